What follows belongs to an exercise in optimizing a design on an open flow for small area, a short achievable clock period and few clock cycles per item; a production flow would make more cautious choices.
At most, simulation tests tie the RTL to the original design; equivalence was not proved.
Runs are listed by start time; runs that overlapped did not see each other's results, and the first one shown may already differ from the original design.
Not every run is shown, and edits may drop behaviour that the tests do not exercise.
Function not checked in run 2: the RTL went through the layout flow alone.

File: flow/run.sh
#!/bin/bash
# synth_recipe.tcl (not shown) runs the flow's synth.tcl, then flattens the netlist and writes it again
# the make line also repeats each setting of config.mk as NAME=value (left out here)
make -C /OpenROAD-flow-scripts/flow DESIGN_CONFIG=/design/flow/config.mk WORK_HOME=/design/flow/orfs CLKGATE_MAP_FILE= SYNTH_SCRIPT=/design/flow/synth_recipe.tcl finish
File: flow/config.mk
export PLATFORM = sky130hd
export DESIGN_NAME = sha256_chunk
export DESIGN_NICKNAME = sha256_chunk
export VERILOG_FILES = /design/flow/design.v
export SDC_FILE = /design/flow/constraint.sdc
export NUM_CORES = 4
export LEC_CHECK = 0
export CAP_MARGIN = 20
export CORE_MARGIN = 2
export CORE_UTILIZATION = 40
export SLEW_MARGIN = 20
File: flow/constraint.sdc
create_clock -name core_clock -period 12.5 [get_ports {clk}]
set_input_delay 2.5000 -clock core_clock [delete_from_list [all_inputs] [get_ports {clk}]]
set_output_delay 2.5000 -clock core_clock [all_outputs]
set_load 0.01 [all_outputs]
File: flow/design.v
`timescale 1ns / 1ps
module sha256_chunk(
		input wire clk, input wire rst,
		input wire in_valid, output wire in_ready,
		input wire [511:0] data, input wire [255:0] V_in,
		output wire out_valid, output wire [255:0] hash
	);
	function [31:0] kconst (input [5:0] idx);
		case (idx)
			6'd0: kconst = 32'h428a2f98;
			6'd1: kconst = 32'h71374491;
			6'd2: kconst = 32'hb5c0fbcf;
			6'd3: kconst = 32'he9b5dba5;
			6'd4: kconst = 32'h3956c25b;
			6'd5: kconst = 32'h59f111f1;
			6'd6: kconst = 32'h923f82a4;
			6'd7: kconst = 32'hab1c5ed5;
			6'd8: kconst = 32'hd807aa98;
			6'd9: kconst = 32'h12835b01;
			6'd10: kconst = 32'h243185be;
			6'd11: kconst = 32'h550c7dc3;
			6'd12: kconst = 32'h72be5d74;
			6'd13: kconst = 32'h80deb1fe;
			6'd14: kconst = 32'h9bdc06a7;
			6'd15: kconst = 32'hc19bf174;
			6'd16: kconst = 32'he49b69c1;
			6'd17: kconst = 32'hefbe4786;
			6'd18: kconst = 32'h0fc19dc6;
			6'd19: kconst = 32'h240ca1cc;
			6'd20: kconst = 32'h2de92c6f;
			6'd21: kconst = 32'h4a7484aa;
			6'd22: kconst = 32'h5cb0a9dc;
			6'd23: kconst = 32'h76f988da;
			6'd24: kconst = 32'h983e5152;
			6'd25: kconst = 32'ha831c66d;
			6'd26: kconst = 32'hb00327c8;
			6'd27: kconst = 32'hbf597fc7;
			6'd28: kconst = 32'hc6e00bf3;
			6'd29: kconst = 32'hd5a79147;
			6'd30: kconst = 32'h06ca6351;
			6'd31: kconst = 32'h14292967;
			6'd32: kconst = 32'h27b70a85;
			6'd33: kconst = 32'h2e1b2138;
			6'd34: kconst = 32'h4d2c6dfc;
			6'd35: kconst = 32'h53380d13;
			6'd36: kconst = 32'h650a7354;
			6'd37: kconst = 32'h766a0abb;
			6'd38: kconst = 32'h81c2c92e;
			6'd39: kconst = 32'h92722c85;
			6'd40: kconst = 32'ha2bfe8a1;
			6'd41: kconst = 32'ha81a664b;
			6'd42: kconst = 32'hc24b8b70;
			6'd43: kconst = 32'hc76c51a3;
			6'd44: kconst = 32'hd192e819;
			6'd45: kconst = 32'hd6990624;
			6'd46: kconst = 32'hf40e3585;
			6'd47: kconst = 32'h106aa070;
			6'd48: kconst = 32'h19a4c116;
			6'd49: kconst = 32'h1e376c08;
			6'd50: kconst = 32'h2748774c;
			6'd51: kconst = 32'h34b0bcb5;
			6'd52: kconst = 32'h391c0cb3;
			6'd53: kconst = 32'h4ed8aa4a;
			6'd54: kconst = 32'h5b9cca4f;
			6'd55: kconst = 32'h682e6ff3;
			6'd56: kconst = 32'h748f82ee;
			6'd57: kconst = 32'h78a5636f;
			6'd58: kconst = 32'h84c87814;
			6'd59: kconst = 32'h8cc70208;
			6'd60: kconst = 32'h90befffa;
			6'd61: kconst = 32'ha4506ceb;
			6'd62: kconst = 32'hbef9a3f7;
			default: kconst = 32'hc67178f2;
		endcase
	endfunction
	function [31:0] rotr (input [31:0] x, input integer n);
		rotr = (x >> n) | (x << (32 - n));
	endfunction
	function [31:0] flipbytes (input [31:0] x);
		flipbytes = {x[7:0], x[15:8], x[23:16], x[31:24]};
	endfunction
	function [31:0] csa_s (input [31:0] x, input [31:0] y, input [31:0] z);
		csa_s = x ^ y ^ z;
	endfunction
	function [31:0] csa_c (input [31:0] x, input [31:0] y, input [31:0] z);
		csa_c = {(x[30:0] & y[30:0]) | (x[30:0] & z[30:0]) | (y[30:0] & z[30:0]), 1'b0};
	endfunction
	reg busy;           
	reg [5:0] t;        
	reg ov;             
	wire last = (t == 6'd63);
	assign in_ready = ~busy | last;
	assign out_valid = ov;
	wire load = in_valid & in_ready;
	always @(posedge clk) begin
		if (rst) begin
			busy <= 1'b0;
			ov <= 1'b0;
			t <= 6'd63;
		end else begin
			ov <= busy & last;
			if (load) begin
				busy <= 1'b1;
				t <= 6'd0;
			end else if (busy) begin
				if (last)
					busy <= 1'b0;
				else
					t <= t + 6'd1;
			end
		end
	end
	reg [31:0] a, b, c, d, e, f, g, h;
	reg [31:0] w[15:0];
	reg [31:0] va[3:0], ve[3:0];
	reg [31:0] ka, ke;    
	wire [31:0] S1 = rotr(e, 6) ^ rotr(e, 11) ^ rotr(e, 25);
	wire [31:0] ch = (e & f) ^ (~e & g);
	wire [31:0] S0 = rotr(a, 2) ^ rotr(a, 13) ^ rotr(a, 22);
	wire [31:0] mj = (a & b) ^ (a & c) ^ (b & c);
	wire [31:0] s0 = rotr(w[1], 7) ^ rotr(w[1], 18) ^ (w[1] >> 3);
	wire [31:0] s1 = rotr(w[14], 17) ^ rotr(w[14], 19) ^ (w[14] >> 10);
	wire [31:0] a1s = csa_s(h, ka, w[0]), a1c = csa_c(h, ka, w[0]);
	wire [31:0] a2s = csa_s(S1, ch, a1s), a2c = csa_c(S1, ch, a1s);
	wire [31:0] a3s = csa_s(S0, mj, a1c), a3c = csa_c(S0, mj, a1c);
	wire [31:0] a4s = csa_s(a2s, a2c, a3s), a4c = csa_c(a2s, a2c, a3s);
	wire [31:0] a5s = csa_s(a4s, a4c, a3c), a5c = csa_c(a4s, a4c, a3c);
	wire [31:0] na = a5s + a5c;
	wire [31:0] e1s = csa_s(d, h, ke), e1c = csa_c(d, h, ke);
	wire [31:0] e2s = csa_s(e1s, e1c, w[0]), e2c = csa_c(e1s, e1c, w[0]);
	wire [31:0] e3s = csa_s(S1, ch, e2s), e3c = csa_c(S1, ch, e2s);
	wire [31:0] e4s = csa_s(e3s, e3c, e2c), e4c = csa_c(e3s, e3c, e2c);
	wire [31:0] ne = e4s + e4c;
	wire [31:0] w1s = csa_s(w[0], w[9], s0), w1c = csa_c(w[0], w[9], s0);
	wire [31:0] w2s = csa_s(w1s, w1c, s1), w2c = csa_c(w1s, w1c, s1);
	wire [31:0] nw = w2s + w2c;
	wire cap = (t[5:2] == 4'd0);                  
	wire addk = (t == 6'd60);
	wire adds = (t == 6'd61) | (t == 6'd62) | last;
	wire [31:0] kin = kconst(t + 6'd1);
	always @(posedge clk) begin
		if (in_ready) begin
			a <= V_in[31:0];
			b <= V_in[63:32];
			c <= V_in[95:64];
			d <= V_in[127:96];
			e <= V_in[159:128];
			f <= V_in[191:160];
			g <= V_in[223:192];
			h <= V_in[255:224];
			w[0] <= flipbytes(data[31:0]);
			w[1] <= flipbytes(data[63:32]);
			w[2] <= flipbytes(data[95:64]);
			w[3] <= flipbytes(data[127:96]);
			w[4] <= flipbytes(data[159:128]);
			w[5] <= flipbytes(data[191:160]);
			w[6] <= flipbytes(data[223:192]);
			w[7] <= flipbytes(data[255:224]);
			w[8] <= flipbytes(data[287:256]);
			w[9] <= flipbytes(data[319:288]);
			w[10] <= flipbytes(data[351:320]);
			w[11] <= flipbytes(data[383:352]);
			w[12] <= flipbytes(data[415:384]);
			w[13] <= flipbytes(data[447:416]);
			w[14] <= flipbytes(data[479:448]);
			w[15] <= flipbytes(data[511:480]);
			ka <= kconst(6'd0);
			ke <= kconst(6'd0);
		end else begin
			a <= na;
			b <= a;
			c <= b;
			d <= c;
			e <= ne;
			f <= e;
			g <= f;
			h <= g;
			w[0] <= w[1];
			w[1] <= w[2];
			w[2] <= w[3];
			w[3] <= w[4];
			w[4] <= w[5];
			w[5] <= w[6];
			w[6] <= w[7];
			w[7] <= w[8];
			w[8] <= w[9];
			w[9] <= w[10];
			w[10] <= w[11];
			w[11] <= w[12];
			w[12] <= w[13];
			w[13] <= w[14];
			w[14] <= w[15];
			w[15] <= nw;
			ka <= (t == 6'd62) ? va[1] : kin;
			ke <= (t == 6'd62) ? ve[1] : kin;
		end
	end
	always @(posedge clk) begin
		va[0] <= va[1];
		va[1] <= va[2];
		va[2] <= va[3] + (addk ? 32'hc67178f2 : (adds ? a : 32'd0));
		va[3] <= last ? na : (cap ? d : va[0]);
		ve[0] <= ve[1];
		ve[1] <= ve[2];
		ve[2] <= ve[3] + (addk ? 32'hc67178f2 : (adds ? e : 32'd0));
		ve[3] <= last ? ne : (cap ? h : ve[0]);
	end
	assign hash = {ve[0], ve[1], ve[2], ve[3], va[0], va[1], va[2], va[3]};
endmodule
==> out/metrics.yaml, run 1 <==
drc: 0
path_max_fanout: 99
largest_reg_flops: 512
synth.most_common_cell: "nand2_1"
cts_hold_buf: 0
htreeDepth: 3
reg.largest.list: "w: 512 flops, va: 128 flops, ve: 128 flops"
place_congestion: 1.034
worst_r2r_startpoint: "t[2]$_SDFFE_PP1P_"
synth_cell_types: 86
grt_pass1_vias: 49530
die_y_microns: 376.9
port_buffers: 1028
yosys_warnings: 4
worst_ep_required_time_ps: 10000
final-setup-viol-count: 0
synth_top_area_frac: 0.3944
hold_viol: 0
dp_hpwl_mm: 218.4
r2r.worst_path.cells: 12
path_class: "flop to output pin"
syn_area_per_cell_sq_um: 8.421
start_kind: "flop"
wl_per_cell_microns: 28.86
clk_pin_slew_ps: 60
regMostFlops: "w"
end_kind: "output pin"
fmax_ghz: 0.1483
r2r_slack_ps: 6090
ant_nets: 0
synth_top_area_cell: "dfxtp_1"
cts_max_path_buffers: 3
vias_per_cell: 5.325
io_pins: 1029
synth-main-ff-cell: "dfxtp_1"
synth_cells: 6606
cts_tree: "built"
holdPathStages: 0
die_x_microns: 376.9
clock_skew_ps: 65.91
rows: 136
postSynth.asyncResetShare: 0
routed_wl_mm: 269.8
clkLatencyLatePin_ps: 770
path_cells: "buf_4 -> and2_1 -> and3_1 -> nand2_1 -> and2_4 -> inv_8 -> clkdlybuf4s50_1"
max-slew-margin-rel: 0.09426
synth_edf_count: 0
syn_nets: 7890
ys_ff_latch: 1096
hold_class: "flop to flop"
synthTopCellsByCount: "nand2_1, dfxtp_1, inv_1"
finalCritPeriodShare: 0.5396
groute.usage.overall: 0.3697
start_util: 0.4036
grt_pass1_wl_mm: 369.2
status: "complete, no violations"
maxCapViolations: 0
syn-cell-area_sq_mm: 0.05563
drt_first_pass_iters: 7
antenna_found_initial: 47
worstReg2RegEnd: "t[3]$_SDFFE_PP1P_"
cp.arrival_ps: 4240
cts.sinks: 1096
core-area_sq_mm: 0.1378
final.setup.tns_ps: 0
final_max_slew_viol_count: 0
drt_first_iter_violations: 4969
finalWorstPathRequiredPeriod_ps: 6745
grt_overflow: 0
hp-start: "va[2][21]$_DFF_P_"
postCtsSetupBuffers: 0
crit_slowest_cell: "clkdlybuf4s50_1"
layout-drive-gt1-share: 0.04339
hold_path_end: "va[1][21]$_DFF_P_"
die-area_sq_mm: 0.1421
synth.area.top_cells: "dfxtp_1, nand2_1, fa_1"
rsz0062_at_grt: "no"
max_stage_delay_ps: 670
vias: 49780
cts-root-buf: "clkbuf_16"
worst_slew_pin_slew_ps: 1344
grt_start_max_net_pins: 215
area.growth.synth_to_final_pct: 28.29
numCtsBuffers: 120
nets: 8719
cts_resized: 0
ys_seq_area_frac: 0.3944
## final cells by class
| type | instances | area, sq um |
|---|---|---|
| Tap cell | 1794 | 2245 |
| Sequential cell | 1096 | 21940 |
| Fill cell | 13090 | 66470 |
| Timing Repair Buffer | 1083 | 10740 |
| Clock buffer | 167 | 3451 |
| Antenna cell | 19 | 47.55 |
| Clock inverter | 56 | 658.1 |
| Inverter | 365 | 1378 |
| Multi-Input combinational cell | 4769 | 30900 |
## worst max path at each step
| stage | startpoint | to | slack, ps |
|---|---|---|---|
| 2_1_floorplan | h[2]$_DFF_P_ | ve[3][28]$_DFF_P_ | 7600 |
| 3_3_place_gp | t[2]$_SDFFE_PP1P_ | t[3]$_SDFFE_PP1P_ | 6380 |
| 3_5_place_dp | t[2]$_SDFFE_PP1P_ | t[3]$_SDFFE_PP1P_ | 6290 |
| 4_1_cts | t[2]$_SDFFE_PP1P_ | in_ready | 5870 |
| 5_1_grt | t[2]$_SDFFE_PP1P_ | in_ready | 5590 |
| 6_report | t[2]$_SDFFE_PP1P_ | in_ready | 5760 |
## placed cells by master, fill, tap and decap left out, types with 24 or more instances in the layout
cell type        instances
o21ai_0                244
buf_4                   52
a31oi_1                 35
clkdlybuf4s50_1       1028
o21bai_1                25
nand2_1               2297
nor2b_1                 68
clkbuf_16              121
nor3_1                  35
nand3_1                 49
clkbuf_8                25
clkinv_2                30
fa_1                   341
inv_1                  362
xor2_1                 107
a21o_1                 132
nor2_1                 158
a211oi_1                93
and2_1                  41
xnor2_1                298
o21a_1                  48
o21ai_1                 24
mux2_2                  32
ha_1                   171
a21oi_1                286
dfxtp_1               1096
o211ai_1                29
## layer usage
metal | global-route usage | up-vias | share of wire
li1 | - | 22820 | -
met1 | 0.4213 | 23910 | 0.37
met2 | 0.6258 | 2390 | 0.48
met3 | 0.08638 | 618 | 0.081
met4 | 0.2286 | 44 | 0.073
met5 | 0 | - | 0.0011
## cell families (layout without fill, tap and decap cells)
family | count (synthesis) | count (layout) | share of synthesized area
flops | 1096 | 1096 | 0.3944
compound gates | 1046 | 1046 | 0.1192
mux | 51 | 51 | 0.01057
xor+xnor | 411 | 411 | 0.06471
other cells | 0 | 19 | 0
buf+inv | 741 | 1671 | 0.05180
simple gates | 2746 | 2746 | 0.1975
fa+ha+maj | 515 | 515 | 0.1618
## critical path: cells and delay by family, from the launching register on
kind / cells / cell delay (ps)
buffers and inverters: 3 / 1400
and+or+nand+nor: 4 / 1550
DFF: 1 / 300
## per-stage QoR
stage	std cells	area [sq um]	util	setup slack, ps	hold WS, ps
after global placement	9107	67200	0.4876	6385	337.2
after CTS	9330	71310	0.5174	5870	335.3
final	9349	71360	0.5177	5755	342.0
after detailed placement	9107	67200	0.4876	6287	336.9
after global routing	9340	71340	0.5176	5589	351.7
after floorplan	6606	55630	-	7601	381.7
Testbench counts, summed over its fixed seeds: cycles 20,496, items 320.
Power of run 1 is not shown: default switching activity piles up to over one toggle a cycle in this logic, so the estimate is an artifact.
==> inputs of run 2 (changes only) <==
--- a/flow/design.v
+++ b/flow/design.v
@@ -90,23 +90,36 @@
 	reg ov;             
-	wire last = (t == 6'd63);
-	assign in_ready = ~busy | last;
+	reg rdy;            
+	reg last, cap, addk, adds, pre;   
+	assign in_ready = rdy;
 	assign out_valid = ov;
-	wire load = in_valid & in_ready;
+	wire load = in_valid & rdy;
+	reg busy_n;
+	reg [5:0] t_n;
+	always @(*) begin
+		busy_n = busy;
+		t_n = t;
+		if (load) begin
+			busy_n = 1'b1;
+			t_n = 6'd0;
+		end else if (busy) begin
+			if (last)
+				busy_n = 1'b0;
+			else
+				t_n = t + 6'd1;
+		end
+		if (rst) begin
+			busy_n = 1'b0;
+			t_n = 6'd63;
+		end
+	end
 	always @(posedge clk) begin
-		if (rst) begin
-			busy <= 1'b0;
-			ov <= 1'b0;
-			t <= 6'd63;
-		end else begin
-			ov <= busy & last;
-			if (load) begin
-				busy <= 1'b1;
-				t <= 6'd0;
-			end else if (busy) begin
-				if (last)
-					busy <= 1'b0;
-				else
-					t <= t + 6'd1;
-			end
-		end
+		busy <= busy_n;
+		t <= t_n;
+		ov <= ~rst & busy & last;
+		rdy <= ~busy_n | (t_n == 6'd63);
+		last <= (t_n == 6'd63);
+		cap <= (t_n[5:2] == 4'd0);
+		addk <= (t_n == 6'd60);
+		adds <= (t_n == 6'd61) | (t_n == 6'd62) | (t_n == 6'd63);
+		pre <= (t_n == 6'd62);
 	end
@@ -136,8 +149,5 @@
 	wire [31:0] nw = w2s + w2c;
-	wire cap = (t[5:2] == 4'd0);                  
-	wire addk = (t == 6'd60);
-	wire adds = (t == 6'd61) | (t == 6'd62) | last;
 	wire [31:0] kin = kconst(t + 6'd1);
 	always @(posedge clk) begin
-		if (in_ready) begin
+		if (rdy) begin
 			a <= V_in[31:0];
@@ -193,4 +203,4 @@
 			w[15] <= nw;
-			ka <= (t == 6'd62) ? va[1] : kin;
-			ke <= (t == 6'd62) ? ve[1] : kin;
+			ka <= pre ? va[1] : kin;
+			ke <= pre ? ve[1] : kin;
 		end
--- a/flow/config.mk
+++ b/flow/config.mk
@@ -10,2 +10,3 @@
 export CORE_UTILIZATION = 40
+export SETUP_SLACK_MARGIN = 5
 export SLEW_MARGIN = 20
==> out/metrics.yaml, run 2 <==
status: "complete, no violations"
synth.most_common_cell: "dfxtp_1"
cts_hold_buf: 0  # unchanged
rsz0062_at_grt: "no"
worst_r2r_startpoint: "a[24]$_DFF_P_"
fmax_ghz: 0.1733  # +17%
grt_start_max_net_pins: 227  # +5.6%
layout-drive-gt1-share: 0.1618  # +0.1184
r2r_slack_ps: 6730  # +640 ps
cts-root-buf: "clkbuf_16"
r2r.worst_path.cells: 17  # +5
vias: 43950  # -12%
grt_use_met1: 0.3921  # -0.02916
end_kind: "flop"
antenna_found_initial: 66  # +40%
ant_nets: 0  # unchanged
start_util: 0.4031  # -0.0004373
clk_pin_slew_ps: 60  # about the same
cp.arrival_ps: 6390  # +2150 ps
worst_ep_required_time_ps: 13110  # +3110 ps
worstReg2RegEnd: "va[3][30]$_DFF_P_"
synth_cell_types: 84  # -2.3%
synth_edf_count: 0  # unchanged
ys_seq_area_frac: 0.3975  # +0.003080
clock_skew_ps: 77.41  # +11.50 ps
synthTopCellsByCount: "dfxtp_1, mux2_2, inv_1"
start_kind: "flop"
largest_reg_flops: 512  # unchanged
dp_slack_ps: 6961  # +673.2 ps
worst_slew_pin_slew_ps: 1146  # -198.8 ps
path_class: "flop to flop"
synth_top_area_cell: "dfxtp_1"
postCtsSetupBuffers: 0  # unchanged
syn-cell-area_sq_mm: 0.05550  # -0.23%
numCtsBuffers: 118  # -1.7%
hp-start: "ve[2][15]$_DFF_P_"
holdPathStages: 0  # unchanged
met2_usage: 0.5996  # -0.02612
finalWorstSetupSlack_ps: 6728  # +973.1 ps
place_congestion: 0.9958  # -3.7%
drt_first_pass_iters: 5  # -2
final_max_slew_viol_count: 0  # unchanged
die-area_sq_mm: 0.1417  # -0.23%
dpl-instance-area_sq_mm: 0.06740  # +0.29%
ys_ff_latch: 1102  # +0.55%
layout_commonest_cell: "dfxtp_1"
cts_resized: 0  # unchanged
regMostFlops: "w"
area.growth.synth_to_final_pct: 29.23
maxCapViolations: 0  # unchanged
gr-max-usage-layer: "met2"
synth-main-ff-cell: "dfxtp_1"
port_buffers: 1028  # unchanged
io_pins: 1029  # unchanged
regArea_sq_mm: 0.02208  # +0.62%
max-slew-margin-rel: 0.2144  # +0.1201
dp_hpwl_mm: 209.1  # -4.3%
syn_area_per_cell_sq_um: 10.67  # +27%
hold_viol: 0  # unchanged
drc: 0  # unchanged
nets: 7386  # -15%
cts_max_path_buffers: 3  # unchanged
vias_per_cell: 5.481  # +2.9%
postSynth.asyncResetShare: 0  # unchanged
grt_overflow: 0  # unchanged
synth.area.top_cells: "dfxtp_1, mux2_2, fa_1"
wl_per_cell_microns: 31.85  # +10%
final-setup-viol-count: 0  # unchanged
drt_first_iter_violations: 3869  # -22%
clkLatencyLatePin_ps: 770  # about the same
cts.sinks: 1102  # +0.55%
finalCritPeriodShare: 0.4617  # -0.07785
core-area_sq_mm: 0.1377  # -0.12%
groute.usage.overall: 0.3502  # -0.01947
use_met3: 0.09228  # +0.005898
htreeDepth: 3  # unchanged
num-fill-cells: 12670  # -3.2%
syn_nets: 6484  # -18%
die_x_microns: 376.5  # -0.12%
synth_cells: 5199  # -21%
stdcell_area_sq_mm: 0.07172  # +0.50%
cts_tree: "built"
hold_class: "flop to flop"
yosys_warnings: 4  # unchanged
reg.largest.list: "w: 512 flops, va: 128 flops, ve: 128 flops"
grt_pass1_wl_mm: 344.7  # -6.6%
synth_top_area_frac: 0.3975  # +0.003080
rows: 136  # unchanged
die_y_microns: 376.5  # -0.12%
routed_wl_mm: 255.4  # -5.3%
path_max_fanout: 7  # -93%
hold_path_end: "ve[1][15]$_DFF_P_"
multi_input_area_sq_mm: 0.03095  # +0.17%
layout_common_cells: "dfxtp_1, clkdlybuf4s50_1, mux2_2"
grt_pass1_vias: 44700  # -9.8%
finalWorstPathRequiredPeriod_ps: 5772  # -973.1 ps
final.setup.tns_ps: 0  # unchanged
[run 2: area by class of cell]
cell class | count | area share
clock buffer | 169 | 0.04845
sequential | 1102 | 0.3078
tap | 1794 | 0.03130
multi-input combinational | 3417 | 0.4316
clock inverter | 48 | 0.01048
antenna | 27 | 0.0009421
inverter | 384 | 0.02010
timing repair buffer | 1078 | 0.1493
[run 2: critical path, stage by stage, from the launching register on]
cell       delay [ps]
dfxtp_1           560
xor2_1            140
xnor2_1           480
fa_1              540
fa_1              560
inv_1              50
fa_1              430
ha_1              250
fa_1              470
a21oi_1           210
o2bb2ai_1         150
o211ai_1          490
a211o_1           230
a31oi_1           120
o41a_1            370
a21boi_1          230
xor2_1            230
a21oi_1            90
[run 2: how the worst max path moves through the flow]
stage | start | end | slack [ps] | cells past startpoint
after global routing | e[27]$_DFF_P_ | va[3][30]$_DFF_P_ | 6550 | 18
after global placement | e[27]$_DFF_P_ | va[3][30]$_DFF_P_ | 6980 | 18
after CTS | a[24]$_DFF_P_ | va[3][30]$_DFF_P_ | 6920 | 17
after floorplan | h[2]$_DFF_P_ | ve[3][28]$_DFF_P_ | 7660 | 17
after detailed placement | a[24]$_DFF_P_ | va[3][30]$_DFF_P_ | 6960 | 17
final | a[24]$_DFF_P_ | va[3][30]$_DFF_P_ | 6730 | 17
[run 2: cells by family (layout without fill, tap and decap cells)]
logic type / count (synthesis) / count (layout) / share of synthesized area
AOI/OAI and AO/OA: 1038 / 1038 / 0.1194
xor gates and xnor gates: 408 / 408 / 0.06466
adders and majority gates: 516 / 516 / 0.1622
buffers and inverters: 680 / 1679 / 0.04649
DFF: 1102 / 1102 / 0.3975
muxes: 735 / 735 / 0.1492
other: 0 / 27 / 0
and+or+nand+nor: 720 / 720 / 0.06056
[run 2: per-layer routing]
metal  part of all wire  vias to the layer above
met5             0.0012                        -
met1               0.36                    21740
met4              0.064                       48
li1                   -                    19530
met3              0.082                      524
met2               0.49                     2106
[run 2: through the flow]
stage,utilization,hold slack (ps),cells
finish,0.5210,349.0,8019
global route,0.5208,350.8,8006
CTS,0.5203,348.5,7991
detailed placement,0.4896,336.4,7774
global placement,0.4896,334.5,7774
floorplan,-,381.7,5199
Power of run 2 is left out for the same reason.
==> inputs of run 3 (changes only) <==
--- a/flow/design.v
+++ b/flow/design.v
@@ -128,3 +128,4 @@
 	reg [31:0] va[3:0], ve[3:0];
-	reg [31:0] ka, ke;    
+	reg [31:0] p;         
+	reg [31:0] kq;        
 	wire [31:0] S1 = rotr(e, 6) ^ rotr(e, 11) ^ rotr(e, 25);
@@ -135,13 +136,10 @@
 	wire [31:0] s1 = rotr(w[14], 17) ^ rotr(w[14], 19) ^ (w[14] >> 10);
-	wire [31:0] a1s = csa_s(h, ka, w[0]), a1c = csa_c(h, ka, w[0]);
-	wire [31:0] a2s = csa_s(S1, ch, a1s), a2c = csa_c(S1, ch, a1s);
-	wire [31:0] a3s = csa_s(S0, mj, a1c), a3c = csa_c(S0, mj, a1c);
-	wire [31:0] a4s = csa_s(a2s, a2c, a3s), a4c = csa_c(a2s, a2c, a3s);
-	wire [31:0] a5s = csa_s(a4s, a4c, a3c), a5c = csa_c(a4s, a4c, a3c);
-	wire [31:0] na = a5s + a5c;
-	wire [31:0] e1s = csa_s(d, h, ke), e1c = csa_c(d, h, ke);
-	wire [31:0] e2s = csa_s(e1s, e1c, w[0]), e2c = csa_c(e1s, e1c, w[0]);
-	wire [31:0] e3s = csa_s(S1, ch, e2s), e3c = csa_c(S1, ch, e2s);
-	wire [31:0] e4s = csa_s(e3s, e3c, e2c), e4c = csa_c(e3s, e3c, e2c);
-	wire [31:0] ne = e4s + e4c;
+	wire [31:0] a1s = csa_s(p, ch, mj), a1c = csa_c(p, ch, mj);
+	wire [31:0] a2s = csa_s(S0, S1, a1s), a2c = csa_c(S0, S1, a1s);
+	wire [31:0] a3s = csa_s(a2s, a2c, a1c), a3c = csa_c(a2s, a2c, a1c);
+	wire [31:0] na = a3s + a3c;
+	wire [31:0] dd = last ? ve[0] : d;
+	wire [31:0] e1s = csa_s(dd, p, ch), e1c = csa_c(dd, p, ch);
+	wire [31:0] e2s = csa_s(S1, e1s, e1c), e2c = csa_c(S1, e1s, e1c);
+	wire [31:0] ne = e2s + e2c;
 	wire [31:0] w1s = csa_s(w[0], w[9], s0), w1c = csa_c(w[0], w[9], s0);
@@ -149,3 +147,7 @@
 	wire [31:0] nw = w2s + w2c;
-	wire [31:0] kin = kconst(t + 6'd1);
+	wire [31:0] pk = pre ? va[1] : kq;
+	wire [31:0] np_r = csa_s(g, w[1], pk) + csa_c(g, w[1], pk);
+	wire [31:0] k0 = kconst(6'd0);
+	wire [31:0] ph = V_in[255:224], pw = flipbytes(data[31:0]);
+	wire [31:0] np_i = csa_s(ph, pw, k0) + csa_c(ph, pw, k0);
 	always @(posedge clk) begin
@@ -176,4 +178,2 @@
 			w[15] <= flipbytes(data[511:480]);
-			ka <= kconst(6'd0);
-			ke <= kconst(6'd0);
 		end else begin
@@ -203,6 +203,11 @@
 			w[15] <= nw;
-			ka <= pre ? va[1] : kin;
-			ke <= pre ? ve[1] : kin;
 		end
 	end
+	always @(posedge clk) begin
+		p <= rdy ? np_i : np_r;
+		kq <= rdy ? kconst(6'd1) : kconst(t + 6'd2);
+	end
+	wire [31:0] l1 = addk ? ~va[3] : (adds ? e : 32'd0);
+	wire [31:0] l2 = addk ? a : 32'd0;
+	wire [31:0] lks = csa_s(ve[3], l1, l2), lkc = csa_c(ve[3], l1, l2);
 	always @(posedge clk) begin
@@ -214,3 +219,3 @@
 		ve[1] <= ve[2];
-		ve[2] <= ve[3] + (addk ? 32'hc67178f2 : (adds ? e : 32'd0));
+		ve[2] <= lks + {lkc[31:1], addk};
 		ve[3] <= last ? ne : (cap ? h : ve[0]);
==> flow/flow/run.sh (new file) <==
#!/bin/bash
# The standard layout (standard.sh), with two changes: ports get plain
# buf_1 cells as their buffers, and repair_timing aims for 8.5 ns of setup
# slack. ORFS writes each step's full log under orfs/logs; standard.sh's own
# output goes to standard.log here.
export BUFFER_PORTS_ARGS="-buffer_cell sky130_fd_sc_hd__buf_1"
export SETUP_SLACK_MARGIN=8.5
bash standard.sh > standard.log 2>&1
==> flow/standard.sh (new file) <==
#!/bin/bash
# synth_recipe.tcl (not shown) runs the flow's synth.tcl, then flattens the netlist and writes it again
# the make line also repeats each setting of config.mk as NAME=value (left out here)
make -C /OpenROAD-flow-scripts/flow DESIGN_CONFIG=/design/flow/config.mk WORK_HOME=/design/flow/orfs CLKGATE_MAP_FILE= SYNTH_SCRIPT=/design/flow/synth_recipe.tcl "${@:-finish}"
--- a/flow/config.mk
+++ b/flow/config.mk
@@ -7,2 +7,3 @@
 export LEC_CHECK = 0
+export ABC_AREA = 1
 export CAP_MARGIN = 20
@@ -10,3 +11,4 @@
 export CORE_UTILIZATION = 40
-export SETUP_SLACK_MARGIN = 5
+export CTS_CLUSTER_DIAMETER = 90
+export CTS_CLUSTER_SIZE = 30
 export SLEW_MARGIN = 20
removed: flow/run.sh
==> out/metrics.yaml, run 3 <==
dp_slack_ps: 7295  # +334.2 ps
core-area_sq_mm: 0.1540  # +12%
synth-main-ff-cell: "dfxtp_1"
synth_simple_gate_area_frac: 0.2554  # +0.1948
die-area_sq_mm: 0.1582  # +12%
layout_commonest_cell: "nand2_1"
drt_first_pass_iters: 9  # +4
io_pins: 1029  # unchanged
synthTopCellsByCount: "nand2_1, dfxtp_1, inv_1"
cts-root-buf: "clkbuf_16"
die_x_microns: 397.7  # +5.6%
path_class: "flop to flop"
syn_area_per_cell_sq_um: 7.216  # -32%
largest_reg_flops: 512  # unchanged
synth_cells: 8592  # +65%
synth_edf_count: 0  # unchanged
clk_pin_slew_ps: 110  # +50 ps
synth_mux_area_frac: 0.009788  # -0.1394
start_kind: "flop"
synth_top_family_by_area: "simple AND/OR/NAND/NOR gates"
cts.sinks: 1102  # unchanged
path_max_fanout: 16  # +9
start_util: 0.4025  # -0.0006864
final.setup.tns_ps: 0  # unchanged
grt_overflow: 0  # unchanged
reg.largest.list: "w: 512 flops, va: 128 flops, ve: 128 flops"
area.growth.synth_to_final_pct: 19.30
htreeDepth: 2  # -1
r2r_slack_ps: 8310  # +1580 ps
grt_pass1_wl_mm: 465.2  # +35%
vias: 63320  # +44%
worst_slew_pin_slew_ps: 1264  # +118.7 ps
synth_top_area_cell: "dfxtp_1"
ys_seq_area_frac: 0.3558  # -0.04168
hold_class: "flop to flop"
cts_tree: "built"
vias_per_cell: 5.451  # -0.54%
ys_ff_latch: 1102  # unchanged
regMostFlops: "w"
synth_top_area_frac: 0.3558  # -0.04168
routed_wl_mm: 352.2  # +38%
synth_compound_area_frac: 0.09794  # -0.02144
fmax_ghz: 0.2385  # +38%
drt_first_iter_violations: 7621  # +97%
final-setup-viol-count: 0  # unchanged
maxCapViolations: 0  # unchanged
ant_nets: 0  # unchanged
rsz0062_at_grt: "yes"
syn-cell-area_sq_mm: 0.06200  # +12%
yosys_warnings: 4  # unchanged
status: "complete, no violations"
synth_cell_types: 52  # -38%
postSynth.asyncResetShare: 0  # unchanged
dp_hpwl_mm: 295.4  # +41%
syn_nets: 9906  # +53%
end_kind: "flop"
hold_viol: 0  # unchanged
synth_xor_area_frac: 0.04759  # -0.01707
place_congestion: 1.112  # +12%
numCtsBuffers: 60  # -49%
groute.usage.overall: 0.4255  # +0.07532
cp.arrival_ps: 4820  # -1570 ps
cts_max_path_buffers: 3  # unchanged
finalCritPeriodShare: 0.3354  # -0.1263
synth.area.top_cells: "dfxtp_1, nand2_1, fa_1"
nets: 10830  # +47%
port_buffers: 1028  # unchanged
placedCellCount: 11400  # +47%
die_y_microns: 397.7  # +5.6%
clock_skew_ps: 49.32  # -28.09 ps
synthAdderAreaFrac: 0.1439  # -0.01838
max-slew-margin-rel: 0.1482  # -0.06620
layout_common_cells: "nand2_1, inv_1, buf_1"
clkLatencyLatePin_ps: 760  # about the same
finalWorstSetupSlack_ps: 8308  # +1579 ps
layout-drive-gt1-share: 0.1054  # -0.05639
fin_hold_ws_ps: 348.3  # -0.7010 ps
wl_per_cell_microns: 30.32  # -4.8%
worst_ep_required_time_ps: 13130  # +20 ps
final_max_slew_viol_count: 0  # unchanged
grt_pass1_vias: 59070  # +32%
rows: 144  # +5.9%
num-fill-cells: 16040  # +27%
synth.most_common_cell: "nand2_1"
grt_start_max_net_pins: 230  # +1.3%
drc: 0  # unchanged
final_cells: 11620  # +45%
finalWorstPathRequiredPeriod_ps: 4192  # -1579 ps
antenna_found_initial: 52  # -21%
run 3: kinds of logic (layout without fill, tap and decap cells):
group | count (synthesis) | in the layout
compound gates | 1136 | 1136
mux | 57 | 57
other cells | 0 | 21
buf+inv | 1435 | 2394
fa+ha+maj | 543 | 543
xor+xnor | 333 | 333
simple gates | 3986 | 3986
flops | 1102 | 1102
run 3: metrics by stage:
stage | cell area (sq um) | utilization
3_3_place_gp | 67770 | 0.4399
4_1_cts | 71830 | 0.4663
2_1_floorplan | 62190 | -
6_report | 73960 | 0.4801
3_5_place_dp | 67770 | 0.4399
5_1_grt | 73920 | 0.4798
run 3: critical path, stage by stage, from the launching register on:
cell and delay [ps]:
dfxtp_1 730, inv_1 550, o21ai_0 1130, ha_1 470
nand2_1 140, inv_1 70, a21oi_1 140, nand2_1 170
nand2_1 100, nand2_1 140, nand2_1 110, nand2_1 100
xor2_1 190
run 3: what timing repair did:
action | in CTS | in global routing
buffers inserted | 37 | 54
setup endpoints to repair | 268 | 152
resized for setup | 536 | 482
hold buffers | 0 | 0
cloned | 2 | 1
pin swaps | 32 | 120
endpoints found under the hold margin | 0 | 0
run 3: cell type report:
class	instances	area, sq um	share of cell area
diodes	21	52.55	0.0007105
clock buffers	62	1540	0.02083
clock inverters	39	701.9	0.009491
inverters	1108	4192	0.05667
multi-input cells	6055	36980	0.5000
flip-flops and latches	1102	22530	0.3046
well taps	2044	2557	0.03458
repair buffers	1185	5413	0.07318
run 3: per-layer routing:
layer  share of wire  vias to the layer above  global-route usage  routed length [microns]
met2            0.44                     3492              0.6587                   154400
met1            0.38                    30290              0.5220                   133800
met4           0.088                       40              0.2999                    31120
li1                -                    28590                   -                        -
met3           0.093                      911             0.09876                    32760
met5         0.00070                        -                   0                      247
run 3: final timing paths:
kind / start / cells after the start / to
setup / recovery: adds$_DFF_P_ / 12 / va[2][19]$_DFF_P_
hold / removal: va[2][19]$_DFF_P_ / 0 / va[1][19]$_DFF_P_
setup reg to reg: adds$_DFF_P_ / 12 / va[2][19]$_DFF_P_
hold reg to reg: va[2][19]$_DFF_P_ / 0 / va[1][19]$_DFF_P_
Testbench counts for the RTL of run 3, summed over its fixed seeds: cycles 20,496, items 320.
Power of run 3 is left out for the same reason.
==> inputs of run 4 (changes only) <==
--- a/flow/config.mk
+++ b/flow/config.mk
@@ -10,5 +10,5 @@
 export CORE_MARGIN = 2
-export CORE_UTILIZATION = 40
-export CTS_CLUSTER_DIAMETER = 90
-export CTS_CLUSTER_SIZE = 30
+export CORE_UTILIZATION = 50
+export CTS_CLUSTER_DIAMETER = 100
+export CTS_CLUSTER_SIZE = 25
 export SLEW_MARGIN = 20
==> out/metrics.yaml, run 4 <==
synth_top_area_frac: 0.3558  # unchanged
rsz0062_at_grt: "yes"
hold_class: "flop to flop"
drc: 0  # unchanged
max_stage_delay_ps: 1190  # +60 ps
clkLatencyLatePin_ps: 770  # about the same
max-slew-margin-rel: 0.09686  # -0.05134
start_kind: "flop"
dp_hpwl_mm: 260.1  # -12%
syn_area_per_cell_sq_um: 7.216  # unchanged
vias_per_cell: 5.797  # +6.3%
fmax_ghz: 0.2417  # +1.3%
rows: 129  # -10%
antenna_found_initial: 27  # -48%
multi_input_area_sq_mm: 0.03635  # -1.7%
worst_ep_required_time_ps: 13140  # about the same
vias: 64610  # +2.0%
grt_start_max_net_pins: 230  # unchanged
clock_skew_ps: 32.42  # -16.90 ps
cts-root-buf: "clkbuf_16"
layout-drive-gt1-share: 0.08994  # -0.01549
die_x_microns: 356.1  # -10%
synthTopCellsByCount: "nand2_1, dfxtp_1, inv_1"
ys_ff_latch: 1102  # unchanged
regMostFlops: "w"
synth_edf_count: 0  # unchanged
core-area_sq_mm: 0.1233  # -20%
num-fill-cells: 11680  # -27%
ant_nets: 0  # unchanged
synth.most_common_cell: "nand2_1"
area.growth.synth_to_final_pct: 16.03
largest_reg_flops: 512  # unchanged
synth_top_area_cell: "dfxtp_1"
nets: 10780  # -0.44%
finalCritPeriodShare: 0.3310  # -0.004439
die-area_sq_mm: 0.1268  # -20%
layout_common_cells: "nand2_1, inv_1, buf_1"
final_max_slew_viol_count: 0  # unchanged
grt_overflow: 0  # unchanged
path_cells: "inv_1 -> o21ai_0 -> ha_1 -> nand2_1 -> inv_1 -> a21oi_1 -> nand2_1 -> nand3_1 -> nand2_1 -> nand2_1 -> nand2_1"
maxCapViolations: 0  # unchanged
syn-cell-area_sq_mm: 0.06200  # unchanged
grt_pass1_vias: 57980  # -1.8%
io_pins: 1029  # unchanged
place_congestion: 1.144  # +2.9%
postSynth.asyncResetShare: 0  # unchanged
wl_per_cell_microns: 28.33  # -6.6%
yosys_warnings: 4  # unchanged
end_kind: "flop"
synth_cells: 8592  # unchanged
layout_commonest_cell: "nand2_1"
final-setup-viol-count: 0  # unchanged
groute.usage.overall: 0.4732  # +0.04766
status: "complete, no violations"
clk_pin_slew_ps: 100  # about the same
syn_nets: 9906  # unchanged
cts_max_path_buffers: 3  # unchanged
cts_hold_buf: 0  # unchanged
port_buffers: 1028  # unchanged
ys_seq_area_frac: 0.3558  # unchanged
synth.area.top_cells: "dfxtp_1, nand2_1, fa_1"
cts.sinks: 1102  # unchanged
routed_wl_mm: 315.7  # -10%
drt_first_iter_violations: 9847  # +29%
synth_cell_types: 52  # unchanged
cts_tree: "built"
hold_viol: 0  # unchanged
grt_pass1_wl_mm: 422.5  # -9.2%
path_class: "flop to flop"
regArea_sq_mm: 0.02253  # unchanged
start_util: 0.5028  # +0.1003
drt_first_pass_iters: 7  # -2
final.setup.tns_ps: 0  # unchanged
htreeDepth: 2  # unchanged
numCtsBuffers: 58  # -3.3%
synth-main-ff-cell: "dfxtp_1"
crit_slowest_cell: "o21ai_0"
path_buf_inv: 2  # unchanged
cp.arrival_ps: 4780  # -40 ps
worst_slew_pin_slew_ps: 1341  # +76.20 ps
path_max_fanout: 16  # unchanged
finalWorstPathRequiredPeriod_ps: 4137  # -55.49 ps
die_y_microns: 356.1  # -10%
reg.largest.list: "w: 512 flops, va: 128 flops, ve: 128 flops"
cp_top_family: "compound AO/OA/AOI/OAI gates"
crit_path_frequent_cell: "nand2_1"
## run 4: cell count changes in the layout (fill, tap and decap cells not counted), sizes merged
cell	before	now
diode	21	25
inv	1119	1112
clkinv	20	9
clkinvlp	7	6
buf	1169	1132
clkbuf	77	66
## run 4: cells by family (layout without fill, tap and decap cells)
| logic type | Yosys count | count (layout) | share of synthesized area |
|---|---|---|---|
| simple gates | 3986 | 3986 | 0.2554 |
| xor+xnor | 333 | 333 | 0.04759 |
| fa+ha+maj | 543 | 543 | 0.1439 |
| buf+inv | 1435 | 2327 | 0.08959 |
| compound gates | 1136 | 1136 | 0.09794 |
| flops | 1102 | 1102 | 0.3558 |
| mux | 57 | 57 | 0.009788 |
| other cells | 0 | 25 | 0 |
## run 4: path summary, 6_finish.rpt
path / slack [ps] / end / cells after the start / start
max: 8360 / va[2][28]$_DFF_P_ / 11 / adds$_DFF_P_
min: 350 / ve[0][0]$_DFF_P_ / 0 / ve[1][0]$_DFF_P_
max reg2reg: 8360 / va[2][28]$_DFF_P_ / 11 / adds$_DFF_P_
min reg2reg: 350 / ve[0][0]$_DFF_P_ / 0 / ve[1][0]$_DFF_P_
## run 4: timing repair
action / 4_1_cts / 5_1_grt
buffers inserted: 28 / 47
resized for setup: 440 / 404
endpoints found under the setup margin: 288 / 164
pin swaps: 17 / 95
cloned: 1 / 1
## run 4: layout make-up
| cell class | count | share of cell area |
|---|---|---|
| diodes | 25 | 0.0008697 |
| clock buffers | 60 | 0.02028 |
| clock inverters | 20 | 0.004940 |
| inverters | 1108 | 0.05821 |
| multi-input cells | 6055 | 0.5053 |
| flip-flops and latches | 1102 | 0.3131 |
| well taps | 1637 | 0.02847 |
| repair buffers | 1139 | 0.06882 |
## run 4: routing by layer
layer	routed length (microns)	track usage	vias up
met2	126600	0.6671	4546
met1	121300	0.6281	30600
met3	42710	0.1562	948
met5	513	0	-
met4	24570	0.2818	28
li1	-	-	28490
## run 4: stage by stage
| stage | hold slack (ps) | cell area [sq um] | setup slack, ps | util | std cells |
|---|---|---|---|---|---|
| floorplan | 381.7 | 62190 | 8472 | - | 8592 |
| global placement | 333.4 | 67030 | 7335 | 0.5436 | 10960 |
| detailed placement | 334.9 | 67040 | 7366 | 0.5436 | 10960 |
| CTS | 347.2 | 70190 | 8379 | 0.5692 | 11070 |
| global route | 355.0 | 71880 | 8379 | 0.5829 | 11120 |
| finish | 345.9 | 71940 | 8363 | 0.5834 | 11150 |
Power of run 4 is left out for the same reason.
==> inputs of run 5 (changes only) <==
--- a/flow/config.mk
+++ b/flow/config.mk
@@ -10,3 +10,3 @@
 export CORE_MARGIN = 2
-export CORE_UTILIZATION = 50
+export CORE_UTILIZATION = 40
 export CTS_CLUSTER_DIAMETER = 100
==> out/metrics.yaml, run 5 <==
worst_ep_required_time_ps: 13110  # -30 ps
drt_first_iter_violations: 7622  # -23%
groute.usage.overall: 0.4260  # -0.04722
path_cells: "inv_1 -> o21ai_0 -> ha_1 -> nand2_1 -> inv_1 -> a21oi_1 -> nand2_1 -> nand2_1 -> nand2_1 -> nand2_1 -> nand2_1 -> xor2_1"
finalWorstPathRequiredPeriod_ps: 4115  # -21.55 ps
synth_cells: 8592  # unchanged
layout_common_cells: "nand2_1, inv_1, buf_1"
largest_reg_flops: 512  # unchanged
core-area_sq_mm: 0.1540  # +25%
finalCritPeriodShare: 0.3292  # -0.001724
rows: 144  # +12%
final.setup.tns_ps: 0  # unchanged
wl_per_cell_microns: 30.35  # +7.1%
synth_simple_gate_area_frac: 0.2554  # unchanged
synth_compound_area_frac: 0.09794  # unchanged
end_kind: "flop"
reg.largest.list: "w: 512 flops, va: 128 flops, ve: 128 flops"
clk_pin_slew_ps: 100  # about the same
clkLatencyLatePin_ps: 770  # about the same
syn-cell-area_sq_mm: 0.06200  # unchanged
routed_wl_mm: 351.7  # +11%
port_buffers: 1028  # unchanged
antenna_found_initial: 47  # +74%
cts_tree: "built"
max_stage_delay_ps: 1110  # -80 ps
synth_edf_count: 0  # unchanged
status: "complete, no violations"
nets: 10810  # +0.32%
cts_max_path_buffers: 3  # unchanged
synth_top_area_frac: 0.3558  # unchanged
max-slew-margin-rel: 0.1659  # +0.06906
hp-start: "va[2][20]$_DFF_P_"
hold_class: "flop to flop"
htreeDepth: 2  # unchanged
synth.area.top_cells: "dfxtp_1, nand2_1, fa_1"
io_pins: 1029  # unchanged
syn_area_per_cell_sq_um: 7.216  # unchanged
ys_seq_area_frac: 0.3558  # unchanged
crit_path_frequent_cell: "nand2_1"
start_util: 0.4025  # -0.1003
rsz0062_at_grt: "yes"
vias: 63210  # -2.2%
cts_hold_buf: 0  # unchanged
die-area_sq_mm: 0.1582  # +25%
clock_skew_ps: 65.04  # +32.62 ps
grt_start_max_net_pins: 230  # unchanged
maxCapViolations: 0  # unchanged
grt_overflow: 0  # unchanged
synth_xor_area_frac: 0.04759  # unchanged
yosys_warnings: 4  # unchanged
fin_hold_ws_ps: 325.7  # -20.20 ps
die_x_microns: 397.7  # +12%
drc: 0  # unchanged
cts.sinks: 1102  # unchanged
synth_mux_area_frac: 0.009788  # unchanged
ant_nets: 0  # unchanged
numCtsBuffers: 58  # unchanged
cts-root-buf: "clkbuf_16"
vias_per_cell: 5.453  # -5.9%
die_y_microns: 397.7  # +12%
path_class: "flop to flop"
synth_top_area_cell: "dfxtp_1"
synthTopCellsByCount: "nand2_1, dfxtp_1, inv_1"
regMostFlops: "w"
layout_commonest_cell: "nand2_1"
synth-main-ff-cell: "dfxtp_1"
path_max_fanout: 16  # unchanged
final-setup-viol-count: 0  # unchanged
postSynth.asyncResetShare: 0  # unchanged
place_congestion: 1.112  # -2.8%
syn_nets: 9906  # unchanged
area.growth.synth_to_final_pct: 17.94
worst_slew_pin_slew_ps: 1238  # -102.5 ps
synth.most_common_cell: "nand2_1"
crit_path_start: "adds$_DFF_P_"
hold_viol: 0  # unchanged
layout-drive-gt1-share: 0.09849  # +0.008547
fmax_ghz: 0.2430  # +0.52%
worst_r2r_startpoint: "adds$_DFF_P_"
crit_slowest_cell: "o21ai_0"
synth_cell_types: 52  # unchanged
grt_pass1_wl_mm: 465.4  # +10%
cp.arrival_ps: 4720  # -60 ps
final_max_slew_viol_count: 0  # unchanged
start_kind: "flop"
synth_top_family_by_area: "simple AND/OR/NAND/NOR gates"
drt_first_pass_iters: 6  # -1
ys_ff_latch: 1102  # unchanged
grt_pass1_vias: 59150  # +2.0%
dp_hpwl_mm: 295.4  # +14%
synthAdderAreaFrac: 0.1439  # unchanged
## run 5: cell counts after synthesis
No cell type changed its count.
## run 5: worst paths after layout
path | endpoint | slack (ps) | cells past startpoint
min | va[1][20]$_DFF_P_ | 330 | 0
min reg2reg | va[1][20]$_DFF_P_ | 330 | 0
max | va[2][19]$_DFF_P_ | 8380 | 12
max reg2reg | va[2][19]$_DFF_P_ | 8380 | 12
## run 5: repair_timing
action                                  in CTS  in global routing
pin swaps                                   36                103
setup buffers                               39                 42
cloned                                       2                  0
endpoints found under the setup margin     263                151
gates resized for setup                    527                422
## run 5: layout make-up
cell class / instances / area (sq um)
fill: 16090 / 80930
multi-input combinational: 6055 / 36640
sequential: 1102 / 22520
timing repair buffer: 1174 / 5308
inverter: 1108 / 4195
tap: 2044 / 2557
clock buffer: 63 / 1500
clock inverter: 22 / 349.1
antenna: 22 / 55.05
## run 5: critical path: cells and delay by family, from the launching register on
kind	cells	cell delay (ps)
compound gates	2	1250
simple gates	6	760
flops	1	690
buf+inv	2	610
fa+ha+maj	1	470
xor+xnor	1	190
## run 5: logic make-up (layout without fill, tap and decap cells)
family,after synthesis,count (layout)
mux,57,57
compound gates,1136,1136
flops,1102,1102
fa+ha+maj,543,543
xor+xnor,333,333
other cells,0,22
simple gates,3986,3986
buf+inv,1435,2367
## run 5: layer usage
layer	global-route usage	routed length, microns	share of wire	vias to the layer above
met3	0.09593	32480	0.092	854
met2	0.6603	154500	0.44	3451
met5	0	214	0.00061	-
met4	0.2971	30590	0.087	34
met1	0.5248	134000	0.38	30310
li1	-	-	-	28560
## run 5: metrics by stage
stage / instances / setup WS (ps) / area (sq um) / utilization
after floorplan: 8592 / 8472 / 62190 / -
after global placement: 11400 / 7272 / 67770 / 0.4399
after detailed placement: 11400 / 7295 / 67770 / 0.4399
after CTS: 11530 / 8489 / 71370 / 0.4633
after global routing: 11570 / 8390 / 73080 / 0.4744
final: 11590 / 8385 / 73120 / 0.4747
Power of run 5 is left out for the same reason.
==> inputs of run 6 (changes only) <==
==> flow/flow/run.sh (replaced) <==
#!/bin/bash
# The standard layout (standard.sh), with two changes: ports get plain
# buf_1 cells as their buffers, and repair_timing aims for 8.75 ns of setup
# slack. ORFS writes each step's full log under orfs/logs; standard.sh's own
# output goes to standard.log here.
export BUFFER_PORTS_ARGS="-buffer_cell sky130_fd_sc_hd__buf_1"
export SETUP_SLACK_MARGIN=8.75
bash standard.sh > standard.log 2>&1
--- a/flow/config.mk
+++ b/flow/config.mk
@@ -10,3 +10,3 @@
 export CORE_MARGIN = 2
-export CORE_UTILIZATION = 40
+export CORE_UTILIZATION = 50
 export CTS_CLUSTER_DIAMETER = 100
==> out/metrics.yaml, run 6 <==
status: "complete, no violations"
cts_max_path_buffers: 3  # unchanged
cp.arrival_ps: 4700  # -20 ps
synth-main-ff-cell: "dfxtp_1"
die-area_sq_mm: 0.1268  # -20%
die_x_microns: 356.1  # -10%
drt_first_pass_iters: 10  # +4
reg.largest.list: "w: 512 flops, va: 128 flops, ve: 128 flops"
cp_top_family: "adder cells"
dpl-instance-area_sq_mm: 0.06768  # -0.13%
yosys_warnings: 4  # unchanged
clock_skew_ps: 54.34  # -10.70 ps
drt_first_iter_violations: 9829  # +29%
die_y_microns: 356.1  # -10%
groute.usage.overall: 0.4775  # +0.05150
cts.sinks: 1102  # unchanged
core-area_sq_mm: 0.1233  # -20%
final_max_slew_viol_count: 0  # unchanged
synth_top_area_frac: 0.3558  # unchanged
hp-start: "ve[1][9]$_DFF_P_"
path_cells: "buf_4 -> xnor2_1 -> xor2_1 -> fa_1 -> inv_2 -> fa_1 -> ha_4 -> nand2_4 -> nand3b_1 -> nand2_2 -> nand2_2 -> nand2_4 -> nand2_1 -> nand2_1 -> nand3_2 -> nand2_2 -> nand2_1 -> nand2_1"
crit_slowest_cell: "xor2_1"
num-fill-cells: 10890  # -32%
start_util: 0.5028  # +0.1003
wl_per_cell_microns: 28.10  # -7.4%
syn-cell-area_sq_mm: 0.06200  # unchanged
r2r.worst_path.cells: 18  # +6
numCtsBuffers: 56  # -3.4%
worst_r2r_startpoint: "a[28]$_DFF_P_"
synthTopCellsByCount: "nand2_1, dfxtp_1, inv_1"
synth_cell_types: 52  # unchanged
crit_path_frequent_cell: "nand2_1"
layout_commonest_cell: "nand2_1"
drc: 0  # unchanged
ys_seq_area_frac: 0.3558  # unchanged
start_kind: "flop"
cts-root-buf: "clkbuf_16"
fmax_ghz: 0.2487  # +2.4%
maxCapViolations: 0  # unchanged
worstReg2RegEnd: "a[31]$_DFF_P_"
synth_edf_count: 0  # unchanged
antenna_found_initial: 33  # -30%
finalWorstSetupSlack_ps: 8480  # +95.10 ps
syn_area_per_cell_sq_um: 7.216  # unchanged
stdcell_area_sq_mm: 0.07816  # +6.9%
worst_slew_pin_slew_ps: 1068  # -170.4 ps
fin_util: 0.6338  # +0.1592
final-setup-viol-count: 0  # unchanged
rsz0062_at_grt: "yes"
path_max_fanout: 5  # -11
dp_slack_ps: 7410  # +115.1 ps
synth.most_common_cell: "nand2_1"
hold_viol: 0  # unchanged
clk_pin_slew_ps: 110  # about the same
ant_nets: 0  # unchanged
area.growth.synth_to_final_pct: 26.07
grt_start_max_net_pins: 238  # +3.5%
grt_overflow: 0  # unchanged
clkLatencyLatePin_ps: 750  # -20 ps
end_kind: "flop"
port_buffers: 1028  # unchanged
path_class: "flop to flop"
nets: 11030  # +2.0%
finalCritPeriodShare: 0.3216  # -0.007608
place_congestion: 1.103  # -0.85%
synth.area.top_cells: "dfxtp_1, nand2_1, fa_1"
rows: 129  # -10%
io_pins: 1029  # unchanged
routed_wl_mm: 320.3  # -8.9%
layout_common_cells: "nand2_1, inv_1, dfxtp_1"
regMostFlops: "w"
syn_nets: 9906  # unchanged
grt_pass1_vias: 59660  # +0.85%
synth_cells: 8592  # unchanged
max_stage_delay_ps: 570  # -540 ps
ys_ff_latch: 1102  # unchanged
htreeDepth: 2  # unchanged
synth_top_area_cell: "dfxtp_1"
max-slew-margin-rel: 0.2856  # +0.1197
vias_per_cell: 5.781  # +6.0%
r2r_slack_ps: 8480  # +100 ps
hold_path_end: "ve[0][9]$_DFF_P_"
largest_reg_flops: 512  # unchanged
holdPathStages: 0  # unchanged
postSynth.asyncResetShare: 0  # unchanged
dp_hpwl_mm: 253.4  # -14%
hold_class: "flop to flop"
cts_tree: "built"
vias: 65890  # +4.2%
final.setup.tns_ps: 0  # unchanged
finalWorstPathRequiredPeriod_ps: 4020  # -95.10 ps
cts_hold_buf: 0  # unchanged
layout-drive-gt1-share: 0.1918  # +0.09329
grt_pass1_wl_mm: 428.9  # -7.8%
path_buf_inv: 2  # unchanged
worst_ep_required_time_ps: 13180  # +70 ps
run 6: cell types whose count changed in the layout (fill, tap and decap cells not counted), moves of 65 or more:
cell     delta
buf_1     -228
buf_4     +197
dfxtp_4   +150
dfxtp_1   -121
buf_2     +102
buf_6      +99
nand2_1    -88
inv_1      -65
run 6: final cells by class:
type	instances	area, sq um	area share
Timing Repair Buffer	1388	8049	0.1030
Tap cell	1637	2048	0.02621
Clock buffer	61	1463	0.01871
Antenna cell	31	77.57	0.0009925
Clock inverter	16	245.2	0.003138
Sequential cell	1102	23050	0.2949
Inverter	1108	4224	0.05404
Multi-Input combinational cell	6055	39000	0.4990
run 6: worst max path at each step:
| stage | to | start | cells past startpoint | slack [ps] |
|---|---|---|---|---|
| floorplan | p[31]$_DFF_P_ | data[25] | 13 | 8480 |
| global placement | a[31]$_DFF_P_ | rdy$_DFF_P_ | 7 | 7470 |
| detailed placement | a[31]$_DFF_P_ | rdy$_DFF_P_ | 7 | 7410 |
| CTS | hash[159] | ve[3][31]$_DFF_P_ | 1 | 8590 |
| global route | a[24]$_DFF_P_ | c[9]$_DFF_P_ | 18 | 8480 |
| finish | a[31]$_DFF_P_ | a[28]$_DFF_P_ | 18 | 8480 |
run 6: through the flow:
stage,std cells,hold WS (ps)
3_3_place_gp,10960,331.8
2_1_floorplan,8592,381.7
6_report,11400,331.2
3_5_place_dp,10960,334.7
5_1_grt,11370,346.1
4_1_cts,11260,339.0
run 6: repair_timing:
item	CTS	global route
cloned	6	5
resized for setup	1328	688
setup endpoints to repair	557	338
setup buffers	214	102
hold endpoints to repair	0	0
pin swaps	122	215
run 6: logic make-up (layout without fill, tap and decap cells):
family | after synthesis | in the layout | synth area share
muxes | 57 | 57 | 0.009788
adders and majority gates | 543 | 543 | 0.1439
and+or+nand+nor | 3986 | 3986 | 0.2554
xor gates and xnor gates | 333 | 333 | 0.04759
other | 0 | 31 | 0
DFF | 1102 | 1102 | 0.3558
buffers and inverters | 1435 | 2573 | 0.08959
AOI/OAI and AO/OA | 1136 | 1136 | 0.09794
run 6: layer usage:
metal / part of all wire / wire length (microns) / GRT usage
met1: 0.38 / 122600 / 0.6380
met2: 0.39 / 125500 / 0.6455
met3: 0.15 / 48350 / 0.1960
met4: 0.073 / 23310 / 0.2705
met5: 0.0014 / 458 / 0
Power of run 6 is left out for the same reason.
==> inputs of run 7 (changes only) <==
==> flow/flow/run.sh (replaced) <==
#!/bin/bash
# The standard layout (standard.sh), with two changes: ports get plain
# buf_1 cells as their buffers, and repair_timing aims for 8.25 ns of setup
# slack. ORFS writes each step's full log under orfs/logs; standard.sh's own
# output goes to standard.log here.
export BUFFER_PORTS_ARGS="-buffer_cell sky130_fd_sc_hd__buf_1"
export SETUP_SLACK_MARGIN=8.25
bash standard.sh > standard.log 2>&1
--- a/flow/config.mk
+++ b/flow/config.mk
@@ -10,3 +10,3 @@
 export CORE_MARGIN = 2
-export CORE_UTILIZATION = 50
+export CORE_UTILIZATION = 40
 export CTS_CLUSTER_DIAMETER = 100
==> out/metrics.yaml, run 7 <==
status: "complete, no violations"
reg.largest.list: "w: 512 flops, va: 128 flops, ve: 128 flops"
syn-cell-area_sq_mm: 0.06200  # unchanged
multi_input_area_sq_mm: 0.03541  # -9.2%
die_x_microns: 397.7  # +12%
hold_path_end: "va[1][21]$_DFF_P_"
synth_xor_area_frac: 0.04759  # unchanged
synthAdderAreaFrac: 0.1439  # unchanged
finalWorstPathRequiredPeriod_ps: 4265  # +244.6 ps
grt_start_max_net_pins: 184  # -23%
r2r.worst_path.cells: 14  # -4
grt_pass1_wl_mm: 454.8  # +6.0%
hold_class: "flop to flop"
path_cells: "buf_1"
drt_first_pass_iters: 6  # -4
htreeDepth: 2  # unchanged
numCtsBuffers: 59  # +5.4%
path_max_fanout: 2  # -3
regMostFlops: "w"
holdPathStages: 0  # unchanged
cp.arrival_ps: 1760  # -2940 ps
clk_pin_slew_ps: 100  # about the same
crit_slowest_cell: "dfxtp_1"
wl_per_cell_microns: 29.53  # +5.1%
layout_common_cells: "nand2_1, inv_1, dfxtp_1"
vias_per_cell: 5.391  # -6.7%
r2r_slack_ps: 8270  # -210 ps
end_kind: "output pin"
path_buf_inv: 1  # -1
synth.area.top_cells: "dfxtp_1, nand2_1, fa_1"
synth_mux_area_frac: 0.009788  # unchanged
synth-main-ff-cell: "dfxtp_1"
num-fill-cells: 16400  # +51%
synth_cell_types: 52  # unchanged
layout-drive-gt1-share: 0.05860  # -0.1332
synth_top_family_by_area: "simple AND/OR/NAND/NOR gates"
hp-start: "va[2][21]$_DFF_P_"
syn_nets: 9906  # unchanged
cts_max_path_buffers: 3  # unchanged
groute.usage.overall: 0.4141  # -0.06334
cp_top_family: "flip-flops"
antenna_found_initial: 40  # +21%
place_congestion: 1.122  # +1.7%
synth_compound_area_frac: 0.09794  # unchanged
synth_cells: 8592  # unchanged
clock_skew_ps: 56.27  # +1.935 ps
start_util: 0.4025  # -0.1003
path_class: "flop to output pin"
yosys_warnings: 4  # unchanged
ys_seq_area_frac: 0.3558  # unchanged
fmax_ghz: 0.2345  # -5.7%
synthTopCellsByCount: "nand2_1, dfxtp_1, inv_1"
synth_top_area_frac: 0.3558  # unchanged
largest_reg_flops: 512  # unchanged
nets: 10780  # -2.2%
start_kind: "flop"
max_stage_delay_ps: 800  # +230 ps
die_y_microns: 397.7  # +12%
worst_ep_required_time_ps: 10000  # -3180 ps
port_buffers: 1028  # unchanged
dp_hpwl_mm: 287.6  # +13%
worst_slew_pin_slew_ps: 1087  # +19.17 ps
final_max_slew_viol_count: 0  # unchanged
hold_viol: 0  # unchanged
layout_commonest_cell: "nand2_1"
cts_tree: "built"
grt_pass1_vias: 58320  # -2.3%
synth_edf_count: 0  # unchanged
die-area_sq_mm: 0.1582  # +25%
synth_simple_gate_area_frac: 0.2554  # unchanged
synth_top_area_cell: "dfxtp_1"
cts-root-buf: "clkbuf_16"
grt_overflow: 0  # unchanged
vias: 62260  # -5.5%
routed_wl_mm: 341.0  # +6.5%
max-slew-margin-rel: 0.2678  # -0.01781
ys_ff_latch: 1102  # unchanged
regArea_sq_mm: 0.02225  # -3.5%
syn_area_per_cell_sq_um: 7.216  # unchanged
final-setup-viol-count: 0  # unchanged
clkLatencyLatePin_ps: 770  # +20 ps
rsz0062_at_grt: "yes"
postSynth.asyncResetShare: 0  # unchanged
core-area_sq_mm: 0.1540  # +25%
rows: 144  # +12%
worstReg2RegEnd: "a[25]$_DFF_P_"
cts_hold_buf: 0  # unchanged
worst_r2r_startpoint: "g[4]$_DFF_P_"
finalCritPeriodShare: 0.3412  # +0.01957
drc: 0  # unchanged
drt_first_iter_violations: 7305  # -26%
cts.sinks: 1102  # unchanged
ant_nets: 0  # unchanged
area.growth.synth_to_final_pct: 14.93
maxCapViolations: 0  # unchanged
synth.most_common_cell: "nand2_1"
io_pins: 1029  # unchanged
final.setup.tns_ps: 0  # unchanged
-- run 7: worst reg2reg max path, stage by stage, from the launching register on --
cell and delay, ps:
dfxtp_1 770, o21ai_4 180, fa_1 490, fa_1 550, inv_1 50, fa_1 480
ha_4 290, or2_2 300, and2_2 250, nand2_1 90, nand2_2 110, nand2_2 110
nand4_1 180, nand3_1 140, nand2_1 110
-- run 7: per-stage QoR --
step	cells	utilization	cell area [sq um]	hold WS, ps	setup slack (ps)
2_1_floorplan	8592	-	62000	381.7	8269
3_3_place_gp	11400	0.4384	67540	332.9	7107
3_5_place_dp	11400	0.4385	67550	335.7	7121
4_1_cts	11490	0.4557	70200	330.1	8195
5_1_grt	11540	0.4624	71230	347.0	8225
6_report	11550	0.4625	71250	321.8	8235
-- run 7: what timing repair did --
item                                    4_1_cts  5_1_grt
pin swaps                                     7       46
endpoints found under the setup margin      168      138
resized for setup                           249      226
gates cloned                                  1        1
buffers inserted                             13       38
endpoints found under the hold margin         0        0
-- run 7: logic make-up (layout without fill, tap and decap cells) --
| family | after synthesis | after routing |
|---|---|---|
| AOI/OAI and AO/OA | 1136 | 1136 |
| xor gates and xnor gates | 333 | 333 |
| adders and majority gates | 543 | 543 |
| buffers and inverters | 1435 | 2331 |
| DFF | 1102 | 1102 |
| muxes | 57 | 57 |
| other | 0 | 16 |
| and+or+nand+nor | 3986 | 3986 |
-- run 7: area by class of cell --
cell class / instances / share of cell area
Clock inverter: 23 / 0.005777
Tap cell: 2044 / 0.03589
Multi-Input combinational cell: 6055 / 0.4970
Inverter: 1108 / 0.05904
Sequential cell: 1102 / 0.3122
Clock buffer: 60 / 0.02077
Antenna cell: 16 / 0.0005619
Timing Repair Buffer: 1140 / 0.06876
-- run 7: worst max path at each step --
stage | startpoint | end | depth (start not counted)
floorplan | data[25] | p[31]$_DFF_P_ | 13
global placement | V_in[235] | p[16]$_DFF_P_ | 14
detailed placement | V_in[235] | p[16]$_DFF_P_ | 14
CTS | a[2]$_DFF_P_ | a[16]$_DFF_P_ | 18
global route | a[26]$_DFF_P_ | va[3][29]$_DFF_P_ | 18
finish | ve[3][16]$_DFF_P_ | hash[144] | 1
-- run 7: per-layer routing --
metal,vias up,track usage,part of all wire
li1,28500,-,-
met1,29850,0.5285,0.39
met2,3153,0.6370,0.44
met3,734,0.06059,0.080
met4,24,0.3055,0.090
met5,-,0,0.00047
Power of run 7 is left out for the same reason.
==> inputs of run 8 (changes only) <==
==> flow/flow/run.sh (replaced) <==
#!/bin/bash
# The standard layout (standard.sh), with two changes: ports get plain
# buf_1 cells as their buffers, and repair_timing aims for 8.5 ns of setup
# slack. ORFS writes each step's full log under orfs/logs; standard.sh's own
# output goes to standard.log here.
export BUFFER_PORTS_ARGS="-buffer_cell sky130_fd_sc_hd__buf_1"
export SETUP_SLACK_MARGIN=8.5
bash standard.sh > standard.log 2>&1
--- a/flow/config.mk
+++ b/flow/config.mk
@@ -10,5 +10,5 @@
 export CORE_MARGIN = 2
-export CORE_UTILIZATION = 40
+export CORE_UTILIZATION = 45
 export CTS_CLUSTER_DIAMETER = 100
-export CTS_CLUSTER_SIZE = 25
+export CTS_CLUSTER_SIZE = 20
 export SLEW_MARGIN = 20
==> out/metrics.yaml, run 8 <==
maxCapViolations: 0  # unchanged
hold_viol: 0  # unchanged
max-slew-margin-rel: 0.2182  # -0.04962
port_buffers: 1028  # unchanged
regArea_sq_mm: 0.02245  # +0.91%
synthTopCellsByCount: "nand2_1, dfxtp_1, inv_1"
vias_per_cell: 5.602  # +3.9%
met2_usage: 0.6630  # +0.02598
path_cells: "buf_2"
final_cells: 11330  # -1.9%
layout-drive-gt1-share: 0.09401  # +0.03541
max_stage_delay_ps: 600  # -200 ps
clock_skew_ps: 33.41  # -22.87 ps
r2r.worst_path.cells: 15  # +1
cts_tree: "built"
ys_seq_area_frac: 0.3558  # unchanged
synth_top_area_cell: "dfxtp_1"
status: "complete, no violations"
cp_top_family: "flip-flops"
largest_reg_flops: 512  # unchanged
reg.largest.list: "w: 512 flops, va: 128 flops, ve: 128 flops"
final.setup.tns_ps: 0  # unchanged
hold_path_end: "ve[0][28]$_DFF_P_"
start_util: 0.4520  # +0.04958
die_x_microns: 375.2  # -5.7%
regMostFlops: "w"
clk_pin_slew_ps: 90  # about the same
holdPathStages: 0  # unchanged
grt_start_max_net_pins: 246  # +34%
worst_r2r_startpoint: "a[31]$_DFF_P_"
start_kind: "flop"
layout_commonest_cell: "nand2_1"
area.growth.synth_to_final_pct: 17.75
worstReg2RegEnd: "va[3][21]$_DFF_P_"
hp-start: "ve[1][28]$_DFF_P_"
fmax_ghz: 0.2451  # +4.6%
drt_first_iter_violations: 8374  # +15%
rows: 136  # -5.6%
groute.usage.overall: 0.4539  # +0.03974
path_buf_inv: 1  # unchanged
dp_slack_ps: 7225  # +104.5 ps
routed_wl_mm: 334.4  # -1.9%
cts.sinks: 1102  # unchanged
wl_per_cell_microns: 29.52  # about the same
grt_pass1_wl_mm: 446.0  # -1.9%
drc: 0  # unchanged
finalCritPeriodShare: 0.3263  # -0.01485
syn-cell-area_sq_mm: 0.06200  # unchanged
cp.arrival_ps: 1580  # -180 ps
synth-main-ff-cell: "dfxtp_1"
ant_nets: 0  # unchanged
vias: 63460  # +1.9%
yosys_warnings: 4  # unchanged
die_y_microns: 375.2  # -5.7%
final-setup-viol-count: 0  # unchanged
numCtsBuffers: 69  # +17%
antenna_found_initial: 23  # -43%
grt_pass1_vias: 58870  # +0.95%
drt_first_pass_iters: 9  # +3
ys_ff_latch: 1102  # unchanged
synth.area.top_cells: "dfxtp_1, nand2_1, fa_1"
worst_slew_pin_slew_ps: 1160  # +73.65 ps
core-area_sq_mm: 0.1372  # -11%
path_class: "flop to output pin"
synth_cells: 8592  # unchanged
rsz0062_at_grt: "yes"
gr-max-usage-layer: "met2"
synth_cell_types: 52  # unchanged
nets: 10810  # +0.32%
synth.most_common_cell: "nand2_1"
dp_hpwl_mm: 273.9  # -4.8%
layout_common_cells: "nand2_1, inv_1, buf_1"
path_max_fanout: 3  # +1
clkLatencyLatePin_ps: 710  # -60 ps
synth_top_area_frac: 0.3558  # unchanged
placedCellCount: 11130  # -2.3%
grt_overflow: 0  # unchanged
finalWorstSetupSlack_ps: 8421  # +185.7 ps
use_met3: 0.1291  # +0.06856
io_pins: 1029  # unchanged
r2r_slack_ps: 8430  # +160 ps
cts_hold_buf: 0  # unchanged
cts_max_path_buffers: 3  # unchanged
synth_edf_count: 0  # unchanged
end_kind: "output pin"
die-area_sq_mm: 0.1408  # -11%
num-fill-cells: 13740  # -16%
final_max_slew_viol_count: 0  # unchanged
multi_input_area_sq_mm: 0.03671  # +3.7%
finalWorstPathRequiredPeriod_ps: 4079  # -185.7 ps
hold_class: "flop to flop"
syn_area_per_cell_sq_um: 7.216  # unchanged
cts-root-buf: "clkbuf_16"
crit_slowest_cell: "dfxtp_1"
grt_use_met1: 0.5756  # +0.04714
syn_nets: 9906  # unchanged
worst_ep_required_time_ps: 10000  # about the same
htreeDepth: 3  # +1
postSynth.asyncResetShare: 0  # unchanged
place_congestion: 1.107  # -1.3%
==> run 8: repair_timing <==
item	in CTS	in global routing
gates cloned	5	4
gates resized for setup	489	427
pin swaps	30	94
setup endpoints to repair	226	165
hold endpoints to repair	0	0
setup buffers	32	49
==> run 8: cell families (layout without fill, tap and decap cells) <==
logic type	Yosys count	count (layout)	share of synthesized area
AND/OR/NAND/NOR	3986	3986	0.2554
buffers and inverters	1435	2363	0.08959
AO/OA/AOI/OAI	1136	1136	0.09794
flip-flops	1102	1102	0.3558
adder cells (fa/ha/maj)	543	543	0.1439
XOR/XNOR	333	333	0.04759
multiplexers	57	57	0.009788
other	0	14	0
==> run 8: metal layers <==
metal | vias up | share of wire
met3 | 935 | 0.11
met1 | 30110 | 0.38
met4 | 28 | 0.088
met5 | - | 0.0013
met2 | 3834 | 0.42
li1 | 28550 | -
==> run 8: final cells by class <==
cell class	count	share of cell area
Antenna cell	14	0.0004799
Clock inverter	14	0.002468
Timing Repair Buffer	1164	0.07365
Inverter	1108	0.05735
Sequential cell	1102	0.3075
Multi-Input combinational cell	6055	0.5028
Tap cell	1794	0.03075
Clock buffer	77	0.02494
==> run 8: per-stage QoR <==
step,hold WS [ps],instance area [sq um],util
after floorplan,381.7,62190,-
after global placement,333.4,67340,0.4910
after detailed placement,337.9,67340,0.4910
after CTS,346.7,71080,0.5183
after global routing,351.8,72970,0.5320
final,348.3,73000,0.5323
==> run 8: how the worst max path moves through the flow <==
stage	from	cells past startpoint	to	slack, ps
4_1_cts	a[24]$_DFF_P_	18	va[3][16]$_DFF_P_	8470
3_3_place_gp	V_in[239]	14	p[18]$_DFF_P_	7210
6_report	va[3][31]$_DFF_P_	1	hash[31]	8420
5_1_grt	c[7]$_DFF_P_	19	va[3][18]$_DFF_P_	8420
2_1_floorplan	data[19]	15	p[23]$_DFF_P_	8470
3_5_place_dp	V_in[239]	14	p[18]$_DFF_P_	7230
Power of run 8 is left out for the same reason.
==> inputs of run 9 (changes only) <==
==> flow/flow/run.sh (replaced) <==
#!/bin/bash
# The standard layout (standard.sh), with two changes: ports get plain
# buf_1 cells as their buffers, and repair_timing aims for 8.25 ns of setup
# slack. ORFS writes each step's full log under orfs/logs; standard.sh's own
# output goes to standard.log here.
export BUFFER_PORTS_ARGS="-buffer_cell sky130_fd_sc_hd__buf_1"
export SETUP_SLACK_MARGIN=8.25
bash standard.sh > standard.log 2>&1
==> out/metrics.yaml, run 9 <==
io_pins: 1029  # unchanged
crit_slowest_cell: "dfxtp_1"
cp_top_family: "flip-flops"
area.growth.synth_to_final_pct: 13.12
syn_nets: 9906  # unchanged
fin_hold_ws_ps: 348.9  # +0.5340 ps
synth_cells: 8592  # unchanged
layout_common_cells: "nand2_1, inv_1, buf_1"
dpl-instance-area_sq_mm: 0.06713  # -0.31%
status: "complete, no violations"
rsz0062_at_grt: "yes"
grt_pass1_wl_mm: 437.1  # -2.0%
syn_area_per_cell_sq_um: 7.216  # unchanged
place_congestion: 1.096  # -0.99%
nets: 10740  # -0.67%
worst-path-stages: 1  # unchanged
path_buf_inv: 1  # unchanged
grt_start_max_net_pins: 210  # -15%
cts-root-buf: "clkbuf_16"
routed_wl_mm: 325.2  # -2.7%
die-area_sq_mm: 0.1408  # unchanged
vias: 62720  # -1.2%
synth.area.top_cells: "dfxtp_1, nand2_1, fa_1"
rows: 136  # unchanged
largest_reg_flops: 512  # unchanged
final.setup.tns_ps: 0  # unchanged
path_max_fanout: 4  # +1
cts_max_path_buffers: 3  # unchanged
groute.usage.overall: 0.4446  # -0.009227
cts.sinks: 1102  # unchanged
synth_edf_count: 0  # unchanged
max_stage_delay_ps: 840  # +240 ps
placedCellCount: 11130  # -0.0090%
final_max_slew_viol_count: 0  # unchanged
finalCritPeriodShare: 0.3445  # +0.01818
stdcell_area_sq_mm: 0.07013  # -3.9%
cp.arrival_ps: 1810  # +230 ps
yosys_warnings: 4  # unchanged
syn-cell-area_sq_mm: 0.06200  # unchanged
drc: 0  # unchanged
num-fill-cells: 13980  # +1.8%
wl_per_cell_microns: 28.89  # -2.1%
grt_overflow: 0  # unchanged
port_buffers: 1028  # unchanged
dp_hpwl_mm: 271.2  # -0.98%
regMostFlops: "w"
layout_commonest_cell: "nand2_1"
clkLatencyLatePin_ps: 740  # +30 ps
antenna_found_initial: 29  # +26%
synthTopCellsByCount: "nand2_1, dfxtp_1, inv_1"
synth.most_common_cell: "nand2_1"
max-slew-margin-rel: 0.1138  # -0.1044
drt_first_iter_violations: 8036  # -4.0%
end_kind: "output pin"
hold_viol: 0  # unchanged
final-setup-viol-count: 0  # unchanged
crit_path_start: "va[3][29]$_DFF_P_"
ant_nets: 0  # unchanged
maxCapViolations: 0  # unchanged
vias_per_cell: 5.572  # -0.53%
worst_ep_required_time_ps: 10000  # about the same
path_class: "flop to output pin"
finalWorstPathRequiredPeriod_ps: 4307  # +227.2 ps
layout-drive-gt1-share: 0.04530  # -0.04872
worst_r2r_startpoint: "a[19]$_DFF_P_"
path_cells: "buf_1"
ys_seq_area_frac: 0.3558  # unchanged
ys_ff_latch: 1102  # unchanged
worst_slew_pin_slew_ps: 1315  # +155.0 ps
start_kind: "flop"
synth-main-ff-cell: "dfxtp_1"
clk_pin_slew_ps: 100  # about the same
die_y_microns: 375.2  # unchanged
reg.largest.list: "w: 512 flops, va: 128 flops, ve: 128 flops"
worstReg2RegEnd: "va[3][21]$_DFF_P_"
grt_pass1_vias: 58400  # -0.80%
r2r_slack_ps: 8240  # -190 ps
core-area_sq_mm: 0.1372  # unchanged
final_cells: 11260  # -0.64%
die_x_microns: 375.2  # unchanged
numCtsBuffers: 69  # unchanged
synth_top_area_frac: 0.3558  # unchanged
clock_skew_ps: 59.75  # +26.35 ps
postSynth.asyncResetShare: 0  # unchanged
fmax_ghz: 0.2322  # -5.3%
htreeDepth: 3  # unchanged
cp-endpoint: "hash[29]"
cts_tree: "built"
drt_first_pass_iters: 8  # -1
hold_class: "flop to flop"
r2r.worst_path.cells: 17  # +2
synth_cell_types: 52  # unchanged
synth_top_area_cell: "dfxtp_1"
start_util: 0.4520  # unchanged
-- run 9: cell types whose count changed in the layout (fill, tap and decap cells not counted), sizes merged --
cell    before   now
buf       1134  1082
clkbuf     102    84
bufbuf       5     1
clkinv       5     9
diode       14    12
bufinv       1     0
-- run 9: how the worst min path moves through the flow --
stage	startpoint	to	slack, ps	cells after the start
final	ve[1][13]$_DFF_P_	ve[0][13]$_DFF_P_	350	0
after global routing	ve[1][3]$_DFF_P_	ve[0][3]$_DFF_P_	360	0
after CTS	ve[1][13]$_DFF_P_	ve[0][13]$_DFF_P_	350	0
after detailed placement	ve[1][6]$_DFF_P_	ve[0][6]$_DFF_P_	340	0
after global placement	ve[1][22]$_DFF_P_	ve[0][22]$_DFF_P_	330	0
after floorplan	va[2][0]$_DFF_P_	va[1][0]$_DFF_P_	380	0
-- run 9: area by class of cell --
class,instances,area [sq um],area share
multi-input cells,6055,34960,0.4985
flip-flops and latches,1102,22230,0.3170
repair buffers,1092,4486,0.06396
inverters,1108,4177,0.05956
well taps,1794,2245,0.03201
clock buffers,75,1790,0.02553
clock inverters,17,216.5,0.003087
diodes,12,30.03,0.0004282
-- run 9: per-layer routing --
layer	global-route usage	share of wire
met1	0.5695	0.39
met2	0.6556	0.42
met3	0.1070	0.11
met4	0.3198	0.086
met5	0	0.00055
-- run 9: what timing repair did --
item                       in CTS  in global routing
setup endpoints to repair     128                117
resized for setup             117                205
cloned                          1                  0
setup buffers                   4                 14
pin swaps                       2                  7
hold buffers                    0                  0
-- run 9: through the flow --
stage | util | worst slack [ps]
6_report | 0.5113 | 8194
3_3_place_gp | 0.4895 | 7329
5_1_grt | 0.5111 | 8188
4_1_cts | 0.5065 | 8204
3_5_place_dp | 0.4895 | 7375
2_1_floorplan | - | 8269
-- run 9: cell families after synthesis --
logic type | count (synthesis) | synth area share
mux | 57 | 0.009788
simple gates | 3986 | 0.2554
buf+inv | 1435 | 0.08959
compound gates | 1136 | 0.09794
fa+ha+maj | 543 | 0.1439
flops | 1102 | 0.3558
xor+xnor | 333 | 0.04759
Power of run 9 is left out for the same reason.
==> inputs of run 10 (changes only) <==
==> flow/flow/run.sh (replaced) <==
#!/bin/bash
# The standard layout (standard.sh), with two changes: ports get plain
# buf_1 cells as their buffers, and repair_timing aims for 8.5 ns of setup
# slack. ORFS writes each step's full log under orfs/logs; standard.sh's own
# output goes to standard.log here.
export BUFFER_PORTS_ARGS="-buffer_cell sky130_fd_sc_hd__buf_1"
export SETUP_SLACK_MARGIN=8.5
bash standard.sh > standard.log 2>&1
--- a/flow/config.mk
+++ b/flow/config.mk
@@ -11,3 +11,3 @@
 export CORE_UTILIZATION = 45
-export CTS_CLUSTER_DIAMETER = 100
+export CTS_CLUSTER_DIAMETER = 80
 export CTS_CLUSTER_SIZE = 20
==> out/metrics.yaml, run 10 <==
status: "complete, no violations"
regMostFlops: "w"
cts_max_path_buffers: 3  # unchanged
start_kind: "flop"
die_x_microns: 375.2  # unchanged
routed_wl_mm: 334.9  # +3.0%
finalCritPeriodShare: 0.3270  # -0.01756
max-slew-margin-rel: 0.2617  # +0.1479
synth_top_area_frac: 0.3558  # unchanged
wl_per_cell_microns: 29.51  # +2.1%
routed.top_layer: "met5"
grt_start_max_net_pins: 246  # +17%
maxCapViolations: 0  # unchanged
numCtsBuffers: 78  # +13%
dp_hpwl_mm: 273.9  # +0.99%
layout-drive-gt1-share: 0.09570  # +0.05041
layout_commonest_cell: "nand2_1"
syn-cell-area_sq_mm: 0.06200  # unchanged
synthTopCellsByCount: "nand2_1, dfxtp_1, inv_1"
clock_skew_ps: 36.79  # -22.97 ps
synth_cell_types: 52  # unchanged
cts_tree: "built"
vias: 64000  # +2.0%
postSynth.asyncResetShare: 0  # unchanged
htreeDepth: 3  # unchanged
nets: 10810  # +0.63%
wl_met1_mm: 127.6  # +1.8%
final-setup-viol-count: 0  # unchanged
syn_nets: 9906  # unchanged
yosys_warnings: 4  # unchanged
vias_per_cell: 5.640  # +1.2%
clkLatencyLatePin_ps: 730  # about the same
grt_overflow: 0  # unchanged
ant_nets: 0  # unchanged
antenna_found_initial: 30  # +3.4%
synth.area.top_cells: "dfxtp_1, nand2_1, fa_1"
start_util: 0.4520  # unchanged
core-area_sq_mm: 0.1372  # unchanged
hold_class: "flop to flop"
cts-root-buf: "clkbuf_16"
wl_met3_mm: 37.96  # +8.4%
synth_cells: 8592  # unchanged
hold_viol: 0  # unchanged
final_max_slew_viol_count: 0  # unchanged
clk_pin_slew_ps: 80  # -20 ps
drt_first_pass_iters: 9  # +1
place_congestion: 1.107  # +1.0%
fin_hold_ws_ps: 349.2  # +0.3780 ps
grt_pass1_vias: 58990  # +1.0%
fmax_ghz: 0.2447  # +5.4%
groute.usage.overall: 0.4544  # +0.009753
end_kind: "flop"
reg.largest.list: "w: 512 flops, va: 128 flops, ve: 128 flops"
area.growth.synth_to_final_pct: 18.51
drt_first_iter_violations: 8668  # +7.9%
finalWorstPathRequiredPeriod_ps: 4087  # -219.5 ps
synth_top_area_cell: "dfxtp_1"
syn_area_per_cell_sq_um: 7.216  # unchanged
cp.arrival_ps: 4720  # +2910 ps
grt_pass1_wl_mm: 446.5  # +2.2%
worst_ep_required_time_ps: 13130  # +3130 ps
port_buffers: 1028  # unchanged
synth-main-ff-cell: "dfxtp_1"
io_pins: 1029  # unchanged
layout_common_cells: "nand2_1, inv_1, buf_1"
path_class: "flop to flop"
worst_slew_pin_slew_ps: 1107  # -208.0 ps
cts.sinks: 1102  # unchanged
largest_reg_flops: 512  # unchanged
rsz0062_at_grt: "yes"
synth_edf_count: 0  # unchanged
die_y_microns: 375.2  # unchanged
drc: 0  # unchanged
ys_ff_latch: 1102  # unchanged
path_max_fanout: 14  # +10
met2WireLength_mm: 140.6  # +3.0%
rows: 136  # unchanged
cts_hold_buf: 0  # unchanged
ys_seq_area_frac: 0.3558  # unchanged
final.setup.tns_ps: 0  # unchanged
die-area_sq_mm: 0.1408  # unchanged
synth.most_common_cell: "nand2_1"
==> run 10: cell counts after synthesis <==
Identical to the previous run, type by type.
==> run 10: path summary, 6_finish.rpt <==
path / startpoint / cells past startpoint / slack, ps / to
hold / removal: ve[1][16]$_DFF_P_ / 0 / 350 / ve[0][16]$_DFF_P_
hold reg to reg: ve[1][16]$_DFF_P_ / 0 / 350 / ve[0][16]$_DFF_P_
setup reg to reg: adds$_DFF_P_ / 14 / 8410 / ve[2][27]$_DFF_P_
setup / recovery: adds$_DFF_P_ / 14 / 8410 / ve[2][27]$_DFF_P_
==> run 10: kinds of logic (layout without fill, tap and decap cells) <==
| family | count (synthesis) | count (layout) | synth area share |
|---|---|---|---|
| AO/OA/AOI/OAI | 1136 | 1136 | 0.09794 |
| XOR/XNOR | 333 | 333 | 0.04759 |
| adder cells (fa/ha/maj) | 543 | 543 | 0.1439 |
| buffers and inverters | 1435 | 2383 | 0.08959 |
| flip-flops | 1102 | 1102 | 0.3558 |
| multiplexers | 57 | 57 | 0.009788 |
| other | 0 | 14 | 0 |
| AND/OR/NAND/NOR | 3986 | 3986 | 0.2554 |
==> run 10: stage by stage <==
stage                     area (sq um)  worst slack [ps]    util  std cells
after detailed placement         67340              7225  0.4910      11130
after floorplan                  62190              8472       -       8592
after global placement           67340              7206  0.4910      11130
after CTS                        71490              8338  0.5213      11290
after global routing             73440              8371  0.5355      11340
final                            73470              8413  0.5357      11350
==> run 10: layout make-up <==
type	count	area (sq um)
Tap cell	1794	2245
Timing Repair Buffer	1151	5259
Clock buffer	89	2053
Sequential cell	1102	22440
Fill cell	13700	63680
Multi-Input combinational cell	6055	36750
Inverter	1108	4182
Clock inverter	35	504.2
Antenna cell	14	35.03
==> run 10: what timing repair did <==
| action | CTS | global route |
|---|---|---|
| pin swaps | 22 | 75 |
| endpoints found under the setup margin | 230 | 176 |
| resized for setup | 455 | 451 |
| gates cloned | 5 | 3 |
| setup buffers | 24 | 45 |
==> run 10: worst max-delay path, stage by stage (launching register included) <==
cell	delay, ps
dfxtp_1	860
nand2_1	270
buf_12	240
o22ai_1	190
fa_1	510
ha_1	380
a21oi_1	230
inv_1	60
nor2_1	240
nand2_1	190
a21oi_1	480
or2_1	190
nand2_1	50
nand2_1	60
nand2_1	40
==> run 10: layer usage <==
metal	track usage	up-vias
li1	-	28580
met4	0.3069	26
met3	0.1278	969
met5	0	-
met2	0.6712	3952
met1	0.5768	30480
Power of run 10 is left out for the same reason.

## re-timing with driven ports
In the flow no input, the clock included, has a driving cell. The finished layouts below were timed again as built, in two steps.
Step 1 sets driving cells, clkbuf_16 on the clock port and buf_2 on the other inputs (assumed; they add their load-dependent delay and slew).
Step 2 times the ports against the registers' clock, not the clock port: input delays grow and output delays shrink by t, the midpoint of the rising clock arrivals with the driver on.
Slacks: no drivers / after step 1 / after step 2; pairs: no drivers / after step 1.
run | t, ns | slack for setup (ns) | hold WS [ns] | worst setup path at the end | clock arrival spread, ns
run 1 | 0.828 | 5.755 / 5.670 / 6.087 | 0.342 / 0.342 / 0.342 | register to register | 0.072 / 0.073
run 2 | 0.809 | 6.728 / 6.728 / 6.728 | 0.349 / 0.349 / 0.349 | register to register | 0.081 / 0.081
run 3 | 0.811 | 8.308 / 8.308 / 7.694 | 0.348 / 0.348 / 0.348 | input to register | 0.052 / 0.052
run 4 | 0.838 | 8.363 / 8.350 / 7.738 | 0.346 / 0.346 / 0.346 | input to register | 0.033 / 0.032
run 5 | 0.805 | 8.385 / 8.385 / 7.724 | 0.326 / 0.326 / 0.326 | input to register | 0.066 / 0.067
run 6 | 0.809 | 8.480 / 8.480 / 7.956 | 0.331 / 0.331 / 0.331 | input to register | 0.056 / 0.056
run 7 | 0.800 | 8.235 / 8.168 / 7.582 | 0.322 / 0.322 / 0.322 | input to register | 0.067 / 0.067
run 8 | 0.782 | 8.421 / 8.332 / 7.783 | 0.348 / 0.348 / 0.348 | input to register | 0.039 / 0.039
run 9 | 0.802 | 8.193 / 8.105 / 7.574 | 0.349 / 0.349 / 0.349 | input to register | 0.059 / 0.060
run 10 | 0.803 | 8.413 / 8.336 / 7.741 | 0.349 / 0.349 / 0.349 | input to register | 0.037 / 0.037
After both steps setup and hold are still met in every run listed. For run 10, which loses most, drivers alone change the setup slack by -0.077 ns; drivers and shift together by -0.672 ns.
